Context: an optimization exercise on an open-source flow, tuned for small area, a short achievable clock period and few clock cycles. The choices shown serve that exercise and are no tape-out recipe. RTL that was checked went through simulation tests only; none was proved equivalent to the original. Order is by start time. A run may have started before the one above it ended, and the first run may already hold edits. Some runs may be left out. An edit can pass the tests and still lose a function that they never use. No functional check of the RTL was part of runs 1 to 3. Power figures rest on the tool's default switching activity, not on a simulated workload.

### design/flow/config.mk
export PLATFORM = sky130hd
export DESIGN_NAME = RISC_V_Base_data_path
export DESIGN_NICKNAME = RISC_V_Base_data_path
export VERILOG_FILES = /design/flow/design.v
export SDC_FILE = /design/flow/constraint.sdc
export NUM_CORES = 4
export LEC_CHECK = 0
export CAP_MARGIN = 20
export CORE_MARGIN = 2
export CORE_UTILIZATION = 40
export SLEW_MARGIN = 20
### design/flow/constraint.sdc
create_clock -name core_clock -period 16.0 [get_ports {cpu_clk}]
set_input_delay 3.2000 -clock core_clock [delete_from_list [all_inputs] [get_ports {cpu_clk}]]
set_output_delay 3.2000 -clock core_clock [all_outputs]
set_load 0.01 [all_outputs]
### design/flow/design.v
`timescale 1ns / 1ps
module PC #(parameter width=32)(
    input logic reset,
    input logic cpu_clk,
    input logic PCSel,          
    input logic [31:0] alu_out,  
    output logic [width-1:0] count     
);
always @(posedge cpu_clk or posedge reset) begin
    if (reset)
        count <= 32'h80000000;
    else if (PCSel)
        count <= {alu_out[31:1], 1'b0};   
    else
        count <= count + 4;   
end
endmodule
`timescale 1ns / 1ps
module imm_gen(
    input logic [4:0] rs1,
    input logic [4:0] rs2,
    input logic [4:0] rd,
    input logic [6:0] func_7,
    input logic [2:0] func_3,
    input logic [2:0] ImmSel,          
    output logic [31:0] immGen_out     
);
always_comb
    case(ImmSel)
        3'b000: begin  
            immGen_out = {{20{func_7[6]}}, func_7, rs2}; 
        end
        3'b001: begin   
            immGen_out = {{12{func_7[6]}}, func_7, rs2, rs1, func_3}; 
        end
        3'b010: begin  
            immGen_out = {{20{func_7[6]}}, func_7, rd}; 
        end
        3'b011: begin  
            immGen_out = {{19{func_7[6]}}, func_7[6], rd[0], func_7[5:0], rd[4:1], 1'b0};
        end
        3'b100: begin  
            immGen_out = {{11{func_7[6]}}, func_7[6], rs1, func_3, rs2[0], func_7[5:0], rs2[4:1], 1'b0}; 
        end
        default: immGen_out = 32'b0;
    endcase
endmodule
`timescale 1ns / 1ps
module reg_file(
    input logic cpu_clk,
    input logic RegWEn,
    input logic [4:0] rs1,
    input logic [4:0] rs2,
    input logic [4:0] rd,
    input logic [31:0]mux_out,
    output logic [31:0] data_R1,
    output logic [31:0] data_R2
);
logic [31:0] reg_file[31:0];
assign data_R1 = (rs1 == 5'd0) ? 32'b0 : reg_file[rs1];
assign data_R2 = (rs2 == 5'd0) ? 32'b0 : reg_file[rs2];
always @(posedge cpu_clk) begin
    if (RegWEn&&rd!=0) begin
        reg_file[rd] = mux_out;
    end
end
endmodule
`timescale 1ns / 1ps
module mux_A(
    input logic ASel,
    input logic [31:0]count,
    input logic [31:0]data_R1,
    output logic [31:0]data_mux_a_out
);
    assign data_mux_a_out = (ASel) ? (count) : (data_R1);
endmodule
`timescale 1ns / 1ps
module mux_B(
    input logic BSel,
    input logic [31:0] ImmGen_out,
    input logic [31:0] data_R2,
    output logic [31:0] data_mux_b_alu
);
    assign data_mux_b_alu = (BSel) ? (ImmGen_out) : (data_R2);
endmodule
`timescale 1ns / 1ps
module ALU (
    input logic [31:0]data_mux_a_out,
    input logic [31:0]data_mux_b_alu,
    input logic [3:0] ALUSel,   
    output logic [31:0] ALU_OUT
);
always_comb begin
    case (ALUSel)
        4'b0000: ALU_OUT = data_mux_a_out +data_mux_b_alu;   
        4'b0001: ALU_OUT = data_mux_a_out -data_mux_b_alu;   
        4'b0010: ALU_OUT = data_mux_a_out &data_mux_b_alu;   
        4'b0011: ALU_OUT = data_mux_a_out |data_mux_b_alu;   
        4'b0100: ALU_OUT = data_mux_a_out ^data_mux_b_alu;   
        4'b0101: ALU_OUT = data_mux_a_out <<data_mux_b_alu[4:0];   
        4'b0110: ALU_OUT = data_mux_a_out >>data_mux_b_alu[4:0];   
        4'b0111: ALU_OUT = $signed(data_mux_a_out) >>> data_mux_b_alu[4:0];   
        4'b1000: ALU_OUT = ($signed(data_mux_a_out) < $signed(data_mux_b_alu)) ? 32'b1 : 32'b0;   
        4'b1001: ALU_OUT = (data_mux_a_out < data_mux_b_alu) ? 32'b1 : 32'b0;   
        4'b1010: ALU_OUT = {data_mux_b_alu<<12}+data_mux_a_out; 
        4'b1011: ALU_OUT = {data_mux_b_alu<<12}; 
        default: ALU_OUT = 32'b0;   
    endcase
end
endmodule
`timescale 1ns / 1ps
module data_mem (
    input  logic [31:0] adr,        
    input  logic [31:0] dataW,      
    input  logic MEMRW,             
    input  logic [2:0] func3,       
    output logic [31:0] dataR,      
    output logic [31:0] mem_adr,
    output logic [31:0] mem_wdata,
    output logic [3:0]  mem_wmask,
    input  logic [31:0] mem_rdata
);
    logic [7:0]  rbyte;
    logic [15:0] rhalf;
    assign mem_adr = adr;
    always_comb begin
        case (adr[1:0])
            2'b00: rbyte = mem_rdata[7:0];
            2'b01: rbyte = mem_rdata[15:8];
            2'b10: rbyte = mem_rdata[23:16];
            default: rbyte = mem_rdata[31:24];
        endcase
        rhalf = adr[1] ? mem_rdata[31:16] : mem_rdata[15:0];
        case (func3[1:0])
            2'b00: dataR = {{24{rbyte[7] & ~func3[2]}}, rbyte};    
            2'b01: dataR = {{16{rhalf[15] & ~func3[2]}}, rhalf};   
            2'b10: dataR = mem_rdata;                              
            default: dataR = 32'b0;
        endcase
    end
    always_comb begin
        mem_wdata = 32'b0;
        mem_wmask = 4'b0;
        if (MEMRW == 1'b1) begin
            case (func3[1:0])
                2'b00: begin  
                    mem_wdata = {4{dataW[7:0]}};
                    mem_wmask = 4'b0001 << adr[1:0];
                end
                2'b01: begin  
                    mem_wdata = {2{dataW[15:0]}};
                    mem_wmask = adr[1] ? 4'b1100 : 4'b0011;
                end
                2'b10: begin  
                    mem_wdata = dataW;
                    mem_wmask = 4'b1111;
                end
                default: ;
            endcase
        end
    end
endmodule
`timescale 1ns / 1ps
module mux_WB #(parameter width=32)(
    input logic [31:0]alu_out,
    input logic [31:0]dataR,
    input logic [width-1:0]count,
    input logic [1:0]WBSel,               
    output logic [31:0]mux_out
);
   always_comb
   begin
    case(WBSel)
   2'b00: begin mux_out=dataR; end
   2'b01: begin mux_out=alu_out; end
   2'b10: begin   mux_out=count + 32'd4; end
    default: begin  mux_out=32'b0; end
    endcase
   end
endmodule
module control_unit(
    input logic [2:0] func_3,   
    input logic [4:0] opcode,   
    input logic func_7,         
    input logic BrEq,           
    input logic BrLt,           
    output logic PCSel,         
    output logic [2:0] ImmSel,  
    output logic BrUn,          
    output logic ASel,          
    output logic BSel,          
    output logic [3:0] ALUSel,  
    output logic MemRW,         
    output logic RegWEn,        
    output logic [1:0]WBSel    
);
assign BrUn = (opcode == 5'b11000) && func_3[1];
always_comb begin
    case(opcode)
        5'b00000: begin   
            case(func_3)
                3'b000: begin   
                  PCSel = 0; ImmSel =0; ASel = 0; BSel = 1; ALUSel =0; MemRW = 0; RegWEn = 1; WBSel = 0;
                end
                3'b001: begin   
                      PCSel = 0; ImmSel =0; ASel = 0; BSel = 1; ALUSel =0; MemRW = 0; RegWEn = 1; WBSel = 0;
                end
                3'b010: begin   
                     PCSel = 0; ImmSel =0; ASel = 0; BSel = 1; ALUSel =0; MemRW = 0; RegWEn = 1; WBSel = 0;
                end
                3'b100: begin   
                     PCSel = 0; ImmSel =0; ASel = 0; BSel = 1; ALUSel =0; MemRW = 0; RegWEn = 1; WBSel = 0;
                end
                3'b101: begin   
                    PCSel = 0; ImmSel =0; ASel = 0; BSel = 1; ALUSel =0; MemRW = 0; RegWEn = 1; WBSel = 0;
                end
                default: begin  PCSel = 0; ImmSel =0; ASel = 0; BSel = 0; ALUSel =0; MemRW = 0; RegWEn = 0; WBSel = 0;
                end
            endcase
        end
        5'b00100: begin   
            case(func_3)
                3'b000: begin   
                    PCSel = 0; ImmSel = 0; ASel = 0; BSel =1; ALUSel =0; MemRW = 0; RegWEn = 1; WBSel = 1;
                end
                3'b001: begin   
                     PCSel = 0; ImmSel = 0; ASel = 0; BSel =1; ALUSel =5; MemRW = 0; RegWEn = 1; WBSel = 1;
                end
                3'b010: begin   
                    PCSel = 0; ImmSel = 0; ASel = 0; BSel =1; ALUSel =8; MemRW = 0; RegWEn = 1; WBSel = 1;
                end
                3'b011: begin   
                     PCSel = 0; ImmSel = 0; ASel = 0; BSel =1; ALUSel =9; MemRW = 0; RegWEn = 1; WBSel = 1;
                end
                3'b100: begin   
                     PCSel = 0; ImmSel = 0; ASel = 0; BSel =1; ALUSel =4; MemRW = 0; RegWEn = 1; WBSel = 1;
                end
                3'b101: begin   
                    if(func_7) begin   
                         PCSel = 0; ImmSel = 0; ASel = 0; BSel =1; ALUSel =7; MemRW = 0; RegWEn = 1; WBSel = 1;
                    end else begin   
                         PCSel = 0; ImmSel = 0; ASel = 0; BSel =1; ALUSel =6; MemRW = 0; RegWEn = 1; WBSel = 1;
                    end
                end
                3'b110: begin   
                    PCSel = 0; ImmSel = 0; ASel = 0; BSel =1; ALUSel =3; MemRW = 0; RegWEn = 1; WBSel = 1;
                end
                3'b111: begin   
                    PCSel = 0; ImmSel = 0; ASel = 0; BSel =1; ALUSel =2; MemRW = 0; RegWEn = 1; WBSel = 1;
                end
                  default: begin  PCSel = 0; ImmSel =0; ASel = 0; BSel = 0; ALUSel =0; MemRW = 0; RegWEn = 0; WBSel = 0;  end
            endcase
        end
        5'b00101: begin   
                  PCSel = 0; ImmSel = 1; ASel = 1; BSel = 1; ALUSel =10; MemRW = 0; RegWEn = 1; WBSel = 1;
        end
        5'b01101: begin   
        PCSel = 0; ImmSel = 1; ASel = 0; BSel = 1; ALUSel = 11; MemRW = 0; RegWEn = 1; WBSel = 1;
        end
        5'b01000: begin   
            case(func_3)
                3'b000: begin   
                    PCSel = 0; ImmSel =2; ASel = 0; BSel = 1; ALUSel = 0; MemRW = 1; RegWEn = 0; WBSel = 0;
                end
                3'b001: begin   
                      PCSel = 0; ImmSel =2; ASel = 0; BSel = 1; ALUSel = 0; MemRW = 1; RegWEn = 0; WBSel = 0;
                end
                3'b010: begin   
                     PCSel = 0; ImmSel =2; ASel = 0; BSel = 1; ALUSel = 0; MemRW = 1; RegWEn = 0; WBSel = 0;
                end
                default: begin  PCSel = 0; ImmSel =0; ASel = 0; BSel = 0; ALUSel =0; MemRW = 0; RegWEn = 0; WBSel = 0; end
            endcase
        end
        5'b01100: begin   
            case(func_3)
                3'b000: begin   
                    if(func_7) begin   
                        PCSel = 0; ImmSel = 0; ASel = 0; BSel = 0; ALUSel =1; MemRW = 0; RegWEn = 1; WBSel = 1;
                    end else begin   
                        PCSel = 0; ImmSel = 0; ASel = 0; BSel = 0; ALUSel =0; MemRW = 0; RegWEn = 1; WBSel = 1;
                    end
                end
                3'b001: begin   
                    PCSel = 0; ImmSel = 0; ASel = 0; BSel = 0; ALUSel =5; MemRW = 0; RegWEn = 1; WBSel = 1;
                end
                3'b010: begin   
                    PCSel = 0; ImmSel = 0; ASel = 0; BSel = 0; ALUSel =8; MemRW = 0; RegWEn = 1; WBSel = 1;
                end
                3'b011: begin   
                        PCSel = 0; ImmSel = 0; ASel = 0; BSel = 0; ALUSel =9; MemRW = 0; RegWEn = 1; WBSel = 1;
                    end                
                3'b100: begin   
                   PCSel = 0; ImmSel = 0; ASel =0; BSel = 0; ALUSel =4; MemRW = 0; RegWEn = 1; WBSel = 1;
                end
                3'b101: begin   
                   if(func_7) begin     
                        PCSel = 0; ImmSel = 0; ASel = 0; BSel = 0; ALUSel =7; MemRW = 0; RegWEn = 1; WBSel = 1;
                    end else begin     
                        PCSel = 0; ImmSel = 0; ASel = 0; BSel = 0; ALUSel =6; MemRW = 0; RegWEn = 1; WBSel = 1;
                    end
                end
                3'b110: begin   
                    PCSel = 0; ImmSel = 0; ASel = 0; BSel = 0; ALUSel =3; MemRW = 0; RegWEn = 1; WBSel = 1;
                end
                3'b111: begin   
                   PCSel = 0; ImmSel = 0; ASel = 0; BSel = 0; ALUSel =2; MemRW = 0; RegWEn = 1; WBSel = 1;
                end
                 default: begin  PCSel = 0; ImmSel =0; ASel = 0; BSel = 0; ALUSel =0; MemRW = 0; RegWEn = 0; WBSel = 0; end
            endcase
        end
        5'b11000: begin   
            case(func_3)
                3'b000: begin   
                if(BrEq)  begin  PCSel =1; ImmSel =3; ASel = 1; BSel = 1; ALUSel = 0; MemRW = 0; RegWEn = 0; WBSel =1;   end          else begin  PCSel =0; ImmSel =0; ASel = 0; BSel = 0; ALUSel = 0; MemRW = 0; RegWEn = 0; WBSel =0;   end       
                end
                3'b001: begin   
               if(!BrEq)  begin  PCSel =1; ImmSel =3; ASel = 1; BSel = 1; ALUSel = 0; MemRW = 0; RegWEn = 0; WBSel =1;   end   else  begin  PCSel =0; ImmSel =0; ASel = 0; BSel = 0; ALUSel = 0; MemRW = 0; RegWEn = 0; WBSel =0;   end
                end
                3'b100: begin   
                   if( BrLt)  begin  PCSel =1; ImmSel =3; ASel = 1; BSel = 1; ALUSel = 0; MemRW = 0; RegWEn = 0; WBSel =1;   end   else begin  PCSel =0; ImmSel =0; ASel = 0; BSel = 0; ALUSel = 0; MemRW = 0; RegWEn = 0; WBSel =0;   end
                end
                3'b101: begin   
               if(!BrLt||BrEq)  begin  PCSel =1; ImmSel =3; ASel = 1; BSel = 1; ALUSel = 0; MemRW = 0; RegWEn = 0; WBSel =1;   end   else begin  PCSel =0; ImmSel =0; ASel = 0; BSel = 0; ALUSel = 0; MemRW = 0; RegWEn = 0; WBSel =0;   end
                end
                3'b110: begin   
               if( BrLt)  begin  PCSel =1; ImmSel =3; ASel = 1; BSel = 1; ALUSel = 0; MemRW = 0; RegWEn = 0; WBSel =1;   end   else begin  PCSel =0; ImmSel =0; ASel = 0; BSel = 0; ALUSel = 0; MemRW = 0; RegWEn = 0; WBSel =0;   end
                end
                3'b111: begin   
                if(!BrLt||BrEq)  begin  PCSel =1; ImmSel =3; ASel = 1; BSel = 1; ALUSel = 0; MemRW = 0; RegWEn = 0; WBSel =1;   end   else begin  PCSel =0; ImmSel =0; ASel = 0; BSel = 0; ALUSel = 0; MemRW = 0; RegWEn = 0; WBSel =0;   end
                end
                default: begin  PCSel =0; ImmSel =0; ASel = 0; BSel = 0; ALUSel = 0; MemRW = 0; RegWEn = 0; WBSel =0;   end 
            endcase
        end
        5'b11001: begin   
            case(func_3)
                3'b000: begin
               PCSel = 1; ImmSel =0; ASel = 0; BSel = 1; ALUSel =0; MemRW = 0; RegWEn = 1; WBSel =2;
                end
                default: begin  PCSel = 0; ImmSel =0; ASel = 0; BSel = 0; ALUSel =0; MemRW = 0; RegWEn = 0; WBSel = 0; end
            endcase
        end
        5'b11011: begin   
            PCSel = 1; ImmSel =4; ASel = 1; BSel = 1; ALUSel = 0; MemRW = 0; RegWEn = 1; WBSel =2;
        end
        default: begin   
            PCSel = 0; ImmSel = 0; ASel = 0; BSel = 0; ALUSel = 0; MemRW = 0; RegWEn = 0; WBSel = 0;
        end
    endcase
end
endmodule
`timescale 1ns / 1ps
module Branch_comp(
    input logic [31:0] data_R1,
    input logic [31:0] data_R2,
    input logic BrUn,
    output logic BrLT,
    output logic BrEQ
);
    always_comb
    begin
        if (!BrUn) begin
            BrLT = ($signed(data_R1) < $signed(data_R2));
            BrEQ = ($signed(data_R1) == $signed(data_R2));
        end else begin
            BrLT = (data_R1 < data_R2);
            BrEQ = (data_R1 == data_R2);
        end
    end
endmodule
`timescale 1ns / 1ps
module RISC_V_Base_data_path(
    input  logic        cpu_clk,
    input  logic        reset,
    output logic [31:0] imem_addr,
    input  logic [31:0] imem_rdata,
    output logic [31:0] dmem_addr,
    output logic [31:0] dmem_wdata,
    output logic [3:0]  dmem_wmask,
    input  logic [31:0] dmem_rdata
);
      parameter [31:0]width=32;      
      parameter [31:0]depth=27000;       
     logic [31:0]data_mux_b_alu;
      logic BrEq;
      logic BrLt;
      logic [2:0]ImmSel;
      logic [width-1:0]PC_val;
      logic RegWEn;
    logic  [31:0]jump_addr, immGen_out, return_address;
    logic [4:0] rs1, rs2, rd;
    logic [6:0] opcode;
    logic func_7_sig;
    logic [6:0] func_7;
    logic [2:0] func_3;
    logic PCSel, BrUn, BSel, ASel, MEMRW;
    logic [3:0] ALUSel;
    logic [31:0] ALU_OUT, data_2_alu, data_R1, data_R2, mux_out_data, dataR, data_mux_a_out;
    logic [1:0] WBSel;
    logic [31:0]mux_out;
    PC #(width)pc_inst (
        .reset(reset),
        .cpu_clk(cpu_clk),
        .PCSel(PCSel),
        .alu_out(ALU_OUT),
        .count(PC_val)
    );
    logic [31:0] inst;
    assign imem_addr  = PC_val;
    assign inst       = imem_rdata;
    assign rs1        = inst[19:15];
    assign rs2        = inst[24:20];
    assign rd         = inst[11:7];
    assign opcode     = inst[6:0];
    assign func_7_sig = inst[30];
    assign func_7     = inst[31:25];
    assign func_3     = inst[14:12];
    imm_gen immgen_inst(
        .rs1(rs1),
        .rs2(rs2),
        .rd(rd),
        .func_7(func_7),
        .func_3(func_3),
        .ImmSel(ImmSel),
        .immGen_out(immGen_out)
    );
    reg_file reg_file_inst (
        .cpu_clk(cpu_clk),
        .RegWEn(RegWEn),
        .rs1(rs1),
        .rs2(rs2),
        .rd(rd),
        .mux_out(mux_out),
        .data_R1(data_R1),
        .data_R2(data_R2)
    );
    mux_B mux_b_inst (
        .BSel(BSel),
        .ImmGen_out(immGen_out),
        .data_R2(data_R2),
        .data_mux_b_alu(data_mux_b_alu)
    );
    ALU alu_inst (
        .data_mux_a_out(data_mux_a_out),
        .data_mux_b_alu(data_mux_b_alu),
        .ALUSel(ALUSel),
        .ALU_OUT(ALU_OUT)
    );
    data_mem data_mem_inst (
        .adr(ALU_OUT),
        .dataW(data_R2),
        .MEMRW(MEMRW),
        .func3(func_3),
        .dataR(dataR),
        .mem_adr(dmem_addr),
        .mem_wdata(dmem_wdata),
        .mem_wmask(dmem_wmask),
        .mem_rdata(dmem_rdata)
    );
    mux_WB mux_wb_inst (
        .alu_out(ALU_OUT),
        .dataR(dataR),
        .count(PC_val),
        .WBSel(WBSel),
        .mux_out(mux_out)
    );
    control_unit control_unit_inst (
        .func_3(func_3),
        .opcode(opcode[6:2]),
        .func_7(func_7_sig),
        .BrEq(BrEq),
        .BrLt(BrLt),
        .PCSel(PCSel),
        .ImmSel(ImmSel),
        .BrUn(BrUn),
        .ASel(ASel),
        .BSel(BSel),
        .ALUSel(ALUSel),
        .MemRW(MEMRW),
        .RegWEn(RegWEn),
        .WBSel(WBSel)
    );
    Branch_comp branch_comp_inst (
        .data_R1(data_R1),
        .data_R2(data_R2),
        .BrUn(BrUn),
        .BrLT(BrLt),
        .BrEQ(BrEq)
    );
    mux_A mux_a_inst (
        .ASel(ASel),
        .count(PC_val),
        .data_R1(data_R1),
        .data_mux_a_out(data_mux_a_out)
    );
endmodule
### design/flow/run.sh
#!/bin/bash
# synth_recipe.tcl (not shown) runs the flow's synth.tcl, then flattens the netlist and writes it again
# the make line also repeats each setting of config.mk as NAME=value (left out here)
make -C /OpenROAD-flow-scripts/flow DESIGN_CONFIG=/design/flow/config.mk WORK_HOME=/design/flow/orfs CLKGATE_MAP_FILE= SYNTH_SCRIPT=/design/flow/synth_recipe.tcl finish
==> reports/qor.txt, run 1 <==
setup repair after global routing missed its margin - true
Critical Path AT - 12.51 ns
Slew HR - 20.34%
GPL Wtd Cong - 1.094
crit end category - output port
latest clock arrival within the worst-skew pair - 0.77 ns
DR WL/cell - 34.55 um
# DRC - 0
routed vias/inst - 6.673
post-place setup slack - -0.3819 ns
width of the die - 400.6 um
pwr dens - 121.8 nW/um^2
CTS tree - yes
Min Hold Slack - 0.7435 ns
count of cell types in the netlist - 106
final net count - 5,146
Core Area - 156,200 um^2
clk_skew - 0.05429 ns
final core occ - 48.08%
placed instance area - 71,130 um^2
Hold Crit Class - reg -> reg
Switch Pwr - 3.115 mW
#FFs+latches synth - 1,055
max cap viols - 0
CP Launch Type - primary input
switching part of the total - 34.05%
Initial Utilization - 40.29%
CTS H-tree depth - 3
vias in the first global route - 45,931
share of layout cells above drive strength 1 - 32.18%
Lkg Pwr - 26.09 nW
setup ws final - 0.2877 ns
Clock Sinks - 1,055
most common cell after layout, fill and taps aside - edfxtp_1
Post-synth EDFFs - 1,024
CP required - 12.80 ns
DRT iter0 DRCs - 6,561
root buf cell - clkbuf_16
fraction of registers with async set/reset - 2.938%
post-route cell area - 75,110 um^2
most frequent CP cell - buf_4
initial antenna violation count - 7
top-level I/O count - 166
P&R area growth vs syn - 19.35%
most frequent cells in the layout - edfxtp_1, mux4_2, buf_4, nor2_1, a21oi_1
CP max stage cell - or4_1
Crit Path Category - in -> out
Die Ht - 400.6 um
status - no timing/DRC/antenna violations
Worst Path Max Fanout - 23
total CTS buffers - 109
pin count of the biggest net entering global routing - 61
postcts setup bufs - 0
synth warn - 8
Total GRT Usage - 29.91%
Final period util - 98.20%
fillcell total - 13,300
Reg power frac - 37.4%
Clock power frac - 29.6%
first-pass GRT wire length - 343.9 mm
grt ovf - 0
Largest stage delay, worst path - 0.59 ns
Max Freq - 0.06364 GHz
Max rail drop VDD - 0.08875 mV
Cell Rows - 145
clock tree buffer depth - 3
Syn Std Cell Area - 62,930 um^2
Initial DRT Pass Iterations - 8
Synth Instances - 4,358
Via Count - 47,215
syn avg cell area - 14.44 um^2
wirelength, routed - 244.4 mm
Max Slew Vio Count - 0
Port-buffer cells - 162
Comb pwr share - 33.0%
post-route ant nets - 0
Least-Margin Pin Slew - 1.186 ns
endpoints failing hold - 0
CTS clk-pin slew, worst paths - 0.06 ns
post-layout min period - 15.71 ns
internal power - 6.033 mW
final setup fails - 0
Seq/Total Area, Yosys - 50.10%
post-DP HPWL - 173.1 mm
Die ar. - 160,500 um^2
Top FF cell, synth - edfxtp_1
==> stage by stage <==
stage	power (mW)	setup TNS (ns)	std cells
after detailed placement	6.364	-0.7995	6875
after global routing	9.419	-0.006303	7074
final	9.149	0	7075
after floorplan	4.926	0	4390
after CTS	9.063	0	7074
after global placement	6.345	-1.085	6874
==> registers in the layout, indices dropped and copies added, names as in the netlist <==
signal and flops:
pc_inst.count 31, reg_file_inst.reg_file 1024
==> worst max-delay path, delay by kind of cell <==
family	cells	cell delay, ns
AO/OA/AOI/OAI	9	2.14
adder cells (fa/ha/maj)	2	0.56
buffers and inverters	12	2.71
multiplexers	3	1.17
AND/OR/NAND/NOR	12	2.72
==> layout make-up <==
cell class,count,area [um^2],share of cell area [%]
Clock buffer,123,2780,3.701
Multi-Input combinational cell,2868,29950,39.88
Sequential cell,1055,31530,41.97
Tap cell,2058,2575,3.428
Clock inverter,76,1013,1.349
Inverter,128,480.5,0.6397
Timing Repair Buffer,766,6782,9.029
Antenna cell,1,2.502,0.003332
==> path summary, 6_finish.rpt <==
kind / depth (start not counted) / to / startpoint / slack, ns
hold / removal: 2 / pc_inst.count[31] / pc_inst.count[31] / 0.74
setup reg to reg: 42 / reg_file_inst.reg_file[11][10] / reg_file_inst.reg_file[31][6] / 5.88
hold reg to reg: 2 / pc_inst.count[31] / pc_inst.count[31] / 0.74
max in group asynchronous: 3 / pc_inst.count[31] / reset / 12.70
setup / recovery: 38 / dmem_addr[24] / imem_rdata[15] / 0.29
min in group asynchronous: 3 / pc_inst.count[12] / reset / 2.89
==> power groups by stage <==
stage / logic, mW / clock network, mW / registers [mW]
finish: 3.02 / 2.71 / 3.42
global route: 3.16 / 2.84 / 3.42
CTS: 2.91 / 2.74 / 3.41
detailed placement: 2.90 / 0 / 3.47
global placement: 2.88 / 0 / 3.46
floorplan: 1.53 / 0 / 3.40
==> logic make-up after synthesis <==
kind of cell	Yosys count	share of synthesized area, %
compound gates	944	10.64
xor+xnor	52	0.7237
fa+ha+maj	152	3.058
buf+inv	467	3.372
flops	1055	50.10
mux	790	25.47
other cells	1	0.005959
simple gates	897	6.631
==> synth_stat cells (18+ instances only) <==
cell type	count	area, um^2
xnor2_1	28	245.2
inv_1	120	450.4
nand2b_1	23	143.9
edfxtp_1	1024	30750
a31oi_1	24	150.1
and3_1	42	262.8
a21o_1	31	232.7
dfrtp_1	30	750.7
mux2i_1	109	1091
xor2_1	24	210.2
buf_2	75	375.4
a221oi_1	49	429.2
a221o_1	23	230.2
nor3_1	80	400.4
a211oi_1	73	548.0
buf_1	56	210.2
nor2_1	325	1220
nand3_1	61	305.3
o221ai_1	25	219.0
or3_1	18	112.6
buf_6	24	270.3
and2_1	24	150.1
a211o_1	18	157.7
a21oi_1	248	1241
nand2_1	225	844.6
o211ai_1	30	225.2
clkbuf_1	160	600.6
buf_4	22	165.2
o22ai_1	26	162.7
a22oi_1	36	270.3
o21ai_0	132	660.6
o21bai_1	21	157.7
ha_1	149	1864
mux2_2	35	394.1
nand4_1	19	118.9
mux4_2	640	14410
==> routing by layer <==
| metal | track usage, % | part of all wire [%] |
|---|---|---|
| met1 | 40.29 | 38 |
| met2 | 45.44 | 45 |
| met3 | 7.844 | 12 |
| met4 | 13.77 | 5.4 |
| met5 | 0 | 0.017 |
==> what timing repair did <==
item                       4_1_cts  5_1_grt
setup endpoints to repair        7       16
gates resized for setup          7       35
pin swaps                        1        4
hold buffers                     0        0
==> inputs of run 2 (changes only) <==
==> design/flow/design.v (replaced) <==
`timescale 1ns / 1ps
module RISC_V_Base_data_path(
    input  logic        cpu_clk,
    input  logic        reset,
    output logic [31:0] imem_addr,
    input  logic [31:0] imem_rdata,
    output logic [31:0] dmem_addr,
    output logic [31:0] dmem_wdata,
    output logic [3:0]  dmem_wmask,
    input  logic [31:0] dmem_rdata
);
    logic [31:2] pc;                        
    logic [31:0] ex_a, ex_b, ex_c;          
    logic        ex_fa, ex_fb, ex_fc;       
    logic [2:0]  ex_f3;                     
    logic [2:0]  ex_op;                     
    logic        ex_alt;                    
    logic        ex_cmp;                    
    logic        ex_link;                   
    logic        ex_pred;                   
    logic [4:0]  ex_rd;
    logic        ex_we, ex_ld, ex_st, ex_br, ex_jalr;    
    logic [31:0] mw_x;                      
    logic [31:0] mw_wdata;
    logic [3:0]  mw_wmask;
    logic [4:0]  mw_rd;
    logic        mw_we, mw_ld;
    logic [2:0]  mw_f3;
    logic [31:0] rf [1:31];
    logic [31:0] ins;
    assign ins       = imem_rdata;
    assign imem_addr = {pc, 2'b00};
    logic [4:0] opc, rs1, rs2, rd;
    logic [2:0] f3;
    assign opc = ins[6:2];
    assign rs1 = ins[19:15];
    assign rs2 = ins[24:20];
    assign rd  = ins[11:7];
    assign f3  = ins[14:12];
    logic d_load, d_opimm, d_auipc, d_store, d_op, d_lui, d_br, d_jalr, d_jal;
    assign d_br    =  opc[4] & ~opc[0];
    assign d_jalr  =  opc[4] &  opc[0] & ~opc[1];
    assign d_jal   =  opc[4] &  opc[1];
    assign d_load  = ~opc[4] & ~opc[3] & ~opc[2];
    assign d_store = ~opc[4] &  opc[3] & ~opc[2];
    assign d_opimm = ~opc[4] & ~opc[3] &  opc[2] & ~opc[0];
    assign d_auipc = ~opc[4] & ~opc[3] &  opc[2] &  opc[0];
    assign d_op    = ~opc[4] &  opc[3] &  opc[2] & ~opc[0];
    assign d_lui   = ~opc[4] &  opc[3] &  opc[2] &  opc[0];
    logic use1, use2, wr;
    assign use1 = ~(d_lui | d_auipc | d_jal);
    assign use2 = d_op | d_br | d_store;
    assign wr   = ~(d_br | d_store) & (rd != 5'd0);
    logic [31:0] imm_i, imm_s, imm_u;
    logic [31:2] imm_bj;
    assign imm_i  = {{20{ins[31]}}, ins[31:20]};
    assign imm_s  = {{20{ins[31]}}, ins[31:25], ins[11:7]};
    assign imm_u  = {ins[31:12], 12'b0};
    assign imm_bj = d_jal ? {{12{ins[31]}}, ins[19:12], ins[20], ins[30:22]}
                          : {{20{ins[31]}}, ins[7], ins[30:25], ins[11:9]};
    logic [31:2] pc4, target;
    assign pc4    = pc + 30'd1;
    assign target = pc + imm_bj;
    logic pred;                             
    assign pred = d_jal | (d_br & ins[31]);
    logic [31:0] wb;
    logic [31:0] r1, r2, v1, v2;
    assign r1 = (rs1 == 5'd0) ? 32'b0 : rf[rs1];
    assign r2 = (rs2 == 5'd0) ? 32'b0 : rf[rs2];
    assign v1 = (mw_we && rs1 == mw_rd) ? wb : r1;
    assign v2 = (mw_we && rs2 == mw_rd) ? wb : r2;
    logic stall, redirect, bubble;
    logic [31:2] redirect_pc;
    assign stall  = ex_ld && ((use1 && rs1 == ex_rd) || (use2 && rs2 == ex_rd));
    assign bubble = stall | redirect;
    always_ff @(posedge cpu_clk or posedge reset) begin
        if (reset)
            pc <= 30'h20000000;
        else if (redirect)
            pc <= redirect_pc;
        else if (!stall)
            pc <= pred ? target : pc4;
    end
    always_ff @(posedge cpu_clk or posedge reset) begin
        if (reset) begin
            ex_we <= 1'b0; ex_ld <= 1'b0; ex_st <= 1'b0; ex_br <= 1'b0; ex_jalr <= 1'b0;
        end else begin
            ex_we   <= ~bubble & wr;
            ex_ld   <= ~bubble & d_load & wr;
            ex_st   <= ~bubble & d_store;
            ex_br   <= ~bubble & d_br;
            ex_jalr <= ~bubble & d_jalr;
        end
    end
    always_ff @(posedge cpu_clk) begin
        ex_a    <= d_lui ? 32'b0 : d_auipc ? {pc, 2'b00} : v1;
        ex_b    <= (d_op | d_br) ? v2 : d_store ? imm_s : (d_lui | d_auipc) ? imm_u : imm_i;
        ex_c    <= d_store ? v2 : {((d_br & ~pred) ? target : pc4), 2'b00};
        ex_fa   <= use1 & ex_we & (rs1 == ex_rd);
        ex_fb   <= (d_op | d_br) & ex_we & (rs2 == ex_rd);
        ex_fc   <= d_store & ex_we & (rs2 == ex_rd);
        ex_f3   <= f3;
        ex_op   <= (d_op | d_opimm) ? f3 : 3'b000;
        ex_alt  <= ins[30] & (d_op | (d_opimm & f3 == 3'b101));
        ex_cmp  <= d_br | ((d_op | d_opimm) & f3[2:1] == 2'b01) | (d_op & f3 == 3'b000 & ins[30]);
        ex_link <= d_jal | d_jalr;
        ex_pred <= pred;
        ex_rd   <= rd;
    end
    logic [31:0] a, b, c;
    assign a = ex_fa ? mw_x : ex_a;
    assign b = ex_fb ? mw_x : ex_b;
    assign c = ex_fc ? mw_x : ex_c;
    logic [32:0] sum;
    assign sum = {1'b0, a} + {1'b0, ex_cmp ? ~b : b} + {32'b0, ex_cmp};
    logic ltu, lt, eq;
    assign ltu = ~sum[32];
    assign lt  = (a[31] ^ b[31]) ? a[31] : sum[31];
    assign eq  = (a == b);
    logic        shl;
    logic [31:0] sh_in, sh_out, sh_rev;
    logic [32:0] sh_ext;
    assign shl = ~ex_op[2];
    always_comb begin
        for (int i = 0; i < 32; i++) sh_rev[i] = a[31 - i];
    end
    assign sh_in  = shl ? sh_rev : a;
    assign sh_ext = {ex_alt & a[31], sh_in};
    logic [31:0] sh_r;
    assign sh_r = 32'($signed(sh_ext) >>> b[4:0]);
    always_comb begin
        for (int i = 0; i < 32; i++) sh_out[i] = shl ? sh_r[31 - i] : sh_r[i];
    end
    logic [31:0] alu;
    always_comb begin
        case (ex_op)
            3'b000: alu = sum[31:0];
            3'b001: alu = sh_out;
            3'b010: alu = {31'b0, lt};
            3'b011: alu = {31'b0, ltu};
            3'b100: alu = a ^ b;
            3'b101: alu = sh_out;
            3'b110: alu = a | b;
            default: alu = a & b;
        endcase
    end
    logic taken;
    always_comb begin
        case (ex_f3[2:1])
            2'b00:   taken = eq;
            2'b10:   taken = lt;
            default: taken = ltu;
        endcase
        taken = taken ^ ex_f3[0];
    end
    assign redirect    = ex_jalr | (ex_br & (taken ^ ex_pred));
    assign redirect_pc = ex_jalr ? sum[31:2] : c[31:2];
    always_ff @(posedge cpu_clk or posedge reset) begin
        if (reset) begin
            mw_we    <= 1'b0;
            mw_wmask <= 4'b0;
        end else begin
            mw_we    <= ex_we;
            mw_wmask <= ~ex_st ? 4'b0000 :
                        ex_f3[1] ? 4'b1111 :
                        ex_f3[0] ? (sum[1] ? 4'b1100 : 4'b0011) :
                        (4'b0001 << sum[1:0]);
        end
    end
    always_ff @(posedge cpu_clk) begin
        mw_x     <= ex_link ? c : alu;
        mw_wdata <= ex_f3[1] ? c : ex_f3[0] ? {2{c[15:0]}} : {4{c[7:0]}};
        mw_rd    <= ex_rd;
        mw_ld    <= ex_ld;
        mw_f3    <= ex_f3;
    end
    assign dmem_addr  = mw_x;
    assign dmem_wdata = mw_wdata;
    assign dmem_wmask = mw_wmask;
    logic [7:0]  lbyte;
    logic [15:0] lhalf;
    logic [31:0] ldv;
    always_comb begin
        case (mw_x[1:0])
            2'b00:   lbyte = dmem_rdata[7:0];
            2'b01:   lbyte = dmem_rdata[15:8];
            2'b10:   lbyte = dmem_rdata[23:16];
            default: lbyte = dmem_rdata[31:24];
        endcase
        lhalf = mw_x[1] ? dmem_rdata[31:16] : dmem_rdata[15:0];
        case (mw_f3[1:0])
            2'b00:   ldv = {{24{lbyte[7] & ~mw_f3[2]}}, lbyte};
            2'b01:   ldv = {{16{lhalf[15] & ~mw_f3[2]}}, lhalf};
            default: ldv = dmem_rdata;
        endcase
    end
    assign wb = mw_ld ? ldv : mw_x;
    always_ff @(posedge cpu_clk) begin
        if (mw_we) rf[mw_rd] <= wb;
    end
endmodule
==> reports/qor.txt, run 2 <==
Worst Path Max Fanout - 14 (was 23)
clock tree buffer depth - 3 (unchanged)
Top FF cell, synth - edfxtp_1 (unchanged)
CP Launch Type - primary input (unchanged)
crit end category - flip-flop (was output port)
first-pass GRT wire length - 346.0 mm (was 343.9 mm)
final net count - 5,023 (was 5,146)
width of the die - 410.4 um (was 400.6 um)
placed instance area - 70,400 um^2 (was 71,130 um^2)
switching part of the total - 36.86% (was 34.05%)
Slew HR - 12.11% (was 20.34%)
synth top area cells - edfxtp_1, mux4_2, dfxtp_1, mux2i_1, a21oi_1 (was edfxtp_1, mux4_2, ha_1, a21oi_1, nor2_1)
Initial Utilization - 40.18% (was 40.29%)
Resize count post-CTS - 0 (was 7)
Die Ht - 410.4 um (was 400.6 um)
Lkg Pwr - 25.30 nW (was 26.09 nW)
#FFs+latches synth - 1,219 (was 1,055)
Max Slew Vio Count - 0 (unchanged)
Fin Setup TNS - 0 ns (unchanged)
Port-buffer cells - 161 (was 162)
setup ws final - 8.524 ns (was 0.2877 ns)
CTS H-tree depth - 4 (was 3)
Reg power frac - 40.6% (was 37.4%)
CTS tree - yes (unchanged)
status - no timing/DRC/antenna violations (unchanged)
most common cell after layout, fill and taps aside - edfxtp_1 (unchanged)
share of layout cells above drive strength 1 - 21.32% (was 32.18%)
grt ovf - 0 (unchanged)
Syn Std Cell Area - 66,080 um^2 (was 62,930 um^2)
post-route cell area - 74,800 um^2 (was 75,110 um^2)
fraction of registers with async set/reset - 3.281% (was 2.938%)
post-layout min period - 7.476 ns (was 15.71 ns)
pwr dens - 145.5 nW/um^2 (was 121.8 nW/um^2)
vias in the first global route - 44,454 (was 45,931)
root buf cell - clkbuf_16 (unchanged)
post-synth top area share - 45.08% (was 48.86%)
Critical Path AT - 8.13 ns (was 12.51 ns)
Final period util - 46.72% (was 98.20%)
P&R area growth vs syn - 13.21% (was 19.35%)
most common cell in the netlist - edfxtp_1 (unchanged)
most frequent cells in the layout - edfxtp_1, mux4_2, a21oi_1, mux2i_1, nor2_1 (was edfxtp_1, mux4_2, buf_4, nor2_1, a21oi_1)
internal power - 6.873 mW (was 6.033 mW)
Core Area - 164,400 um^2 (was 156,200 um^2)
Post-Place Cells - 6,879 (was 6,875)
Comb pwr share - 31.0% (was 33.0%)
synth warn - 1 (was 8)
Max Freq - 0.1338 GHz (was 0.06364 GHz)
postcts setup bufs - 0 (unchanged)
Largest register FFs - 992 (was 1,024)
top-level I/O count - 166 (unchanged)
Clock power frac - 28.5% (was 29.6%)
post-route total power - 10.89 mW (was 9.149 mW)
endpoints failing hold - 0 (unchanged)
routed vias/inst - 6.413 (was 6.673)
# DRC - 0 (unchanged)
Die ar. - 168,500 um^2 (was 160,500 um^2)
CP required - 16.65 ns (was 12.80 ns)
DRT iter0 DRCs - 5,848 (was 6,561)
GPL Wtd Cong - 1.024 (was 1.094)
Max rail drop VDD - 0.09845 mV (was 0.08875 mV)
most frequent cells after synthesis - edfxtp_1, mux4_2, nor2_1 (unchanged)
post-DP HPWL - 168.1 mm (was 173.1 mm)
post-place setup slack - 7.861 ns (was -0.3819 ns)
Non-Filler Instances - 7,133 (was 7,075)
Initial DRT Pass Iterations - 6 (was 8)
Post-synth EDFFs - 992 (was 1,024)
CTS clk-pin slew, worst paths - 0.06 ns (about the same)
pin count of the biggest net entering global routing - 130 (was 61)
DR WL/cell - 34.96 um (was 34.55 um)
Switch Pwr - 4.013 mW (was 3.115 mW)
Least-Margin Pin Slew - 1.282 ns (was 1.186 ns)
Crit Path Category - in -> reg (was in -> out)
Seq/Total Area, Yosys - 52.26% (was 50.10%)
wirelength, routed - 249.4 mm (was 244.4 mm)
final setup fails - 0 (unchanged)
Cell Rows - 149 (was 145)
Synth Instances - 4,759 (was 4,358)
cell taking the most area after synthesis - edfxtp_1 (unchanged)
latest clock arrival within the worst-skew pair - 0.80 ns (was 0.77 ns)
Via Count - 45,741 (was 47,215)
post-route ant nets - 0 (unchanged)
clk_skew - 0.04511 ns (was 0.05429 ns)
setup repair after global routing missed its margin - false (was true)
count of cell types in the netlist - 89 (was 106)
Hold Crit Class - reg -> reg (unchanged)
total CTS buffers - 137 (was 109)
Clock Sinks - 1,219 (was 1,055)
initial antenna violation count - 13 (was 7)
syn avg cell area - 13.88 um^2 (was 14.44 um^2)
max cap viols - 0 (unchanged)
hold buffers post-CTS - 0 (unchanged)
Total GRT Usage - 29.28% (was 29.91%)
==> run 2: changes by cell type in the layout (fill, tap and decap cells not counted), sizes merged, moves of 32 or more <==
cell,before,now
a21oi,253,316
nor3,80,45
edfxtp,1024,992
o21ai,141,220
mux2i,109,311
nand2,226,286
a211oi,76,44
buf,615,141
a221oi,63,17
dfxtp,0,187
clkbuf,124,176
xnor2,28,84
mux4,644,585
==> run 2: area by class of cell <==
type	count	area, um^2
Antenna cell	6	15.01
Clock buffer	176	3650
Clock inverter	72	728.2
Fill cell	14583	89630
Inverter	147	551.8
Multi-Input combinational cell	3032	29940
Sequential cell	1219	34550
Tap cell	2189	2739
Timing Repair Buffer	292	2633
==> run 2: final timing paths <==
check | start | endpoint | slack [ns] | cells after the start
setup reg to reg | ex_fb | pc[30] | 8.94 | 17
min in group asynchronous | reset | mw_wmask[0] | 2.97 | 2
max in group asynchronous | reset | ex_jalr | 12.32 | 2
hold reg to reg | ex_rd[4] | mw_rd[4] | 0.40 | 0
hold / removal | ex_rd[4] | mw_rd[4] | 0.40 | 0
setup / recovery | imem_rdata[6] | ex_c[31] | 8.52 | 15
==> run 2: stage by stage <==
| step | hold slack [ns] | util [%] |
|---|---|---|
| 3_5_place_dp | 0.3886 | 42.81 |
| 5_1_grt | 0.4080 | 45.48 |
| 4_1_cts | 0.4006 | 45.48 |
| 6_report | 0.4016 | 45.49 |
| 3_3_place_gp | 0.3949 | 42.81 |
| 2_1_floorplan | 0.3290 | - |
==> run 2: cells by family after synthesis <==
group | synth area share (%)
xor gates and xnor gates | 1.776
other | 0.005675
buffers and inverters | 3.003
and+or+nand+nor | 5.844
adders and majority gates | 2.447
muxes | 25.39
DFF | 52.26
AOI/OAI and AO/OA | 9.275
==> run 2: layer usage <==
layer / vias up / GRT usage, % / part of all wire [%] / wire, um
li1: 19046 / - / - / -
met1: 23576 / 38.46 / 39 / 96540
met2: 2515 / 44.91 / 45 / 113000
met3: 594 / 6.249 / 9.3 / 23110
met4: 10 / 17.04 / 6.7 / 16700
met5: - / 0 / 0.024 / 59
==> run 2: worst max-delay path, stage by stage <==
cell,delay [ns]
clkdlybuf4s50_1,0.95
nand2_1,0.36
and2_1,0.36
a21o_1,0.19
ha_1,0.37
nand3_1,0.15
nor3b_1,0.20
nand3_1,0.16
a2111o_1,0.48
a21oi_1,0.27
nor2_1,0.10
o21ai_0,0.35
xnor2_1,0.14
o21ai_0,0.66
a21oi_1,0.14
==> run 2: power by group through the flow <==
stage	clock network, mW	registers, mW	logic [mW]
finish	3.10	4.41	3.37
global route	3.26	4.41	3.52
CTS	3.14	4.39	3.28
detailed placement	0	4.45	3.27
global placement	0	4.45	3.26
floorplan	0	4.27	1.78
==> inputs of run 3 (changes only) <==
--- a/design/flow/design.v
+++ b/design/flow/design.v
@@ -12,4 +12,5 @@
     logic [31:2] pc;                        
+    logic [31:0] ir;                        
+    logic        d_valid;
     logic [31:0] ex_a, ex_b, ex_c;          
-    logic        ex_fa, ex_fb, ex_fc;       
     logic [2:0]  ex_f3;                     
@@ -28,5 +29,8 @@
     logic [2:0]  mw_f3;
+    logic [31:0] w_data;                    
+    logic [1:0]  w_lo;
+    logic [4:0]  w_rd;
+    logic        w_we, w_ld;
+    logic [2:0]  w_f3;
     logic [31:0] rf [1:31];
-    logic [31:0] ins;
-    assign ins       = imem_rdata;
     assign imem_addr = {pc, 2'b00};
@@ -34,7 +38,7 @@
     logic [2:0] f3;
-    assign opc = ins[6:2];
-    assign rs1 = ins[19:15];
-    assign rs2 = ins[24:20];
-    assign rd  = ins[11:7];
-    assign f3  = ins[14:12];
+    assign opc = ir[6:2];
+    assign rs1 = ir[19:15];
+    assign rs2 = ir[24:20];
+    assign rd  = ir[11:7];
+    assign f3  = ir[14:12];
     logic d_load, d_opimm, d_auipc, d_store, d_op, d_lui, d_br, d_jalr, d_jal;
@@ -53,31 +57,50 @@
     assign wr   = ~(d_br | d_store) & (rd != 5'd0);
-    logic [31:0] imm_i, imm_s, imm_u;
-    logic [31:2] imm_bj;
-    assign imm_i  = {{20{ins[31]}}, ins[31:20]};
-    assign imm_s  = {{20{ins[31]}}, ins[31:25], ins[11:7]};
-    assign imm_u  = {ins[31:12], 12'b0};
-    assign imm_bj = d_jal ? {{12{ins[31]}}, ins[19:12], ins[20], ins[30:22]}
-                          : {{20{ins[31]}}, ins[7], ins[30:25], ins[11:9]};
+    logic [31:0] imm_i, imm_s, imm_u4;
+    logic [31:2] imm_bj, off_bj;
+    assign imm_i  = {{20{ir[31]}}, ir[31:20]};
+    assign imm_s  = {{20{ir[31]}}, ir[31:25], ir[11:7]};
+    assign imm_u4 = {ir[31:12] - 20'd1, 12'hffc};
+    assign imm_bj = d_jal ? {{12{ir[31]}}, ir[19:12], ir[20], ir[30:22]}
+                          : {{20{ir[31]}}, ir[7], ir[30:25], ir[11:9]};
+    assign off_bj = imm_bj - 30'd1;
     logic [31:2] pc4, target;
     assign pc4    = pc + 30'd1;
-    assign target = pc + imm_bj;
+    assign target = pc + off_bj;
     logic pred;                             
-    assign pred = d_jal | (d_br & ins[31]);
+    assign pred = d_valid & (d_jal | (d_br & ir[31]));
     logic [31:0] wb;
     logic [31:0] r1, r2, v1, v2;
-    assign r1 = (rs1 == 5'd0) ? 32'b0 : rf[rs1];
-    assign r2 = (rs2 == 5'd0) ? 32'b0 : rf[rs2];
-    assign v1 = (mw_we && rs1 == mw_rd) ? wb : r1;
-    assign v2 = (mw_we && rs2 == mw_rd) ? wb : r2;
+    always_comb begin
+        r1 = 32'b0;
+        r2 = 32'b0;
+        for (int i = 1; i < 32; i++) begin
+            r1 = r1 | (rf[i] & {32{rs1 == i[4:0]}});
+            r2 = r2 | (rf[i] & {32{rs2 == i[4:0]}});
+        end
+    end
+    assign v1 = (mw_we && rs1 == mw_rd) ? mw_x : (w_we && rs1 == w_rd) ? wb : r1;
+    assign v2 = (mw_we && rs2 == mw_rd) ? mw_x : (w_we && rs2 == w_rd) ? wb : r2;
+    logic fa, fb, fc;
+    assign fa = use1 & ex_we & (rs1 == ex_rd);
+    assign fb = (d_op | d_br) & ex_we & (rs2 == ex_rd);
+    assign fc = d_store & ex_we & (rs2 == ex_rd);
     logic stall, redirect, bubble;
     logic [31:2] redirect_pc;
-    assign stall  = ex_ld && ((use1 && rs1 == ex_rd) || (use2 && rs2 == ex_rd));
-    assign bubble = stall | redirect;
-    always_ff @(posedge cpu_clk or posedge reset) begin
-        if (reset)
-            pc <= 30'h20000000;
-        else if (redirect)
-            pc <= redirect_pc;
-        else if (!stall)
-            pc <= pred ? target : pc4;
+    assign stall  = d_valid && ((ex_ld && ((use1 && rs1 == ex_rd) || (use2 && rs2 == ex_rd))) ||
+                                (mw_ld && ((use1 && rs1 == mw_rd) || (use2 && rs2 == mw_rd))));
+    assign bubble = ~d_valid | stall | redirect;
+    always_ff @(posedge cpu_clk or posedge reset) begin
+        if (reset) begin
+            pc      <= 30'h20000000;
+            d_valid <= 1'b0;
+        end else if (redirect) begin
+            pc      <= redirect_pc;
+            d_valid <= 1'b0;
+        end else if (!stall) begin
+            pc      <= pred ? target : pc4;
+            d_valid <= ~pred;
+        end
+    end
+    always_ff @(posedge cpu_clk) begin
+        if (!stall) ir <= imem_rdata;
     end
@@ -94,13 +117,11 @@
     end
-    always_ff @(posedge cpu_clk) begin
-        ex_a    <= d_lui ? 32'b0 : d_auipc ? {pc, 2'b00} : v1;
-        ex_b    <= (d_op | d_br) ? v2 : d_store ? imm_s : (d_lui | d_auipc) ? imm_u : imm_i;
-        ex_c    <= d_store ? v2 : {((d_br & ~pred) ? target : pc4), 2'b00};
-        ex_fa   <= use1 & ex_we & (rs1 == ex_rd);
-        ex_fb   <= (d_op | d_br) & ex_we & (rs2 == ex_rd);
-        ex_fc   <= d_store & ex_we & (rs2 == ex_rd);
+    logic [31:0] res;                       
+    always_ff @(posedge cpu_clk) begin
+        ex_a    <= fa ? res : d_lui ? 32'b0 : d_auipc ? {pc, 2'b00} : v1;
+        ex_b    <= fb ? res : (d_op | d_br) ? v2 : d_store ? imm_s : d_auipc ? imm_u4 : d_lui ? {ir[31:12], 12'b0} : imm_i;
+        ex_c    <= fc ? res : d_store ? v2 : {((d_br & ~pred) ? target : pc), 2'b00};
         ex_f3   <= f3;
         ex_op   <= (d_op | d_opimm) ? f3 : 3'b000;
-        ex_alt  <= ins[30] & (d_op | (d_opimm & f3 == 3'b101));
-        ex_cmp  <= d_br | ((d_op | d_opimm) & f3[2:1] == 2'b01) | (d_op & f3 == 3'b000 & ins[30]);
+        ex_alt  <= ir[30] & (d_op | d_opimm) & (f3 == 3'b101);
+        ex_cmp  <= d_br | ((d_op | d_opimm) & f3[2:1] == 2'b01) | (d_op & f3 == 3'b000 & ir[30]);
         ex_link <= d_jal | d_jalr;
@@ -110,5 +131,5 @@
     logic [31:0] a, b, c;
-    assign a = ex_fa ? mw_x : ex_a;
-    assign b = ex_fb ? mw_x : ex_b;
-    assign c = ex_fc ? mw_x : ex_c;
+    assign a = ex_a;
+    assign b = ex_b;
+    assign c = ex_c;
     logic [32:0] sum;
@@ -146,2 +167,3 @@
     end
+    assign res = ex_link ? c : alu;
     logic taken;
@@ -170,3 +192,3 @@
     always_ff @(posedge cpu_clk) begin
-        mw_x     <= ex_link ? c : alu;
+        mw_x     <= res;
         mw_wdata <= ex_f3[1] ? c : ex_f3[0] ? {2{c[15:0]}} : {4{c[7:0]}};
@@ -179,2 +201,13 @@
     assign dmem_wmask = mw_wmask;
+    always_ff @(posedge cpu_clk or posedge reset) begin
+        if (reset) w_we <= 1'b0;
+        else       w_we <= mw_we;
+    end
+    always_ff @(posedge cpu_clk) begin
+        w_data <= mw_ld ? dmem_rdata : mw_x;
+        w_lo   <= mw_x[1:0];
+        w_rd   <= mw_rd;
+        w_ld   <= mw_ld;
+        w_f3   <= mw_f3;
+    end
     logic [7:0]  lbyte;
@@ -183,18 +216,18 @@
     always_comb begin
-        case (mw_x[1:0])
-            2'b00:   lbyte = dmem_rdata[7:0];
-            2'b01:   lbyte = dmem_rdata[15:8];
-            2'b10:   lbyte = dmem_rdata[23:16];
-            default: lbyte = dmem_rdata[31:24];
-        endcase
-        lhalf = mw_x[1] ? dmem_rdata[31:16] : dmem_rdata[15:0];
-        case (mw_f3[1:0])
-            2'b00:   ldv = {{24{lbyte[7] & ~mw_f3[2]}}, lbyte};
-            2'b01:   ldv = {{16{lhalf[15] & ~mw_f3[2]}}, lhalf};
-            default: ldv = dmem_rdata;
-        endcase
-    end
-    assign wb = mw_ld ? ldv : mw_x;
-    always_ff @(posedge cpu_clk) begin
-        if (mw_we) rf[mw_rd] <= wb;
+        case (w_lo)
+            2'b00:   lbyte = w_data[7:0];
+            2'b01:   lbyte = w_data[15:8];
+            2'b10:   lbyte = w_data[23:16];
+            default: lbyte = w_data[31:24];
+        endcase
+        lhalf = w_lo[1] ? w_data[31:16] : w_data[15:0];
+        case (w_f3[1:0])
+            2'b00:   ldv = {{24{lbyte[7] & ~w_f3[2]}}, lbyte};
+            2'b01:   ldv = {{16{lhalf[15] & ~w_f3[2]}}, lhalf};
+            default: ldv = w_data;
+        endcase
+    end
+    assign wb = w_ld ? ldv : w_data;
+    always_ff @(posedge cpu_clk) begin
+        if (w_we) rf[w_rd] <= wb;
     end
==> design/flow/flow/run.sh (new file) <==
#!/bin/bash
cp standard.sh standard_sh_copy.log
export SETUP_SLACK_MARGIN=11
bash standard.sh > standard.log 2>&1
==> design/flow/standard.sh (new file) <==
#!/bin/bash
# synth_recipe.tcl (not shown) runs the flow's synth.tcl, then flattens the netlist and writes it again
# the make line also repeats each setting of config.mk as NAME=value (left out here)
make -C /OpenROAD-flow-scripts/flow DESIGN_CONFIG=/design/flow/config.mk WORK_HOME=/design/flow/orfs CLKGATE_MAP_FILE= SYNTH_SCRIPT=/design/flow/synth_recipe.tcl "${@:-finish}"
--- a/design/flow/config.mk
+++ b/design/flow/config.mk
@@ -9,3 +9,3 @@
 export CORE_MARGIN = 2
-export CORE_UTILIZATION = 40
+export CORE_UTILIZATION = 55
 export SLEW_MARGIN = 20
removed: design/flow/run.sh
==> reports/qor.txt, run 3 <==
status - no timing/DRC/antenna violations (unchanged)
#FFs+latches synth - 1,291 (was 1,219)
Seq/Total Area, Yosys - 55.85% (was 52.26%)
Worst R2R Start - ir[21] (was ex_fb)
vias in the first global route - 55,080 (was 44,454)
Fin Setup TNS - 0 ns (unchanged)
Max rail drop VDD - 0.1189 mV (was 0.09845 mV)
synth top area cells - edfxtp_1, a22oi_1, dfxtp_1, nand2_1, ha_1 (was edfxtp_1, mux4_2, dfxtp_1, mux2i_1, a21oi_1)
Final period util - 32.63% (was 46.72%)
CP required - 16.68 ns (was 16.65 ns)
pin count of the biggest net entering global routing - 67 (was 130)
total CTS buffers - 138 (was 137)
post-route total power - 11.58 mW (was 10.89 mW)
P&R area growth vs syn - 14.18% (was 13.21%)
count of cell types in the netlist - 105 (was 89)
Largest register FFs - 992 (unchanged)
Hold Crit Class - reg -> reg (unchanged)
width of the die - 347.7 um (was 410.4 um)
Clock Sinks - 1,291 (was 1,219)
Post-synth EDFFs - 1,022 (was 992)
max cap viols - 0 (unchanged)
endpoints failing hold - 0 (unchanged)
Worst Path Max Fanout - 22 (was 14)
Slew HR - 12.71% (was 12.11%)
Port-buffer cells - 161 (unchanged)
CTS H-tree depth - 4 (unchanged)
post-layout min period - 5.220 ns (was 7.476 ns)
setup repair after global routing missed its margin - true (was false)
Crit. Startpoint - ir[21] (was imem_rdata[6])
most frequent cells after synthesis - edfxtp_1, a22oi_1, nand2_1 (was edfxtp_1, mux4_2, nor2_1)
hold path startpoint - mw_f3[0] (was ex_rd[4])
syn avg cell area - 11.28 um^2 (was 13.88 um^2)
grt ovf - 0 (unchanged)
Die Ht - 347.7 um (was 410.4 um)
cell taking the most area after synthesis - edfxtp_1 (unchanged)
Least-Margin Pin Slew - 1.296 ns (was 1.282 ns)
clock tree buffer depth - 3 (unchanged)
Total GRT Usage - 53.82% (was 29.28%)
final setup fails - 0 (unchanged)
clk_skew - 0.04017 ns (was 0.04511 ns)
share of layout cells above drive strength 1 - 14.58% (was 21.32%)
CP Launch Type - flip-flop (was primary input)
Initial DRT Pass Iterations - 11 (was 6)
fraction of registers with async set/reset - 3.253% (was 3.281%)
wirelength, routed - 333.9 mm (was 249.4 mm)
most common cell after layout, fill and taps aside - edfxtp_1 (unchanged)
synth warn - 1 (unchanged)
most frequent cells in the layout - edfxtp_1, a22oi_1, nand2_1, nor2_1, a21oi_1 (was edfxtp_1, mux4_2, a21oi_1, mux2i_1, nor2_1)
Via Count - 60,120 (was 45,741)
Die ar. - 120,900 um^2 (was 168,500 um^2)
post-route ant nets - 0 (unchanged)
latest clock arrival within the worst-skew pair - 0.82 ns (was 0.80 ns)
Syn Std Cell Area - 64,970 um^2 (was 66,080 um^2)
post-synth top area share - 47.23% (was 45.08%)
Synth Instances - 5,761 (was 4,759)
DR WL/cell - 44.28 um (was 34.96 um)
routed vias/inst - 7.973 (was 6.413)
GPL Wtd Cong - 1.063 (was 1.024)
CTS tree - yes (unchanged)
Core Area - 117,600 um^2 (was 164,400 um^2)
Crit Path Category - reg -> reg (was in -> reg)
root buf cell - clkbuf_16 (unchanged)
Min Hold Slack - 0.3421 ns (was 0.4016 ns)
Lkg Pwr - 26.76 nW (was 25.30 nW)
Initial Utilization - 55.25% (was 40.18%)
post-DP HPWL - 200.7 mm (was 168.1 mm)
crit end category - flip-flop (unchanged)
Top FF cell, synth - edfxtp_1 (unchanged)
initial antenna violation count - 33 (was 13)
Max Freq - 0.1916 GHz (was 0.1338 GHz)
Critical Path AT - 5.90 ns (was 8.13 ns)
final net count - 6,077 (was 5,023)
Max Slew Vio Count - 0 (unchanged)
most common cell in the netlist - edfxtp_1 (unchanged)
# DRC - 0 (unchanged)
CTS clk-pin slew, worst paths - 0.07 ns (was 0.06 ns)
Cell Rows - 126 (was 149)
pwr dens - 156.0 nW/um^2 (was 145.5 nW/um^2)
top-level I/O count - 166 (unchanged)
first-pass GRT wire length - 446.7 mm (was 346.0 mm)
DRT iter0 DRCs - 13,937 (was 5,848)
-- run 3: cells by family (layout without fill, tap and decap cells) --
family                   Yosys count  in the layout  share of synthesized area [%]
AO/OA/AOI/OAI                   1885           1885                          20.58
AND/OR/NAND/NOR                 1517           1517                          10.87
flip-flops                      1291           1291                          55.85
buffers and inverters            557            781                          3.360
multiplexers                     221            221                          4.647
XOR/XNOR                         158            158                          2.141
adder cells (fa/ha/maj)          131            131                          2.546
other                              1             20                       0.005771
-- run 3: worst max-delay path: stages (launching register included) --
cell      delay [ns]
edfxtp_1        0.68
nor3b_1         0.93
and2_2          0.68
buf_4           0.61
a22oi_1         0.15
nand2_1         0.12
nor4_1          0.06
nand4_1         0.23
o21ai_0         0.54
o21ai_0         0.33
o21ai_0         0.31
o21ai_0         0.42
-- run 3: path summary, 6_finish.rpt --
path | endpoint | slack [ns] | cells past startpoint
min | w_f3[0] | 0.34 | 0
min reg2reg | w_f3[0] | 0.34 | 0
max reg2reg | ex_b[7] | 10.78 | 11
max | ex_b[7] | 10.78 | 11
max in group asynchronous | pc[18] | 12.52 | 2
min in group asynchronous | pc[13] | 2.89 | 2
-- run 3: metal layers --
layer | wire, um | vias up | track usage [%]
met5 | 588 | - | 1.361
met4 | 37450 | 39 | 45.20
met3 | 57180 | 2173 | 24.16
met2 | 135200 | 6804 | 75.85
met1 | 103500 | 28315 | 62.58
li1 | - | 22789 | -
-- run 3: final cells by class --
type	count	area, um^2
Sequential cell	1291	36390
Inverter	126	475.5
Tap cell	1536	1922
Timing Repair Buffer	409	3505
Multi-Input combinational cell	3914	27490
Fill cell	9287	43420
Clock inverter	79	778.2
Clock buffer	167	3592
Antenna cell	18	45.04
-- run 3: what timing repair did --
item | 4_1_cts | 5_1_grt
hold buffers | 0 | 0
setup buffers | 34 | 12
pin swaps | 5 | 13
gates resized for setup | 99 | 47
endpoints found under the setup margin | 100 | 48
-- run 3: stage by stage --
step | worst slack, ns | area [um^2] | std cells | utilization [%]
after floorplan | 11.06 | 64980 | 5762 | -
after global placement | 9.838 | 68990 | 7228 | 58.67
after detailed placement | 9.787 | 69010 | 7229 | 58.68
after CTS | 11.00 | 73810 | 7509 | 62.76
after global routing | 10.92 | 74150 | 7523 | 63.05
final | 10.78 | 74190 | 7540 | 63.08
-- run 3: where the power goes --
| group | switching [mW] | internal [mW] |
|---|---|---|
| registers | 0.504 | 4.31 |
| clock network | 1.42 | 1.77 |
| logic | 2.35 | 1.21 |
| total | 4.28 | 7.30 |
==> inputs of run 4 (changes only) <==
--- a/design/flow/design.v
+++ b/design/flow/design.v
@@ -12,2 +12,3 @@
     logic [31:2] pc;                        
+    logic [31:2] pc_n;                      
     logic [31:0] ir;                        
@@ -35,3 +36,3 @@
     logic [31:0] rf [1:31];
-    assign imem_addr = {pc, 2'b00};
+    assign imem_addr = {~pc_n, 2'b00};
     logic [4:0] opc, rs1, rs2, rd;
@@ -69,3 +70,5 @@
     logic pred;                             
-    assign pred = d_valid & (d_jal | (d_br & ir[31]));
+    logic same;                             
+    assign same = rs1 == rs2;
+    assign pred = d_valid & (d_jal | (d_br & (same ? ~(f3[2] ^ f3[0]) : ir[31])));
     logic [31:0] wb;
@@ -91,2 +94,4 @@
     assign bubble = ~d_valid | stall | redirect;
+    logic [31:2] pc_next;
+    assign pc_next = redirect ? redirect_pc : stall ? pc : pred ? target : pc4;
     always_ff @(posedge cpu_clk or posedge reset) begin
@@ -94,9 +99,9 @@
             pc      <= 30'h20000000;
+            pc_n    <= ~30'h20000000;
             d_valid <= 1'b0;
-        end else if (redirect) begin
-            pc      <= redirect_pc;
-            d_valid <= 1'b0;
-        end else if (!stall) begin
-            pc      <= pred ? target : pc4;
-            d_valid <= ~pred;
+        end else begin
+            pc      <= pc_next;
+            pc_n    <= ~pc_next;
+            if (redirect)    d_valid <= 1'b0;
+            else if (!stall) d_valid <= ~pred;
         end
==> design/flow/flow/run.sh (replaced) <==
#!/bin/bash
# The standard layout, with timing repair aiming for setup slack well
# above zero (the constraints are unchanged), so that the achieved period
# shrinks. The full output of the flow goes to standard.log.
export SETUP_SLACK_MARGIN=11.5
bash standard.sh > standard.log 2>&1
--- a/design/flow/config.mk
+++ b/design/flow/config.mk
@@ -9,3 +9,3 @@
 export CORE_MARGIN = 2
-export CORE_UTILIZATION = 55
+export CORE_UTILIZATION = 40
 export SLEW_MARGIN = 20
==> reports/qor.txt, run 4 <==
status - no timing/DRC/antenna violations (unchanged)
Reg power frac - 40.5% (was 41.6%)
Lkg Pwr - 28.69 nW (was 26.76 nW)
Clock power frac - 27.5% (was 27.6%)
clk_skew - 0.05921 ns (was 0.04017 ns)
Port-buffer cells - 161 (unchanged)
Initial DRT Pass Iterations - 12 (was 11)
Seq/Total Area, Yosys - 54.88% (was 55.85%)
most common cell after layout, fill and taps aside - edfxtp_1 (unchanged)
final net count - 6,377 (was 6,077)
pin count of the biggest net entering global routing - 73 (was 67)
grt ovf - 0 (unchanged)
Switch Pwr - 4.758 mW (was 4.276 mW)
GR Util met2 - 58.32% (was 75.85%)
CTS clk-pin slew, worst paths - 0.06 ns (was 0.07 ns)
Final period util - 30.46% (was 32.63%)
vias in the first global route - 57,655 (was 55,080)
top-level I/O count - 166 (unchanged)
post-DP HPWL - 223.0 mm (was 200.7 mm)
Max rail drop VDD - 0.1076 mV (was 0.1189 mV)
routed vias/inst - 7.383 (was 7.973)
most frequent cells after synthesis - edfxtp_1, a22oi_1, nand2_1 (unchanged)
DRT iter0 DRCs - 13,426 (was 13,937)
syn avg cell area - 11.24 um^2 (was 11.28 um^2)
CP Launch Type - flip-flop (unchanged)
Core Area - 167,400 um^2 (was 117,600 um^2)
P&R area growth vs syn - 17.13% (was 14.18%)
post-synth top area share - 45.43% (was 47.23%)
first-pass GRT wire length - 488.6 mm (was 446.7 mm)
switching part of the total - 38.06% (was 36.94%)
Initial Utilization - 40.35% (was 55.25%)
Max Freq - 0.2052 GHz (was 0.1916 GHz)
most frequent cells in the layout - edfxtp_1, a22oi_1, nand2_1, buf_4, nor2_1 (was edfxtp_1, a22oi_1, nand2_1, nor2_1, a21oi_1)
Syn Std Cell Area - 67,550 um^2 (was 64,970 um^2)
hold buffers post-CTS - 0 (unchanged)
Via Count - 62,973 (was 60,120)
Fin Setup TNS - 0 ns (unchanged)
cell taking the most area after synthesis - edfxtp_1 (unchanged)
Synth Instances - 6,011 (was 5,761)
most common cell in the netlist - edfxtp_1 (unchanged)
endpoints failing hold - 0 (unchanged)
root buf cell - clkbuf_16 (unchanged)
GPL Wtd Cong - 1.053 (was 1.063)
flop2flop setup slack - 11.13 ns (was 10.78 ns)
Slew HR - 15.84% (was 12.71%)
Worst Path Max Fanout - 22 (unchanged)
fraction of registers with async set/reset - 5.450% (was 3.253%)
post-place setup slack - 10.36 ns (was 9.787 ns)
latest clock arrival within the worst-skew pair - 0.85 ns (was 0.82 ns)
internal power - 7.743 mW (was 7.299 mW)
post-layout min period - 4.874 ns (was 5.220 ns)
Max Slew Vio Count - 0 (unchanged)
CTS tree - yes (unchanged)
total CTS buffers - 143 (was 138)
CP required - 16.63 ns (was 16.68 ns)
# DRC - 0 (unchanged)
synth warn - 1 (unchanged)
Largest register FFs - 992 (unchanged)
max cap viols - 0 (unchanged)
Post-synth EDFFs - 1,022 (unchanged)
Hold Crit Class - reg -> reg (unchanged)
DR WL/cell - 43.22 um (was 44.28 um)
#FFs+latches synth - 1,321 (was 1,291)
Clock Sinks - 1,321 (was 1,291)
Total GRT Usage - 41.11% (was 53.82%)
width of the die - 414.9 um (was 347.7 um)
Comb pwr share - 32.0% (was 30.7%)
Top FF cell, synth - edfxtp_1 (unchanged)
setup repair after global routing missed its margin - true (unchanged)
Die Ht - 414.9 um (was 347.7 um)
met1 Usage GRT - 48.06% (was 62.58%)
share of layout cells above drive strength 1 - 19.06% (was 14.58%)
grt peak-use layer - met2 (unchanged)
Critical Path AT - 5.50 ns (was 5.90 ns)
Die ar. - 172,200 um^2 (was 120,900 um^2)
final setup fails - 0 (unchanged)
Cell Rows - 150 (was 126)
Least-Margin Pin Slew - 1.262 ns (was 1.296 ns)
wirelength, routed - 368.6 mm (was 333.9 mm)
Crit Path Category - reg -> reg (unchanged)
pwr dens - 158.0 nW/um^2 (was 156.0 nW/um^2)
M3 GR Usage - 18.05% (was 24.16%)
synth top area cells - edfxtp_1, a22oi_1, dfxtp_1, nand2_1, ha_1 (unchanged)
initial antenna violation count - 31 (was 33)
crit end category - flip-flop (unchanged)
clock tree buffer depth - 3 (unchanged)
count of cell types in the netlist - 106 (was 105)
setup ws final - 11.13 ns (was 10.78 ns)
post-route ant nets - 0 (unchanged)
CTS H-tree depth - 4 (unchanged)
## run 4: repair_timing
action                                  4_1_cts  5_1_grt
resized for setup                           608      142
setup buffers                                52       42
pin swaps                                    21       37
endpoints found under the setup margin      212      166
cloned                                        4        4
endpoints found under the hold margin         0        0
## run 4: final cells by class
class,instances,area (um^2)
fillers,15095,88290
flip-flops and latches,1321,37210
multi-input cells,4079,29590
repair buffers,476,4083
clock buffers,180,3810
well taps,2204,2758
clock inverters,77,972.2
inverters,157,605.6
diodes,33,82.58
repair inverters,2,10.01
## run 4: stage by stage
step	area [um^2]	hold WS [ns]	utilization [%]	power, mW	instances
floorplan	67560	0.3096	-	6.690	6012
global placement	72420	0.3178	43.26	8.528	8135
global route	79040	0.3453	47.22	12.72	8498
CTS	77950	0.3425	46.56	12.08	8448
finish	79120	0.3423	47.26	12.50	8529
detailed placement	72420	0.3269	43.26	8.545	8135
## run 4: critical path: stages (launching register included)
cell and delay (ns):
edfxtp_1 0.36, buf_4 0.26, nor2_2 0.34, buf_4 0.44
and2_2 0.22, buf_4 0.42, buf_4 0.54, a22oi_1 0.17
nand2_1 0.17, nor3_1 0.07, a31oi_2 0.57, mux2i_1 0.36
o221ai_2 0.72
## run 4: path summary, 6_finish.rpt
kind	to	depth (start not counted)	from
min reg2reg	w_f3[0]	0	mw_f3[0]
min in group asynchronous	pc[24]	3	reset
max	ex_b[5]	12	ir[20]
min	w_f3[0]	0	mw_f3[0]
max reg2reg	ex_b[5]	12	ir[20]
max in group asynchronous	mw_wmask[2]	3	reset
## run 4: logic make-up (layout without fill, tap and decap cells)
family,count (synthesis),after routing,share of synthesized area [%]
other cells,1,35,0.005552
buf+inv,613,892,3.616
fa+ha+maj,131,131,2.449
simple gates,1670,1670,11.93
compound gates,1836,1837,19.55
mux,300,300,5.764
flops,1321,1321,54.88
xor+xnor,139,139,1.802
## run 4: per-layer routing
metal	wire, um	up-vias
li1	-	23959
met1	121400	30263
met4	38890	34
met3	57530	2067
met2	150100	6650
met5	603	-
## run 4: power groups by stage
stage | sequential, mW | clock [mW] | combinational, mW
6_report | 5.07 | 3.44 | 4.00
5_1_grt | 5.05 | 3.55 | 4.11
4_1_cts | 5.01 | 3.42 | 3.65
3_5_place_dp | 5.09 | 0 | 3.46
3_3_place_gp | 5.09 | 0 | 3.44
2_1_floorplan | 4.73 | 0 | 1.96
Testbench counts for the RTL of run 4, summed over its fixed seeds: cycles 361,065.
==> inputs of run 5 (changes only) <==
--- a/design/flow/design.v
+++ b/design/flow/design.v
@@ -12,3 +12,2 @@
     logic [31:2] pc;                        
-    logic [31:2] pc_n;                      
     logic [31:0] ir;                        
@@ -30,9 +29,4 @@
     logic [2:0]  mw_f3;
-    logic [31:0] w_data;                    
-    logic [1:0]  w_lo;
-    logic [4:0]  w_rd;
-    logic        w_we, w_ld;
-    logic [2:0]  w_f3;
     logic [31:0] rf [1:31];
-    assign imem_addr = {~pc_n, 2'b00};
+    assign imem_addr = {pc, 2'b00};
     logic [4:0] opc, rs1, rs2, rd;
@@ -83,4 +77,4 @@
     end
-    assign v1 = (mw_we && rs1 == mw_rd) ? mw_x : (w_we && rs1 == w_rd) ? wb : r1;
-    assign v2 = (mw_we && rs2 == mw_rd) ? mw_x : (w_we && rs2 == w_rd) ? wb : r2;
+    assign v1 = (mw_we && rs1 == mw_rd) ? wb : r1;
+    assign v2 = (mw_we && rs2 == mw_rd) ? wb : r2;
     logic fa, fb, fc;
@@ -91,4 +85,3 @@
     logic [31:2] redirect_pc;
-    assign stall  = d_valid && ((ex_ld && ((use1 && rs1 == ex_rd) || (use2 && rs2 == ex_rd))) ||
-                                (mw_ld && ((use1 && rs1 == mw_rd) || (use2 && rs2 == mw_rd))));
+    assign stall  = d_valid && ex_ld && ((use1 && rs1 == ex_rd) || (use2 && rs2 == ex_rd));
     assign bubble = ~d_valid | stall | redirect;
@@ -99,3 +92,2 @@
             pc      <= 30'h20000000;
-            pc_n    <= ~30'h20000000;
             d_valid <= 1'b0;
@@ -103,3 +95,2 @@
             pc      <= pc_next;
-            pc_n    <= ~pc_next;
             if (redirect)    d_valid <= 1'b0;
@@ -206,13 +197,2 @@
     assign dmem_wmask = mw_wmask;
-    always_ff @(posedge cpu_clk or posedge reset) begin
-        if (reset) w_we <= 1'b0;
-        else       w_we <= mw_we;
-    end
-    always_ff @(posedge cpu_clk) begin
-        w_data <= mw_ld ? dmem_rdata : mw_x;
-        w_lo   <= mw_x[1:0];
-        w_rd   <= mw_rd;
-        w_ld   <= mw_ld;
-        w_f3   <= mw_f3;
-    end
     logic [7:0]  lbyte;
@@ -221,18 +201,18 @@
     always_comb begin
-        case (w_lo)
-            2'b00:   lbyte = w_data[7:0];
-            2'b01:   lbyte = w_data[15:8];
-            2'b10:   lbyte = w_data[23:16];
-            default: lbyte = w_data[31:24];
-        endcase
-        lhalf = w_lo[1] ? w_data[31:16] : w_data[15:0];
-        case (w_f3[1:0])
-            2'b00:   ldv = {{24{lbyte[7] & ~w_f3[2]}}, lbyte};
-            2'b01:   ldv = {{16{lhalf[15] & ~w_f3[2]}}, lhalf};
-            default: ldv = w_data;
-        endcase
-    end
-    assign wb = w_ld ? ldv : w_data;
-    always_ff @(posedge cpu_clk) begin
-        if (w_we) rf[w_rd] <= wb;
+        case (mw_x[1:0])
+            2'b00:   lbyte = dmem_rdata[7:0];
+            2'b01:   lbyte = dmem_rdata[15:8];
+            2'b10:   lbyte = dmem_rdata[23:16];
+            default: lbyte = dmem_rdata[31:24];
+        endcase
+        lhalf = mw_x[1] ? dmem_rdata[31:16] : dmem_rdata[15:0];
+        case (mw_f3[1:0])
+            2'b00:   ldv = {{24{lbyte[7] & ~mw_f3[2]}}, lbyte};
+            2'b01:   ldv = {{16{lhalf[15] & ~mw_f3[2]}}, lhalf};
+            default: ldv = dmem_rdata;
+        endcase
+    end
+    assign wb = mw_ld ? ldv : mw_x;
+    always_ff @(posedge cpu_clk) begin
+        if (mw_we) rf[mw_rd] <= wb;
     end
--- a/design/flow/config.mk
+++ b/design/flow/config.mk
@@ -7,2 +7,3 @@
 export LEC_CHECK = 0
+export ABC_AREA = 1
 export CAP_MARGIN = 20
@@ -10,2 +11,4 @@
 export CORE_UTILIZATION = 40
+export CTS_CLUSTER_DIAMETER = 100
+export CTS_CLUSTER_SIZE = 25
 export SLEW_MARGIN = 20
==> reports/qor.txt, run 5 <==
initial antenna violation count - 41 (was 31)
internal power - 5.958 mW (was 7.743 mW)
post-route cell area - 75,300 um^2 (was 79,120 um^2)
share of layout cells above drive strength 1 - 13.66% (was 19.06%)
Max rail drop VDD - 0.1058 mV (was 0.1076 mV)
Die Ht - 407.5 um (was 414.9 um)
Final period util - 29.26% (was 30.46%)
synth warn - 1 (unchanged)
Non-Filler Instances - 9,696 (was 8,529)
syn avg cell area - 9.099 um^2 (was 11.24 um^2)
most frequent cells after synthesis - nand2_1, edfxtp_1, inv_1 (was edfxtp_1, a22oi_1, nand2_1)
CP required - 16.65 ns (was 16.63 ns)
Clock power frac - 18.8% (was 27.5%)
total CTS buffers - 61 (was 143)
Crit Path Category - in -> reg (was reg -> reg)
Seq/Total Area, Yosys - 54.36% (was 54.88%)
pwr dens - 135.7 nW/um^2 (was 158.0 nW/um^2)
P&R area growth vs syn - 15.63% (was 17.13%)
#FFs+latches synth - 1,247 (was 1,321)
Initial DRT Pass Iterations - 10 (was 12)
CP Launch Type - primary input (was flip-flop)
Least-Margin Pin Slew - 1.385 ns (was 1.262 ns)
clk_skew - 0.1034 ns (was 0.05921 ns)
Critical Path AT - 5.33 ns (was 5.50 ns)
cell taking the most area after synthesis - edfxtp_1 (unchanged)
status - no timing/DRC/antenna violations (unchanged)
Switch Pwr - 4.257 mW (was 4.758 mW)
Post-Place Cells - 9,352 (was 8,135)
Die ar. - 166,000 um^2 (was 172,200 um^2)
wirelength, routed - 378.5 mm (was 368.6 mm)
# DRC - 0 (unchanged)
Max Slew Vio Count - 0 (unchanged)
setup ws final - 11.32 ns (was 11.13 ns)
hold buffers post-CTS - 0 (unchanged)
Synth Instances - 7,157 (was 6,011)
met2 routed WL - 152.3 mm (was 150.1 mm)
most frequent cells in the layout - nand2_1, edfxtp_1, inv_1, o21ai_0, nor2_1 (was edfxtp_1, a22oi_1, nand2_1, buf_4, nor2_1)
post-layout min period - 4.682 ns (was 4.874 ns)
grt ovf - 0 (unchanged)
Max Freq - 0.2136 GHz (was 0.2052 GHz)
Slew HR - 6.195% (was 15.84%)
synth top area cells - edfxtp_1, nand2_1, dfxtp_1, inv_1, o21ai_0 (was edfxtp_1, a22oi_1, dfxtp_1, nand2_1, ha_1)
Port-buffer cells - 161 (unchanged)
CTS clk-pin slew, worst paths - 0.10 ns (was 0.06 ns)
wire length on met3 - 60.23 mm (was 57.53 mm)
Lkg Pwr - 29.31 nW (was 28.69 nW)
DRT iter0 DRCs - 12,484 (was 13,426)
Largest register FFs - 992 (unchanged)
routed vias/inst - 6.725 (was 7.383)
final net count - 7,648 (was 6,377)
count of cell types in the netlist - 66 (was 106)
post-route ant nets - 0 (unchanged)
post-place setup slack - 9.272 ns (was 10.36 ns)
placed instance area - 70,180 um^2 (was 72,420 um^2)
most common cell in the netlist - nand2_1 (was edfxtp_1)
setup repair after global routing missed its margin - true (unchanged)
Total GRT Usage - 43.63% (was 41.11%)
Min Hold Slack - 0.4034 ns (was 0.3423 ns)
Cell Rows - 148 (was 150)
post-synth top area share - 47.13% (was 45.43%)
Worst Path Max Fanout - 7 (was 22)
vias in the first global route - 58,028 (was 57,655)
latest clock arrival within the worst-skew pair - 0.84 ns (was 0.85 ns)
Clock Sinks - 1,247 (was 1,321)
pin count of the biggest net entering global routing - 100 (was 73)
width of the die - 407.5 um (was 414.9 um)
Reg power frac - 43.4% (was 40.5%)
first-pass GRT wire length - 495.9 mm (was 488.6 mm)
post-DP HPWL - 237.9 mm (was 223.0 mm)
Comb pwr share - 37.7% (was 32.0%)
max cap viols - 0 (unchanged)
Core Area - 162,200 um^2 (was 167,400 um^2)
Top FF cell, synth - edfxtp_1 (unchanged)
final setup fails - 0 (unchanged)
Via Count - 65,203 (was 62,973)
DR WL/cell - 39.03 um (was 43.22 um)
switching part of the total - 41.67% (was 38.06%)
most common cell after layout, fill and taps aside - nand2_1 (was edfxtp_1)
crit end category - flip-flop (unchanged)
M1 WL - 124.3 mm (was 121.4 mm)
clock tree buffer depth - 3 (unchanged)
Post-synth EDFFs - 1,022 (unchanged)
CTS tree - yes (unchanged)
root buf cell - clkbuf_16 (unchanged)
Fin Setup TNS - 0 ns (unchanged)
top-level I/O count - 166 (unchanged)
Initial Utilization - 40.14% (was 40.35%)
endpoints failing hold - 0 (unchanged)
Syn Std Cell Area - 65,120 um^2 (was 67,550 um^2)
fraction of registers with async set/reset - 3.288% (was 5.450%)
CTS H-tree depth - 2 (was 4)
top sig layer - met5 (unchanged)
Hold Crit Class - reg -> reg (unchanged)
GPL Wtd Cong - 1.063 (was 1.053)
-- run 5: cell types whose count changed in the layout (fill, tap and decap cells not counted), moves of 86 or more --
cell	previous run	this run
mux2i_1	118	13
nand2_1	508	1676
o22ai_1	22	185
o21ai_0	147	428
clkbuf_16	149	63
nand3_1	217	380
a221oi_1	25	163
and3_1	139	3
mux2_2	116	0
nor2_1	270	386
a22oi_1	800	50
inv_1	116	750
-- run 5: kinds of logic (layout without fill, tap and decap cells) --
kind of cell               Yosys count  in the layout  share of synthesized area (%)
buffers and inverters             1173           1466                          7.040
xor gates and xnor gates           122            122                          1.641
adders and majority gates          131            131                          2.540
muxes                               13             13                         0.1998
AOI/OAI and AO/OA                 1582           1594                          15.53
other                                1             47                       0.005759
DFF                               1247           1247                          54.36
and+or+nand+nor                   2888           2901                          18.68
-- run 5: repair_timing --
item / in CTS / in global routing
endpoints found under the setup margin: 1135 / 417
pin swaps: 42 / 69
buffers inserted: 121 / 58
gates cloned: 29 / 2
gates resized for setup: 667 / 203
-- run 5: power by group through the flow --
stage	registers [mW]	clock network (mW)	logic [mW]
after global routing	4.43	1.99	3.95
after detailed placement	4.58	0	2.98
final	4.44	1.92	3.86
after global placement	4.59	0	2.96
after floorplan	4.35	0	1.59
after CTS	4.41	1.89	3.49
-- run 5: critical path: stages --
cell	delay, ns
buf_4	0.14
nand3b_1	0.17
nand3_2	0.12
nor2_4	0.07
a21oi_4	0.18
a21oi_4	0.07
buf_12	0.18
o211ai_1	0.17
nand2_4	0.21
o22ai_4	0.44
nand2_2	0.17
o211ai_1	0.13
nand2_1	0.07
-- run 5: stage by stage --
| stage | power (mW) | util [%] |
|---|---|---|
| after floorplan | 5.935 | - |
| after global placement | 7.547 | 43.26 |
| after detailed placement | 7.567 | 43.26 |
| after CTS | 9.788 | 45.55 |
| after global routing | 10.37 | 46.36 |
| final | 10.22 | 46.42 |
-- run 5: routing by layer --
metal	track usage, %	vias to the layer above
met5	4.109	-
met4	37.06	42
met3	20.81	1976
met2	61.37	6363
met1	49.34	30970
li1	-	25852
-- run 5: worst paths after layout --
check / start / endpoint / slack, ns / cells past startpoint
setup / recovery: dmem_rdata[31] / ex_a[22] / 11.32 / 13
hold / removal: ex_rd[1] / mw_rd[1] / 0.40 / 0
setup reg to reg: ir[16] / ex_a[26] / 11.36 / 15
hold reg to reg: ex_rd[1] / mw_rd[1] / 0.40 / 0
max in group asynchronous: reset / pc[17] / 12.35 / 2
min in group asynchronous: reset / pc[7] / 2.94 / 2
-- run 5: layout make-up --
class | instances | area, um^2
Fill cell | 15658 | 86920
Sequential cell | 1247 | 35580
Multi-Input combinational cell | 4763 | 27100
Timing Repair Buffer | 546 | 4727
Inverter | 828 | 3171
Tap cell | 2175 | 2721
Clock buffer | 71 | 1564
Clock inverter | 17 | 301.5
Antenna cell | 45 | 112.6
Timing Repair inverter | 4 | 27.53
Testbench counts for the RTL of run 5, summed over its fixed seeds: cycles 359,519.
==> inputs of run 6 (changes only) <==
--- a/design/flow/design.v
+++ b/design/flow/design.v
@@ -77,4 +77,4 @@
     end
-    assign v1 = (mw_we && rs1 == mw_rd) ? wb : r1;
-    assign v2 = (mw_we && rs2 == mw_rd) ? wb : r2;
+    assign v1 = (mw_we && rs1 == mw_rd) ? mw_x : r1;
+    assign v2 = (mw_we && rs2 == mw_rd) ? mw_x : r2;
     logic fa, fb, fc;
@@ -85,3 +85,4 @@
     logic [31:2] redirect_pc;
-    assign stall  = d_valid && ex_ld && ((use1 && rs1 == ex_rd) || (use2 && rs2 == ex_rd));
+    assign stall  = d_valid && ((ex_ld && ((use1 && rs1 == ex_rd) || (use2 && rs2 == ex_rd))) ||
+                                (mw_ld && ((use1 && rs1 == mw_rd) || (use2 && rs2 == mw_rd))));
     assign bubble = ~d_valid | stall | redirect;
@@ -89,11 +90,9 @@
     assign pc_next = redirect ? redirect_pc : stall ? pc : pred ? target : pc4;
+    always_ff @(posedge cpu_clk) begin
+        pc <= reset ? 30'h20000000 : pc_next;
+    end
     always_ff @(posedge cpu_clk or posedge reset) begin
-        if (reset) begin
-            pc      <= 30'h20000000;
-            d_valid <= 1'b0;
-        end else begin
-            pc      <= pc_next;
-            if (redirect)    d_valid <= 1'b0;
-            else if (!stall) d_valid <= ~pred;
-        end
+        if (reset)           d_valid <= 1'b0;
+        else if (redirect)   d_valid <= 1'b0;
+        else if (!stall)     d_valid <= ~pred;
     end
@@ -176,12 +175,10 @@
     always_ff @(posedge cpu_clk or posedge reset) begin
-        if (reset) begin
-            mw_we    <= 1'b0;
-            mw_wmask <= 4'b0;
-        end else begin
-            mw_we    <= ex_we;
-            mw_wmask <= ~ex_st ? 4'b0000 :
-                        ex_f3[1] ? 4'b1111 :
-                        ex_f3[0] ? (sum[1] ? 4'b1100 : 4'b0011) :
-                        (4'b0001 << sum[1:0]);
-        end
+        if (reset) mw_we <= 1'b0;
+        else       mw_we <= ex_we;
+    end
+    always_ff @(posedge cpu_clk) begin
+        mw_wmask <= (reset | ~ex_st) ? 4'b0000 :
+                    ex_f3[1] ? 4'b1111 :
+                    ex_f3[0] ? (sum[1] ? 4'b1100 : 4'b0011) :
+                    (4'b0001 << sum[1:0]);
     end
--- a/design/flow/flow/run.sh
+++ b/design/flow/flow/run.sh
@@ -4,3 +4,3 @@
 # shrinks. The full output of the flow goes to standard.log.
-export SETUP_SLACK_MARGIN=11.5
+export SETUP_SLACK_MARGIN=11.6
 bash standard.sh > standard.log 2>&1
==> reports/qor.txt, run 6 <==
status - no timing/DRC/antenna violations (unchanged)
most common cell in the netlist - nand2_1 (unchanged)
crit-path cells - inv_1, nand2_1, nor2_2, nand2_2, buf_4, clkinv_2, nand2_1, o21ai_0, a221oi_1, o2111ai_1, nor2_1, nand3_1, o21ai_0, o22ai_1, inv_1, nand2_1 (was buf_4, nand3b_1, nand3_2, nor2_4, a21oi_4, a21oi_4, buf_12, o211ai_1, nand2_4, o22ai_4, nand2_2, o211ai_1, nand2_1)
largest family of logic cells by synthesized area - simple AND/OR/NAND/NOR gates (unchanged)
Synth Area in Compound Gates - 15.44% (was 15.53%)
#FFs+latches synth - 1,247 (unchanged)
vias in the first global route - 57,973 (was 58,028)
synth top area cells - edfxtp_1, nand2_1, dfxtp_1, inv_1, o21ai_0 (unchanged)
Max rail drop VDD - 0.1050 mV (was 0.1058 mV)
Port-buffer cells - 161 (unchanged)
Worst Path Max Fanout - 9 (was 7)
DR WL/cell - 38.34 um (was 39.03 um)
Largest stage delay, worst path - 0.53 ns (was 0.44 ns)
most common cell after layout, fill and taps aside - nand2_1 (unchanged)
flop2flop setup slack - 11.28 ns (was 11.36 ns)
fraction of registers with async set/reset - 0.5613% (was 3.288%)
Max Freq - 0.2120 GHz (was 0.2136 GHz)
max cap viols - 0 (unchanged)
DRT iter0 DRCs - 13,583 (was 12,484)
CP bufs+invs - 4 (was 2)
R2R cell count - 16 (was 15)
Crit Path Category - reg -> reg (was in -> reg)
hold path startpoint - ex_c[6] (was ex_rd[1])
Crit. Startpoint - ir[21] (was dmem_rdata[31])
Die ar. - 165,700 um^2 (was 166,000 um^2)
reg2reg end - ex_b[3] (was ex_a[26])
Lkg Pwr - 28.93 nW (was 29.31 nW)
CP required - 16.65 ns (about the same)
post-synth top area share - 47.22% (was 47.13%)
CTS H-tree depth - 2 (unchanged)
Fin Setup TNS - 0 ns (unchanged)
Total GRT Usage - 43.73% (was 43.63%)
post-route ant nets - 0 (unchanged)
Initial Utilization - 40.38% (was 40.14%)
most frequent cells in the layout - nand2_1, edfxtp_1, inv_1, o21ai_0, nor2_1 (unchanged)
CP max stage cell - edfxtp_1 (was o22ai_4)
setup repair after global routing missed its margin - true (unchanged)
pin count of the biggest net entering global routing - 85 (was 100)
initial antenna violation count - 42 (was 41)
count of cell types in the netlist - 69 (was 66)
cell family with most CP delay - simple AND/OR/NAND/NOR gates (was compound AO/OA/AOI/OAI gates)
crit end category - flip-flop (unchanged)
Top FF cell, synth - edfxtp_1 (unchanged)
most frequent cells after synthesis - nand2_1, edfxtp_1, inv_1 (unchanged)
endpoints failing hold - 0 (unchanged)
simple-gate share of the synthesized area - 18.80% (was 18.68%)
GPL Wtd Cong - 1.054 (was 1.063)
Core Area - 160,900 um^2 (was 162,200 um^2)
Hold Path Depth - 0 (unchanged)
post-layout min period - 4.717 ns (was 4.682 ns)
final setup fails - 0 (unchanged)
CTS clk-pin slew, worst paths - 0.10 ns (about the same)
cell taking the most area after synthesis - edfxtp_1 (unchanged)
fillcell total - 15,402 (was 15,658)
first-pass GRT wire length - 490.1 mm (was 495.9 mm)
setup ws final - 11.28 ns (was 11.32 ns)
share of layout cells above drive strength 1 - 12.77% (was 13.66%)
Final period util - 29.48% (was 29.26%)
Synth Area in Adders - 2.545% (was 2.540%)
root buf cell - clkbuf_16 (unchanged)
clock tree buffer depth - 3 (unchanged)
routed vias/inst - 6.774 (was 6.725)
P&R area growth vs syn - 15.49% (was 15.63%)
Initial DRT Pass Iterations - 9 (was 10)
Critical Path AT - 5.37 ns (was 5.33 ns)
Slew HR - 12.57% (was 6.195%)
Max Slew Vio Count - 0 (unchanged)
WHS Endpoint - mw_wdata[6] (was mw_rd[1])
most frequent CP cell - nand2_1
pwr dens - 125.3 nW/um^2 (was 135.7 nW/um^2)
# DRC - 0 (unchanged)
Clock Sinks - 1,247 (unchanged)
post-DP HPWL - 233.0 mm (was 237.9 mm)
total CTS buffers - 61 (unchanged)
Min Hold Slack - 0.3769 ns (was 0.4034 ns)
top-level I/O count - 166 (unchanged)
Hold Crit Class - reg -> reg (unchanged)
post-synthesis xor/xnor area fraction - 1.792% (was 1.641%)
wirelength, routed - 372.1 mm (was 378.5 mm)
Worst R2R Start - ir[21] (was ir[16])
Syn Std Cell Area - 64,990 um^2 (was 65,120 um^2)
synth warn - 1 (unchanged)
Largest register FFs - 992 (unchanged)
Synth Instances - 7,188 (was 7,157)
latest clock arrival within the worst-skew pair - 0.83 ns (was 0.84 ns)
syn avg cell area - 9.042 um^2 (was 9.099 um^2)
Die Ht - 407.1 um (was 407.5 um)
mux contribution to synthesized area - 0.2156% (was 0.1998%)
Via Count - 65,753 (was 65,203)
CTS tree - yes (unchanged)
width of the die - 407.1 um (was 407.5 um)
clk_skew - 0.08457 ns (was 0.1034 ns)
grt ovf - 0 (unchanged)
Least-Margin Pin Slew - 1.307 ns (was 1.385 ns)
post-place setup slack - 9.391 ns (was 9.272 ns)
Cell Rows - 147 (was 148)
final net count - 7,665 (was 7,648)
Seq/Total Area, Yosys - 54.21% (was 54.36%)
CP Launch Type - flip-flop (was primary input)
Post-synth EDFFs - 1,022 (unchanged)
[run 6: cell count changes after synthesis, sizes merged, moves of 12 or more]
cell / delta
o22ai: +13
a211oi: -35
nand3: -96
o221ai: -24
clkbuf: +17
o211ai: -25
a21oi: +34
nor4: +13
dfxtp: +34
buf: -20
nand4: +47
nor3: -12
dfrtp: -33
nor2: +66
[run 6: worst max-delay path by stage]
stage | end | slack, ns | depth (start not counted)
final | ex_b[3] | 11.28 | 16
after global routing | dmem_addr[14] | 11.44 | 1
after CTS | dmem_addr[30] | 11.46 | 1
after detailed placement | rf[1][18] | 9.39 | 7
after global placement | rf[26][18] | 9.43 | 7
after floorplan | rf[10][22] | 10.91 | 7
[run 6: timing repair]
| action | CTS | global route |
|---|---|---|
| hold buffers | 0 | 0 |
| pin swaps | 30 | 20 |
| setup buffers | 119 | 26 |
| setup endpoints to repair | 1060 | 940 |
| hold endpoints to repair | 0 | 0 |
| gates cloned | 18 | 1 |
| resized for setup | 753 | 130 |
[run 6: where the power goes]
group | total [mW] | leakage [nW] | internal (mW) | switching (mW)
Combinational | 3.18 | 16.8 | 0.939 | 2.24
Sequential | 4.30 | 11.3 | 4.05 | 0.253
Clock | 1.92 | 0.898 | 0.760 | 1.16
Total | 9.40 | 28.9 | 5.75 | 3.65
[run 6: logic make-up (layout without fill, tap and decap cells)]
group	Yosys count	count (layout)
AOI/OAI and AO/OA	1580	1596
xor gates and xnor gates	133	133
adders and majority gates	131	131
buffers and inverters	1174	1455
DFF	1247	1247
muxes	14	14
other	1	62
and+or+nand+nor	2908	2909
[run 6: per-layer routing]
| layer | part of all wire, % | GRT usage, % | vias up |
|---|---|---|---|
| met2 | 39 | 59.36 | 6801 |
| met3 | 17 | 22.09 | 2093 |
| met5 | 0.070 | 0.8623 | - |
| met1 | 32 | 50.46 | 30968 |
| li1 | - | - | 25863 |
| met4 | 11 | 37.74 | 28 |
[run 6: layout make-up]
type                       instances  area (um^2)  area share, %
antenna                           60        150.1         0.2000
timing repair buffer             541         4982          6.638
clock inverter                    14        277.8         0.3701
clock buffer                      68         1574          2.097
inverter                         832         3187          4.246
tap                             2160         2703          3.601
multi-input combinational       4785        26680          35.55
sequential                      1247        35500          47.30
[run 6: stage by stage]
step	area (um^2)	instances	utilization, %	power [mW]
after global routing	74940	9659	46.56	9.536
after detailed placement	70240	9400	43.64	6.877
after floorplan	65290	7189	-	5.555
after global placement	70200	9399	43.62	6.863
after CTS	74180	9619	46.09	9.094
final	75060	9707	46.64	9.404
Testbench counts for the RTL of run 6, summed over its fixed seeds: cycles 361,065.
==> inputs of run 7 (changes only) <==
--- a/design/flow/design.v
+++ b/design/flow/design.v
@@ -13,3 +13,10 @@
     logic [31:0] ir;                        
+    logic [31:2] pc_d;                      
     logic        d_valid;
+    logic        d_hit;                     
+    logic [1:0]  d_hidx;                    
+    logic [3:0]  btb_v;
+    logic [7:2]  btb_tag [0:3];
+    logic [11:2] btb_tgt [0:3];
+    logic [1:0]  btb_rr;                    
     logic [31:0] ex_a, ex_b, ex_c;          
@@ -31,2 +38,15 @@
     assign imem_addr = {pc, 2'b00};
+    logic [3:0]  hit_k;
+    logic        hit;
+    logic [1:0]  hidx;
+    logic [11:2] f_tgt;
+    logic [31:2] f_next;
+    always_comb begin
+        for (int k = 0; k < 4; k++) hit_k[k] = btb_v[k] & (btb_tag[k] == pc[7:2]);
+        hit   = |hit_k;
+        hidx  = {hit_k[3] | hit_k[2], hit_k[3] | hit_k[1]};
+        f_tgt = ({10{hit_k[0]}} & btb_tgt[0]) | ({10{hit_k[1]}} & btb_tgt[1]) |
+                ({10{hit_k[2]}} & btb_tgt[2]) | ({10{hit_k[3]}} & btb_tgt[3]);
+    end
+    assign f_next = hit ? {pc[31:12], f_tgt} : pc + 30'd1;
     logic [4:0] opc, rs1, rs2, rd;
@@ -52,13 +72,12 @@
     assign wr   = ~(d_br | d_store) & (rd != 5'd0);
-    logic [31:0] imm_i, imm_s, imm_u4;
-    logic [31:2] imm_bj, off_bj;
+    logic [31:0] imm_i, imm_s, imm_u;
+    logic [31:2] imm_bj;
     assign imm_i  = {{20{ir[31]}}, ir[31:20]};
     assign imm_s  = {{20{ir[31]}}, ir[31:25], ir[11:7]};
-    assign imm_u4 = {ir[31:12] - 20'd1, 12'hffc};
+    assign imm_u  = {ir[31:12], 12'b0};
     assign imm_bj = d_jal ? {{12{ir[31]}}, ir[19:12], ir[20], ir[30:22]}
                           : {{20{ir[31]}}, ir[7], ir[30:25], ir[11:9]};
-    assign off_bj = imm_bj - 30'd1;
     logic [31:2] pc4, target;
-    assign pc4    = pc + 30'd1;
-    assign target = pc + off_bj;
+    assign pc4    = pc_d + 30'd1;
+    assign target = pc_d + imm_bj;
     logic pred;                             
@@ -88,4 +107,7 @@
     assign bubble = ~d_valid | stall | redirect;
-    logic [31:2] pc_next;
-    assign pc_next = redirect ? redirect_pc : stall ? pc : pred ? target : pc4;
+    logic [31:2] exp_next, pc_next;
+    logic        d_redir;
+    assign exp_next = pred ? target : pc4;
+    assign d_redir  = d_valid & ~stall & (pc != exp_next);
+    assign pc_next  = redirect ? redirect_pc : stall ? pc : d_redir ? exp_next : f_next;
     always_ff @(posedge cpu_clk) begin
@@ -94,8 +116,34 @@
     always_ff @(posedge cpu_clk or posedge reset) begin
-        if (reset)           d_valid <= 1'b0;
-        else if (redirect)   d_valid <= 1'b0;
-        else if (!stall)     d_valid <= ~pred;
-    end
-    always_ff @(posedge cpu_clk) begin
-        if (!stall) ir <= imem_rdata;
+        if (reset)                   d_valid <= 1'b0;
+        else if (redirect | d_redir) d_valid <= 1'b0;
+        else if (!stall)             d_valid <= 1'b1;
+    end
+    always_ff @(posedge cpu_clk) begin
+        if (!stall) begin
+            ir     <= imem_rdata;
+            pc_d   <= pc;
+            d_hit  <= hit;
+            d_hidx <= hidx;
+        end
+    end
+    logic [1:0] wslot;
+    assign wslot = d_hit ? d_hidx : btb_rr;
+    always_ff @(posedge cpu_clk or posedge reset) begin
+        if (reset) begin
+            btb_v  <= 4'b0;
+            btb_rr <= 2'b0;
+        end else if (d_redir && !redirect) begin
+            if (pred) begin
+                btb_v[wslot] <= 1'b1;
+                if (!d_hit) btb_rr <= btb_rr + 2'd1;
+            end else if (d_hit) begin
+                btb_v[d_hidx] <= 1'b0;
+            end
+        end
+    end
+    always_ff @(posedge cpu_clk) begin
+        if (d_redir && !redirect && pred) begin
+            btb_tag[wslot] <= pc_d[7:2];
+            btb_tgt[wslot] <= target[11:2];
+        end
     end
@@ -114,5 +162,5 @@
     always_ff @(posedge cpu_clk) begin
-        ex_a    <= fa ? res : d_lui ? 32'b0 : d_auipc ? {pc, 2'b00} : v1;
-        ex_b    <= fb ? res : (d_op | d_br) ? v2 : d_store ? imm_s : d_auipc ? imm_u4 : d_lui ? {ir[31:12], 12'b0} : imm_i;
-        ex_c    <= fc ? res : d_store ? v2 : {((d_br & ~pred) ? target : pc), 2'b00};
+        ex_a    <= fa ? res : d_lui ? 32'b0 : d_auipc ? {pc_d, 2'b00} : v1;
+        ex_b    <= fb ? res : (d_op | d_br) ? v2 : d_store ? imm_s : (d_lui | d_auipc) ? imm_u : imm_i;
+        ex_c    <= fc ? res : d_store ? v2 : {((d_br & ~pred) ? target : pc4), 2'b00};
         ex_f3   <= f3;
==> reports/qor.txt, run 7 <==
Largest register FFs - 992 (unchanged)
width of the die - 421.5 um (was 407.1 um)
max cap viols - 0 (unchanged)
Max Freq - 0.2085 GHz (was 0.2120 GHz)
routed vias/inst - 6.593 (was 6.774)
Final period util - 29.98% (was 29.48%)
CTS tree - yes (unchanged)
fillcell total - 16,580 (was 15,402)
DRT iter0 DRCs - 12,828 (was 13,583)
Total GRT Usage - 40.90% (was 43.73%)
Critical Path AT - 5.50 ns (was 5.37 ns)
Comb pwr share - 35.7% (was 33.8%)
wirelength, routed - 379.8 mm (was 372.1 mm)
Synth Area in Compound Gates - 15.53% (was 15.44%)
crit-path cells - buf_4, nor2_1, nand3_1, inv_2, buf_4, nand2_1, o2111ai_1, nor4_1, a21oi_1, o221ai_1, nand2_1 (was inv_1, nand2_1, nor2_2, nand2_2, buf_4, clkinv_2, nand2_1, o21ai_0, a221oi_1, o2111ai_1, nor2_1, nand3_1, o21ai_0, o22ai_1, inv_1, nand2_1)
switching part of the total - 40.20% (was 38.87%)
Initial Utilization - 40.16% (was 40.38%)
R2R cell count - 11 (was 16)
initial antenna violation count - 44 (was 42)
post-route cell area - 81,360 um^2 (was 75,060 um^2)
GPL Wtd Cong - 1.042 (was 1.054)
Post-synth EDFFs - 1,119 (was 1,022)
internal power - 6.504 mW (was 5.749 mW)
grt ovf - 0 (unchanged)
Crit Path Category - reg -> reg (unchanged)
most frequent cells in the layout - nand2_1, edfxtp_1, inv_1, o21ai_0, buf_4 (was nand2_1, edfxtp_1, inv_1, o21ai_0, nor2_1)
status - no timing/DRC/antenna violations (unchanged)
Die Ht - 421.5 um (was 407.1 um)
simple-gate share of the synthesized area - 18.48% (was 18.80%)
sequential cell area - 38,550 um^2 (was 35,500 um^2)
Least-Margin Pin Slew - 1.300 ns (was 1.307 ns)
post-synthesis xor/xnor area fraction - 1.356% (was 1.792%)
final net count - 8,200 (was 7,665)
setup ws final - 11.20 ns (was 11.28 ns)
DR WL/cell - 36.57 um (was 38.34 um)
clock tree buffer depth - 3 (unchanged)
endpoints failing hold - 0 (unchanged)
# DRC - 0 (unchanged)
CP required - 16.71 ns (was 16.65 ns)
Max Slew Vio Count - 0 (unchanged)
post-synth top area share - 48.18% (was 47.22%)
Clock Sinks - 1,350 (was 1,247)
latest clock arrival within the worst-skew pair - 0.81 ns (was 0.83 ns)
CP Launch Type - flip-flop (unchanged)
CTS clk-pin slew, worst paths - 0.10 ns (about the same)
first-pass GRT wire length - 503.6 mm (was 490.1 mm)
post-layout min period - 4.797 ns (was 4.717 ns)
mux contribution to synthesized area - 0.3732% (was 0.2156%)
Die ar. - 177,700 um^2 (was 165,700 um^2)
root buf cell - clkbuf_16 (unchanged)
post-place setup slack - 8.948 ns (was 9.391 ns)
post-route ant nets - 0 (unchanged)
fraction of registers with async set/reset - 0.9630% (was 0.5613%)
Core Area - 173,600 um^2 (was 160,900 um^2)
Synth Instances - 7,656 (was 7,188)
vias in the first global route - 62,042 (was 57,973)
Switch Pwr - 4.372 mW (was 3.655 mW)
cell family with most CP delay - buffers and inverters (was simple AND/OR/NAND/NOR gates)
multi-input logic area - 28,510 um^2 (was 26,680 um^2)
Max rail drop VDD - 0.1173 mV (was 0.1050 mV)
#FFs+latches synth - 1,350 (was 1,247)
clk_skew - 0.07603 ns (was 0.08457 ns)
Initial DRT Pass Iterations - 9 (unchanged)
Hold Path Depth - 0 (unchanged)
cell taking the most area after synthesis - edfxtp_1 (unchanged)
Syn Std Cell Area - 69,740 um^2 (was 64,990 um^2)
P&R area growth vs syn - 16.67% (was 15.49%)
Lkg Pwr - 31.91 nW (was 28.93 nW)
count of cell types in the netlist - 65 (was 69)
Fin Setup TNS - 0 ns (unchanged)
syn avg cell area - 9.109 um^2 (was 9.042 um^2)
Critical Path Stages - 11 (was 16)
post-DP HPWL - 244.3 mm (was 233.0 mm)
Cell Rows - 153 (was 147)
Synth Area in Adders - 2.318% (was 2.545%)
crit end category - flip-flop (unchanged)
CP bufs+invs - 3 (was 4)
Worst Path Max Fanout - 15 (was 9)
CP max stage cell - inv_2 (was edfxtp_1)
Slew HR - 13.01% (was 12.57%)
Via Count - 68,454 (was 65,753)
total CTS buffers - 68 (was 61)
most frequent cells after synthesis - nand2_1, edfxtp_1, inv_1 (unchanged)
Seq/Total Area, Yosys - 54.91% (was 54.21%)
Top FF cell, synth - edfxtp_1 (unchanged)
CTS H-tree depth - 3 (was 2)
top-level I/O count - 166 (unchanged)
synth warn - 1 (unchanged)
most common cell after layout, fill and taps aside - nand2_1 (unchanged)
final core occ - 46.86% (was 46.64%)
Min Hold Slack - 0.3961 ns (was 0.3769 ns)
Hold Crit Class - reg -> reg (unchanged)
Reg power frac - 44.9% (was 45.7%)
largest family of logic cells by synthesized area - simple AND/OR/NAND/NOR gates (unchanged)
Largest stage delay, worst path - 0.77 ns (was 0.53 ns)
Clock power frac - 19.4% (was 20.4%)
hold buffers post-CTS - 0 (unchanged)
pwr dens - 133.7 nW/um^2 (was 125.3 nW/um^2)
most common cell in the netlist - nand2_1 (unchanged)
setup repair after global routing missed its margin - true (unchanged)
final setup fails - 0 (unchanged)
share of layout cells above drive strength 1 - 13.31% (was 12.77%)
synth top area cells - edfxtp_1, nand2_1, dfxtp_1, inv_1, o21ai_0 (unchanged)
placed instance area - 75,310 um^2 (was 70,240 um^2)
pin count of the biggest net entering global routing - 93 (was 85)
Port-buffer cells - 161 (unchanged)
[run 7: changes by cell type after synthesis, sizes merged, moves of 37 or more]
cell,delta
a221oi,+51
buf,-46
clkbuf,+53
edfxtp,+97
inv,+95
nand2,+231
nand3,+53
nor2,-62
o22ai,-37
[run 7: final cells by class]
cell class / instances / share of cell area (%)
Multi-Input combinational cell: 5048 / 35.04
Tap cell: 2325 / 3.575
Inverter: 929 / 4.366
Clock buffer: 77 / 2.133
Timing Repair Buffer: 609 / 7.039
Clock inverter: 19 / 0.3937
Sequential cell: 1350 / 47.38
Antenna cell: 26 / 0.07997
[run 7: cells by family (layout without fill, tap and decap cells)]
logic type,Yosys count,after routing
compound gates,1664,1675
fa+ha+maj,128,128
simple gates,3101,3109
flops,1350,1350
buf+inv,1278,1634
mux,26,26
xor+xnor,108,108
other cells,1,28
[run 7: power by group through the flow]
stage               logic (mW)  registers [mW]  clock network, mW
floorplan                 1.70            4.71                  0
global placement          3.05            4.94                  0
detailed placement        3.08            4.94                  0
CTS                       3.50            4.83               2.08
global route              4.03            4.87               2.20
finish                    3.89            4.88               2.11
[run 7: what timing repair did]
item / in CTS / in global routing
setup endpoints to repair: 973 / 934
cloned: 22 / 7
resized for setup: 753 / 200
pin swaps: 30 / 52
buffers inserted: 133 / 63
[run 7: per-layer routing]
metal	global-route usage, %	up-vias	part of all wire, %
met5	0	-	0.11
met4	35.53	38	11
met3	15.61	1859	15
met2	58.39	6206	41
met1	48.07	32647	33
li1	-	27704	-
[run 7: metrics by stage]
| step | power (mW) | cells |
|---|---|---|
| final | 10.88 | 10383 |
| after global routing | 11.09 | 10360 |
| after CTS | 10.42 | 10286 |
| after detailed placement | 8.022 | 10035 |
| after global placement | 7.993 | 10032 |
| after floorplan | 6.414 | 7657 |
[run 7: final timing paths]
| path | startpoint | end | slack, ns |
|---|---|---|---|
| worst max-delay path | ir[16] | ex_a[16] | 11.20 |
| worst min-delay path | ex_c[3] | mw_wdata[3] | 0.40 |
| worst min register to register | ex_c[3] | mw_wdata[3] | 0.40 |
| min in group asynchronous | reset | d_valid | 2.91 |
| worst max register to register | ir[16] | ex_a[16] | 11.20 |
| max in group asynchronous | reset | mw_we | 12.65 |
Testbench counts for the RTL of run 7, summed over its fixed seeds: cycles 333,548.

## separate check: timing with driven ports
The flow's constraints put no driver on any port. The routed layouts listed below were extracted and timed again, unchanged, in two steps.
Step 1 assumes that a clkbuf_16 drives the clock port and a buf_2 every other input.
Step 2, shift: input delay + t, output delay - t, t = (earliest + latest rising clock arrival at the registers) / 2. This alone moves slack from input paths to output paths.
a / b / c = no drivers / after step 1 / after step 2; a / b = the first two.
run | t (ns) | setup slack, ns | worst register clock-pin slew, ns
run 1 | 0.818 | 0.288 / 0.238 / 0.238 | 0.07 / 0.07
run 2 | 0.866 | 8.524 / 8.585 / 7.719 | 0.07 / 0.07
run 3 | 0.871 | 10.780 / 10.780 / 10.780 | 0.07 / 0.07
run 4 | 0.907 | 11.127 / 11.127 / 11.127 | 0.07 / 0.07
run 5 | 0.873 | 11.318 / 11.243 / 10.479 | 0.11 / 0.11
run 6 | 0.867 | 11.283 / 11.283 / 10.684 | 0.12 / 0.12
run 7 | 0.867 | 11.203 / 11.203 / 10.781 | 0.12 / 0.12
After both steps setup and hold are still met in every run listed. The setup slack of run 5, which loses most, moves by -0.075 ns with the drivers and by -0.839 ns with both steps.
